This design comes from an exercise in tuning for a short achievable clock period and few clock cycles on the open sky130 flow, not from production work.
Only simulation tests tie the RTL to the original design; equivalence was not proved.
Order is by start time. A run may have started before the one above it ended, and the first run may already hold edits.
Some runs may be left out. An edit can pass the tests and still lose a function that they never use.
Power figures rest on the tool's default switching activity, not on a simulated workload.

## flow/design.v

```verilog
`timescale 1ns / 1ps
module CPU(clk,rst,imem_addr,imem_rdata,dmem_addr,dmem_wdata,dmem_we,dmem_rdata);
input clk,rst;
output [31:0]imem_addr;
input [31:0]imem_rdata;
output [31:0]dmem_addr;
output [31:0]dmem_wdata;
output dmem_we;
input [31:0]dmem_rdata;
wire [31:0]Inst_code;
wire [5:0]op_code,funct;
wire [4:0]rs_addr,rt_addr,rd_addr,shamt;
wire [31:0]F;
wire OF,ZF;
wire [31:0]M_R_Data;
wire [2:0]ALU_OP;
wire [4:0]W_Addr;
wire imm_s,rt_imm_s,Mem_Write,Write_Reg;
wire [1:0]w_r_s;
wire [31:0]imm_data;
wire [31:0]R_Data_A;
wire [31:0]R_Data_B;
wire [15:0]imm;
wire [31:0]ALU_B;
wire [31:0]W_Data;
wire [1:0]PC_s;
wire [25:0]address;
wire [1:0]wr_data_s;
wire [31:0]PC_new;
wire [31:0]PC;
PC pc1(clk,rst,PC_s,R_Data_A,address,PC,imm_data,PC_new);
assign imem_addr = PC;
assign Inst_code = imem_rdata;
assign op_code = Inst_code[31:26];
assign rs_addr = Inst_code[25:21];
assign rt_addr = Inst_code[20:16];
assign rd_addr = Inst_code[15:11];
assign shamt = Inst_code[10:6];
assign funct = Inst_code[5:0];
assign imm = Inst_code[15:0];
assign address = Inst_code[25:0];
OP_Func op(op_code,funct,Write_Reg,ALU_OP,w_r_s,imm_s,rt_imm_s,Mem_Write,wr_data_s,PC_s,ZF);
assign W_Addr = (w_r_s[1])?5'b11111:((w_r_s[0])?rt_addr:rd_addr);
assign imm_data = (imm_s)?{{16{imm[15]}},imm}:{{16{1'b0}},imm};
Fourth_experiment_first F1(rs_addr,rt_addr,Write_Reg,R_Data_A,R_Data_B,rst,clk,W_Addr,W_Data);
assign ALU_B = (rt_imm_s)?imm_data:R_Data_B;
Third_experiment_first T1(OF,ZF,ALU_OP,R_Data_A,ALU_B,F); 
assign dmem_addr = F;
assign dmem_wdata = R_Data_B;
assign dmem_we = Mem_Write;
assign M_R_Data = dmem_rdata;
assign W_Data = (wr_data_s[1])?PC+4:((wr_data_s[0])? M_R_Data:F);
endmodule
`timescale 1ns / 1ps
module PC(clk,rst,PC_s,R_Data_A,address,PC,imm_data,PC_new);
input clk,rst;
input [1:0]PC_s;
input [31:0]R_Data_A;
input [25:0]address;
input [31:0]imm_data;
output reg[31:0]PC;
output [31:0]PC_new;
assign PC_new = PC +4;
always@(posedge clk or posedge rst)
	begin
		if(rst)
			begin PC <= 32'h0000_0000; end
		else
		begin
			case (PC_s)   
				2'b00:	PC <= PC_new;
				2'b01:	PC  <= R_Data_A;	
				2'b10:   PC <= PC_new + (imm_data<<2);	
				2'b11:	PC  <= {PC_new[31:28],address,2'b00};
			endcase
		end
	end
endmodule
`timescale 1ns / 1ps
module OP_Func(op_code,funct,Write_Reg,ALU_OP,w_r_s,imm_s,rt_imm_s,Mem_Write,wr_data_s,PC_s,ZF);
input [5:0]op_code;
input [5:0]funct;
input ZF;
output reg[2:0]ALU_OP;
output reg Write_Reg;
output reg [1:0]wr_data_s;
output reg imm_s;
output reg rt_imm_s;
output reg Mem_Write;
output reg [1:0]w_r_s;
output reg [1:0]PC_s;
always@(*)
	begin	
			Write_Reg=1;
			ALU_OP=3'b100;
			wr_data_s=0;
			imm_s=0;
			rt_imm_s=0;
			Mem_Write=0;
			w_r_s=0;
			PC_s = 0;
				if(op_code==6'b000000)
					begin 
						case(funct)
						6'b100000:begin ALU_OP=3'b100; end
						6'b100010:begin ALU_OP=3'b101; end
						6'b100100:begin ALU_OP=3'b000;end
						6'b100101:begin ALU_OP=3'b001;end
						6'b100110:begin ALU_OP=3'b010;end
						6'b100111:begin ALU_OP=3'b011;end
						6'b101011:begin ALU_OP=3'b110;end
						6'b000100:begin ALU_OP=3'b111;end
						6'b001000:begin Write_Reg=0;PC_s = 2'b01; end
						endcase 
					end
				else
					begin
						case(op_code)
							6'b001000:begin w_r_s=2'b01;imm_s=1;rt_imm_s=1;end  
							6'b001100:begin w_r_s=2'b01;rt_imm_s=1;ALU_OP=3'b000; end  
							6'b001110:begin w_r_s=2'b01;rt_imm_s=1;ALU_OP=3'b010;end  
							6'b001011:begin w_r_s=2'b01;rt_imm_s=1;ALU_OP=3'b110; end  
							6'b100011:begin w_r_s=2'b01;imm_s=1;rt_imm_s=1;wr_data_s=2'b01; end  
							6'b101011:begin imm_s=1;rt_imm_s=1;Write_Reg=0;Mem_Write=1; end  
							6'b000100:begin ALU_OP=3'b101;PC_s = (ZF)?2'b10:2'b00; Write_Reg = 1'b0;end  
							6'b000101:begin ALU_OP=3'b101;PC_s = (ZF)?2'b00:2'b10; Write_Reg = 1'b0;end  
							6'b000010:begin Write_Reg=0;PC_s = 2'b11; end  
							6'b000011:begin w_r_s=2'b10;wr_data_s=2'b10;PC_s = 2'b11; end  
					endcase
				end
			end
endmodule
`timescale 1ns / 1ps
module Fourth_experiment_first(R_Addr_A,R_Addr_B,Write_Reg,R_Data_A,R_Data_B,Reset,Clk,W_Addr,W_Data);
input [4:0]R_Addr_A,R_Addr_B,W_Addr;
input Write_Reg,Reset,Clk;
input[31:0] W_Data;
output [31:0] R_Data_A,R_Data_B;
reg [31:0] REG_Files[0:31];
integer i;
always @ (posedge Clk or posedge Reset)
	begin
		if(Reset)
			begin
				for(i=0;i<=31;i=i+1)
					REG_Files[i]<=0;
			end
		else
			begin
				if(Write_Reg)
					REG_Files[W_Addr]<=W_Data;
			end
	end
	assign R_Data_A = REG_Files[R_Addr_A];
	assign R_Data_B = REG_Files[R_Addr_B];
endmodule
`timescale 1ns / 1ps
module Third_experiment_first(OF,ZF,ALU_OP,A,B,F);
input [2:0]ALU_OP;
input [31:0]A,B;
output reg[31:0]F;
reg C32;
output reg OF;
output reg ZF;
always @(*)
 begin
	C32=1'b0;
	case(ALU_OP)
			 3'b000:F=A&B;
			 3'b001:F=A|B;
			 3'b010:F=A^B;
			 3'b011:F=A~^B;
			 3'b100:{C32,F}=A+B;
			 3'b101:{C32,F}=A-B;
			 3'b110:begin if(A<B)  F=32'h0000_0001;else F=32'h0000_0000;end
			 3'b111:begin F=B<<A;end
	endcase
	if(F==32'h0000_0000)	
			ZF=1;
	else
			ZF=0;
	OF=C32^F[31]^A[31]^B[31];	
	end
endmodule
```

## flow/run.sh

```bash
#!/bin/bash
# synth_recipe.tcl (not shown) runs the flow's synth.tcl, then flattens the netlist and writes it again
# the make line also repeats each setting of config.mk as NAME=value (left out here)
make -C /OpenROAD-flow-scripts/flow DESIGN_CONFIG=/design/flow/config.mk WORK_HOME=/design/flow/orfs CLKGATE_MAP_FILE= SYNTH_SCRIPT=/design/flow/synth_recipe.tcl finish
```

## flow/config.mk

```make
export PLATFORM = sky130hd
export DESIGN_NAME = CPU
export DESIGN_NICKNAME = CPU
export VERILOG_FILES = /design/flow/design.v
export SDC_FILE = /design/flow/constraint.sdc
export NUM_CORES = 4
export LEC_CHECK = 0
export CAP_MARGIN = 20
export CORE_MARGIN = 2
export CORE_UTILIZATION = 40
export SETUP_SLACK_MARGIN = 1
export SLEW_MARGIN = 20
```

## flow/constraint.sdc

```tcl
create_clock -name core_clock -period 12.0 [get_ports {clk}]
set_input_delay 2.4000 -clock core_clock [delete_from_list [all_inputs] [get_ports {clk}]]
set_output_delay 2.4000 -clock core_clock [all_outputs]
set_load 0.01 [all_outputs]
```

==> results.sh, run 1 <==
export IMPL_crit_start="imem_rdata[23]"
export IMPL_setup_violations=0
export IMPL_power_density_nw_per_um2=248
export IMPL_r2r_start="F1.REG_Files[9][0]"
export IMPL_grt_pass1_wl_mm=562
export IMPL_required_ps=9600
export IMPL_fp_coreArea_um2=162000
export IMPL_die_area_um2=166000
export IMPL_maxCapViolations=0
export IMPL_yosysMostFrequentCell="nand2_1"
export IMPL_setup_slack_ps=914
export IMPL_synth_area_top_cells="dfrtp_1 41%, o21ai_0 8.9%, nand2_1 7.1%"
export IMPL_seq_area_um2=26400
export IMPL_min_period_over_period_pct=92.4
export IMPL_pwr_share_seq_pct=34.7
export IMPL_fill_cells=15800
export IMPL_grt_max_degree=167
export IMPL_ys_flop_type="dfrtp_1"
export IMPL_crit_slowest_cell="a21oi_1"
export IMPL_firstDrtPassIters=8
export IMPL_final_hold_violation_count=0
export IMPL_ios=163
export IMPL_vdd_ir_drop_worst_uv=258
export IMPL_fin_crit_ps=11090
export IMPL_rsz0062_at_grt="yes"
export IMPL_vias_per_cell=7.05
export IMPL_chipWidth_um=408
export IMPL_comb_power_share_pct=45.1
export IMPL_gp_congestion=1.10
export IMPL_drt_iter0_drc=12900
export IMPL_synthArstFlopShare_pct=100
export IMPL_worstSetupPathType="input pin to output pin"
export IMPL_p_int_mw=10.1
export IMPL_area_growth_pct=19.4
export IMPL_final_cell_count_no_fill=10500
export IMPL_post_route_drc_count=0
export IMPL_hold_start="F1.REG_Files[24][2]"
export IMPL_synth_area_per_cell_um2=8.12
export IMPL_synth_common_cells="1,240 x nand2_1, 1,162 x o21ai_0, 1,056 x dfrtp_1"
export IMPL_yosys_warnings=5
export IMPL_track_usage_pct=47.8
export IMPL_dp_slack_ps=-465
export IMPL_clk_pin_slew_ps=60
export IMPL_synth_cell_types=112
export IMPL_p_switching_mw=9.18
export IMPL_tightest_slew_ps=1320
export IMPL_clockBufferDepth=3
export IMPL_final_max_slew_violation_count=0
export IMPL_ys_ff_latch=1056
export IMPL_cts_tree="yes"
export IMPL_power_leakage_nw=35.9
export IMPL_reg2reg_depth=34
export IMPL_detail_route_antenna_nets=0
export IMPL_cts_buffers=119
export IMPL_multi_input_area_um2=36500
export IMPL_die_y_um=408
export IMPL_antenna_found_initial=42
export IMPL_place_inst=10200
export IMPL_r2r_slack_ps=3710
export IMPL_wirelength_mm=411
export IMPL_row_count=148
export IMPL_critPathMostFrequentCell="buf_4"
export IMPL_seq_area_frac_synth_pct=40.5
export IMPL_skew_ps=84.1
export IMPL_drive_above_1_share_pct=15.1
export IMPL_synth_top_area_share_pct=40.5
export IMPL_max_freq_mhz=90.2
export IMPL_synth_top_area_cell="dfrtp_1"
export IMPL_vias=74300
export IMPL_cts_sinks=1056
export IMPL_synth_edf_count=0
export IMPL_initial_core_util_pct=40.2
export IMPL_hp_class="flop to flop"
export IMPL_whs_path_depth=2
export IMPL_netlist_instances=8037
export IMPL_relSlewSlack_pct=11.9
export IMPL_hpwl_mm=282
export IMPL_cp_end_kind="output pin"
export IMPL_syn_area_um2=65200
export IMPL_place_port_buffers=162
export IMPL_grt_overflow_total=0
export IMPL_switching_share_pct=47.6
export IMPL_critPathLaunchType="input pin"
export IMPL_crit_arrival_ps=8690
export IMPL_max_stage_delay_ps=960
export IMPL_cts_root_buffer_cell="clkbuf_16"
export IMPL_cp_max_fo=23
export IMPL_htreeDepth=3
export IMPL_grt_pass1_vias=68700
export IMPL_p_clk_share_pct=20.3
export IMPL_detail_route_wl_per_cell_um=39.0
export IMPL_nNetsFinal=8443
export IMPL_clkLatencyLatePin_ps=860
export IMPL_status="finished clean"
[cells in the final DEF, fill, tap and decap left out, types with 24 or more instances in the layout]
cell | Yosys | layout
a221oi_1 | 55 | 51
nand2_1 | 1240 | 1203
a221o_1 | 25 | 25
nor4_1 | 67 | 58
xnor2_1 | 39 | 39
nand4_1 | 240 | 240
buf_4 | 20 | 612
nand3_1 | 690 | 690
o21ai_0 | 1162 | 1126
a32oi_1 | 29 | 28
buf_12 | 0 | 49
nor3_1 | 79 | 71
a31oi_1 | 39 | 33
a22oi_1 | 205 | 205
nor2_2 | 4 | 31
a21oi_1 | 230 | 220
ha_1 | 126 | 124
o211ai_1 | 31 | 31
mux2_2 | 44 | 44
clkinv_2 | 0 | 24
mux2i_1 | 63 | 61
o22ai_1 | 35 | 31
a2111oi_0 | 118 | 88
nand2_4 | 0 | 32
and3_1 | 523 | 521
xor2_1 | 32 | 32
inv_1 | 135 | 133
clkbuf_16 | 0 | 119
a211oi_1 | 46 | 41
a22o_1 | 29 | 29
clkdlybuf4s50_1 | 0 | 146
dfrtp_1 | 1056 | 1056
nor2_1 | 356 | 313
and4_1 | 29 | 27
or3_1 | 31 | 29
[flip-flops by register name (all words and copies together), names as in the netlist]
signal,cells
F1.REG_Files,1024
pc1.PC,32
[power groups by stage]
stage | sequential (mW) | combinational (mW) | clock (mW)
finish | 6.68 | 8.69 | 3.91
global route | 6.77 | 9.08 | 4.04
CTS | 6.57 | 8.23 | 3.88
detailed placement | 6.60 | 8.06 | 0
global placement | 6.60 | 8.00 | 0
floorplan | 5.90 | 4.38 | 0
[worst max-delay path, delay by kind of cell]
| family | cells | cell delay, ps |
|---|---|---|
| simple gates | 4 | 790 |
| buf+inv | 11 | 2160 |
| fa+ha+maj | 1 | 340 |
| mux | 1 | 190 |
| compound gates | 10 | 2730 |
[routing by layer]
metal	GRT usage, %	vias up	wire [um]	share of wire (%)
li1	-	29800	-	-
met5	0.259	-	292	0.071
met2	67.1	6600	163000	40
met1	57.7	35700	145000	35
met4	36.9	32	41800	10
met3	20.1	2111	61100	15
[final timing paths]
path,to
max,dmem_addr[31]
min,F1.REG_Files[24][2]
max reg2reg,pc1.PC[4]
min reg2reg,F1.REG_Files[24][2]
max in group asynchronous,F1.REG_Files[7][18]
min in group asynchronous,F1.REG_Files[20][29]
[per-stage QoR]
stage	utilization [%]	total power, mW	cell area (um^2)	hold slack [ps]	TNS [ps]
global placement	44.3	14.6	72000	469	-806
detailed placement	44.4	14.7	72100	480	-510
floorplan	-	10.3	65300	450	-5239380
finish	48.0	19.3	77900	492	0
global route	47.9	19.9	77800	524	0
CTS	47.6	18.7	77300	493	0
[layout make-up]
type,count,share of cell area [%]
Multi-Input combinational cell,6081,46.9
Sequential cell,1056,33.9
Timing Repair Buffer,846,9.70
Clock buffer,155,4.24
Tap cell,2175,3.49
Clock inverter,63,0.975
Inverter,144,0.699
Antenna cell,20,0.0643
[what timing repair did]
item / CTS / global route
setup endpoints to repair: 20 / 12
pin swaps: 31 / 25
hold buffers: 0 / 0
resized for setup: 161 / 76
setup buffers: 52 / 18
gates cloned: 9 / 2
[kinds of logic (layout without fill, tap and decap cells)]
logic type	after synthesis	after routing	share of synthesized area, %
multiplexers	111	111	1.85
AND/OR/NAND/NOR	3489	3499	26.5
other	0	20	0
adder cells (fa/ha/maj)	129	129	2.51
flip-flops	1056	1056	40.5
XOR/XNOR	71	71	0.953
AO/OA/AOI/OAI	2271	2271	21.8
buffers and inverters	910	1208	5.86
Testbench counts, summed over its fixed seeds: cycles 27,658.
==> inputs of run 2 (changes only) <==
==> flow/design.v (replaced) <==
`timescale 1ns / 1ps
module CPU(clk,rst,imem_addr,imem_rdata,dmem_addr,dmem_wdata,dmem_we,dmem_rdata);
input clk,rst;
output [31:0]imem_addr;
input [31:0]imem_rdata;
output [31:0]dmem_addr;
output [31:0]dmem_wdata;
output dmem_we;
input [31:0]dmem_rdata;
reg [7:0] fidx;
reg [7:0] ras;
wire stall;
wire redirect;
wire [7:0] redirect_idx;
assign imem_addr = {22'd0, fidx, 2'b00};
wire [31:0] fi = imem_rdata;
wire f_isj   = (fi[31:27] == 5'b00001);               
wire f_isjal = (fi[31:26] == 6'b000011);
wire f_isbne = (fi[31:26] == 6'b000101);
wire f_isjr  = (fi[31:26] == 6'b000000) && (fi[5:0] == 6'b001000);
wire [7:0] finc = fidx + 8'd1;
wire [7:0] fbt  = finc + fi[7:0];
wire [7:0] fpred = f_isj ? fi[7:0] : f_isbne ? fbt : f_isjr ? ras : finc;
reg d_valid;
reg [31:0] d_ins;
reg [7:0] d_idx;
reg [7:0] d_pnext;
always @(posedge clk or posedge rst) begin
  if (rst) begin
    fidx <= 8'd0;
    ras <= 8'd0;
    d_valid <= 1'b0;
  end else if (redirect) begin
    fidx <= redirect_idx;
    d_valid <= 1'b0;
  end else if (!stall) begin
    fidx <= fpred;
    d_valid <= 1'b1;
    if (f_isjal) ras <= finc;
  end
end
always @(posedge clk) begin
  if (!stall) begin
    d_ins <= fi;
    d_idx <= fidx;
    d_pnext <= fpred;
  end
end
wire [5:0] op = d_ins[31:26];
wire [5:0] fn = d_ins[5:0];
wire [4:0] rs = d_ins[25:21];
wire [4:0] rt = d_ins[20:16];
wire [4:0] rd = d_ins[15:11];
wire [15:0] imm = d_ins[15:0];
wire isR    = (op == 6'b000000);
wire i_jr   = isR && (fn == 6'b001000);
wire i_addi = (op == 6'b001000);
wire i_andi = (op == 6'b001100);
wire i_xori = (op == 6'b001110);
wire i_sltiu= (op == 6'b001011);
wire i_lw   = (op == 6'b100011);
wire i_sw   = (op == 6'b101011);
wire i_beq  = (op == 6'b000100);
wire i_bne  = (op == 6'b000101);
wire i_j    = (op == 6'b000010);
wire i_jal  = (op == 6'b000011);
wire i_other = !(isR || i_addi || i_andi || i_xori || i_sltiu || i_lw || i_sw ||
                 i_beq || i_bne || i_j || i_jal);
reg [2:0] aluop;
always @(*) begin
  aluop = 3'b100;
  if (isR) begin
    case (fn)
      6'b100010: aluop = 3'b101;
      6'b100100: aluop = 3'b000;
      6'b100101: aluop = 3'b001;
      6'b100110: aluop = 3'b010;
      6'b100111: aluop = 3'b011;
      6'b101011: aluop = 3'b110;
      6'b000100: aluop = 3'b111;
      default:   aluop = 3'b100;
    endcase
  end else if (i_andi) aluop = 3'b000;
  else if (i_xori) aluop = 3'b010;
  else if (i_sltiu) aluop = 3'b110;
  else if (i_beq || i_bne) aluop = 3'b101;
end
wire d_useimm = i_addi || i_andi || i_xori || i_sltiu || i_lw || i_sw;
wire d_sext   = i_addi || i_lw || i_sw;
wire [31:0] d_immv = {{16{d_sext & imm[15]}}, imm};
wire d_wen = (isR && !i_jr) || i_addi || i_andi || i_xori || i_sltiu || i_lw || i_jal || i_other;
wire [4:0] d_wd = i_jal ? 5'd31 : (i_addi || i_andi || i_xori || i_sltiu || i_lw) ? rt : rd;
wire d_usert = (isR && !i_jr) || i_beq || i_bne || i_sw || i_other;    
wire d_users = !i_j && !i_jal;
reg [31:0] rf [0:31];
wire [31:0] rf_rs = rf[rs];
wire [31:0] rf_rt = rf[rt];
reg e_valid, e_wen, e_load;
reg [4:0] e_wd;
reg m_valid, m_wen, m_load;
reg [4:0] m_wd;
reg [31:0] res_M;
reg w_wen;
reg [4:0] w_wd;
reg [31:0] wb_val;
wire e_hit_s = e_valid && e_wen && (e_wd == rs);
wire e_hit_t = e_valid && e_wen && (e_wd == rt);
wire m_hit_s = m_valid && m_wen && (m_wd == rs);
wire m_hit_t = m_valid && m_wen && (m_wd == rt);
wire w_hit_s = w_wen && (w_wd == rs);
wire w_hit_t = w_wen && (w_wd == rt);
assign stall = d_valid && e_load && ((d_users && e_hit_s) || (d_usert && e_hit_t));
wire [31:0] m_val = m_load ? dmem_rdata : res_M;
wire [31:0] rsv = m_hit_s ? m_val : w_hit_s ? wb_val : rf_rs;
wire [31:0] rtv = m_hit_t ? m_val : w_hit_t ? wb_val : rf_rt;
reg [31:0] A_E, B_E, S_E;
reg fA, fB, fS;
reg [2:0] e_aluop;
reg e_link, e_store, e_beq, e_bne, e_jr, e_jmp, e_predtk;
reg [7:0] e_alt, e_pnext;
reg [25:0] e_tgt;
reg [15:0] e_imm;
wire [7:0] d_inc = d_idx + 8'd1;
wire [7:0] d_bt  = d_inc + imm[7:0];
wire d_go = d_valid && !stall && !redirect;
always @(posedge clk or posedge rst) begin
  if (rst) begin
    e_valid <= 1'b0;
    e_wen <= 1'b0;
    e_load <= 1'b0;
    e_store <= 1'b0;
    e_beq <= 1'b0;
    e_bne <= 1'b0;
    e_jr <= 1'b0;
    e_jmp <= 1'b0;
  end else begin
    e_valid <= d_go;
    e_wen <= d_go && d_wen;
    e_load <= d_go && i_lw;
    e_store <= d_go && i_sw;
    e_beq <= d_go && i_beq;
    e_bne <= d_go && i_bne;
    e_jr <= d_go && i_jr;
    e_jmp <= d_go && (i_j || i_jal);
  end
end
always @(posedge clk) begin
  e_wd <= d_wd;
  e_aluop <= aluop;
  e_link <= i_jal;
  e_predtk <= i_bne;
  e_alt <= i_bne ? d_inc : d_bt;
  e_pnext <= d_pnext;
  e_tgt <= d_ins[25:0];
  e_imm <= imm;
  A_E <= rsv;
  B_E <= d_useimm ? d_immv : rtv;
  S_E <= rtv;
  fA <= e_hit_s;
  fB <= e_hit_t && !d_useimm;
  fS <= e_hit_t;
end
wire [31:0] a = fA ? res_M : A_E;
wire [31:0] b = fB ? res_M : B_E;
wire [31:0] s = fS ? res_M : S_E;
reg [31:0] epc;
wire [31:0] epc4 = epc + 32'd4;
reg [31:0] alu;
always @(*) begin
  case (e_aluop)
    3'b000: alu = a & b;
    3'b001: alu = a | b;
    3'b010: alu = a ^ b;
    3'b011: alu = ~(a ^ b);
    3'b100: alu = a + b;
    3'b101: alu = a - b;
    3'b110: alu = {31'd0, a < b};
    default: alu = (a[31:5] == 27'd0) ? (b << a[4:0]) : 32'd0;
  endcase
end
wire [31:0] e_res = e_link ? epc4 : alu;
wire eq = (a == s);
wire taken = (e_beq && eq) || (e_bne && !eq);
wire br_miss = (e_beq || e_bne) && (taken != e_predtk);
wire jr_miss = e_jr && (a[9:2] != e_pnext);
assign redirect = br_miss || jr_miss;
assign redirect_idx = e_jr ? a[9:2] : e_alt;
wire [31:0] e_bt = epc4 + {14'd0, e_imm, 2'b00};
always @(posedge clk or posedge rst) begin
  if (rst) epc <= 32'd0;
  else if (e_valid) begin
    if (e_jr) epc <= a;
    else if (e_jmp) epc <= {epc4[31:28], e_tgt, 2'b00};
    else if (taken) epc <= e_bt;
    else epc <= epc4;
  end
end
reg [31:0] sd_M;
reg we_M;
always @(posedge clk or posedge rst) begin
  if (rst) begin
    m_valid <= 1'b0;
    m_wen <= 1'b0;
    m_load <= 1'b0;
    we_M <= 1'b0;
  end else begin
    m_valid <= e_valid;
    m_wen <= e_wen;
    m_load <= e_load;
    we_M <= e_store;
  end
end
always @(posedge clk) begin
  m_wd <= e_wd;
  res_M <= e_res;
  sd_M <= s;
end
assign dmem_addr = res_M;
assign dmem_wdata = sd_M;
assign dmem_we = we_M;
always @(posedge clk or posedge rst) begin
  if (rst) w_wen <= 1'b0;
  else w_wen <= m_wen;
end
always @(posedge clk) begin
  w_wd <= m_wd;
  wb_val <= m_val;
end
integer i;
always @(posedge clk or posedge rst) begin
  if (rst) begin
    for (i = 0; i < 32; i = i + 1) rf[i] <= 32'd0;
  end else if (w_wen) begin
    rf[w_wd] <= wb_val;
  end
end
endmodule
==> results.sh, run 2 <==
export IMPL_hp_class="flop to flop"
export IMPL_setup_violations=0
export IMPL_detail_route_antenna_nets=0
export IMPL_cts_sinks=1391
export IMPL_p_int_mw=12.5
export IMPL_ys_ff_latch=1391
export IMPL_grt_pass1_wl_mm=515
export IMPL_cts_tree="yes"
export IMPL_synth_top_area_cell="dfrtp_1"
export IMPL_cts_resized=0
export IMPL_syn_area_um2=74400
export IMPL_final_hold_violation_count=0
export IMPL_setup_slack_ps=6460
export IMPL_largest_reg_flops=1024
export IMPL_crit_chain="buf_4, mux2_2, ha_1, a21o_1, a21oi_1, o41ai_1, or3_1, a221o_1, a32oi_1, or3b_1, or4_1, o211ai_1, a2bb2oi_1"
export IMPL_grt_max_degree=167
export IMPL_post_cts_buffers=0
export IMPL_yosysMostFrequentCell="mux2_2"
export IMPL_yosys_warnings=2
export IMPL_crit_start="fA"
export IMPL_dp_slack_ps=6590
export IMPL_clockBufferDepth=3
export IMPL_firstDrtPassIters=7
export IMPL_ios=163
export IMPL_final_common_cell="mux2_2"
export IMPL_min_period_over_period_pct=46.2
export IMPL_cts_hold_buf=0
export IMPL_netlist_instances=7005
export IMPL_r2r_start="fA"
export IMPL_vias=67300
export IMPL_crit_buf_inv=1
export IMPL_area_growth_pct=13.1
export IMPL_pwr_share_seq_pct=42.5
export IMPL_gp_congestion=1.00
export IMPL_synth_area_top_cells="dfrtp_1 37%, mux2_2 17%, dfxtp_1 6.9%"
export IMPL_comb_power_share_pct=33.0
export IMPL_hold_start="d_pnext[1]"
export IMPL_drive_above_1_share_pct=24.3
export IMPL_p_clk_share_pct=24.5
export IMPL_p_switching_mw=8.48
export IMPL_required_ps=12750
export IMPL_antenna_found_initial=21
export IMPL_place_port_buffers=138
export IMPL_vias_per_cell=7.07
export IMPL_switching_share_pct=40.4
export IMPL_die_area_um2=190000
export IMPL_status="finished clean"
export IMPL_crit_arrival_ps=6290
export IMPL_ys_flop_type="dfrtp_1"
export IMPL_worstSetupPathType="flop to flop"
export IMPL_clkLatencyLatePin_ps=850
export IMPL_critPathLaunchType="flop"
export IMPL_grt_overflow_total=0
export IMPL_synth_cell_types=94
export IMPL_tightest_slew_ps=1350
export IMPL_crit_slowest_cell="mux2_2"
export IMPL_chipWidth_um=435
export IMPL_track_usage_pct=38.2
export IMPL_final_max_slew_violation_count=0
export IMPL_cts_root_buffer_cell="clkbuf_16"
export IMPL_fin_crit_ps=5540
export IMPL_cp_max_fo=56
export IMPL_grt_pass1_vias=63800
export IMPL_vdd_ir_drop_worst_uv=171
export IMPL_skew_ps=61.9
export IMPL_relSlewSlack_pct=9.55
export IMPL_seq_area_um2=33800
export IMPL_maxCapViolations=0
export IMPL_cp_end_kind="flop"
export IMPL_max_freq_mhz=180
export IMPL_row_count=158
export IMPL_drt_iter0_drc=12100
export IMPL_mostFrequentLayoutCells="1,102 x mux2_2, 1,085 x dfrtp_1, 635 x a22oi_1"
export IMPL_wirelength_mm=375
export IMPL_cp_top_family="compound AO/OA/AOI/OAI gates"
export IMPL_synth_common_cells="1,102 x mux2_2, 1,086 x dfrtp_1, 635 x a22oi_1"
export IMPL_detail_route_wl_per_cell_um=39.4
export IMPL_synth_edf_count=48
export IMPL_die_y_um=435
export IMPL_rsz0062_at_grt="no"
export IMPL_synth_top_area_share_pct=36.5
export IMPL_htreeDepth=4
export IMPL_max_stage_delay_ps=820
export IMPL_nNetsFinal=7096
export IMPL_place_area_um2=78700
export IMPL_power_density_nw_per_um2=250
export IMPL_seq_area_frac_synth_pct=45.4
export IMPL_synthArstFlopShare_pct=78.1
export IMPL_fill_cells=17300
export IMPL_power_leakage_nw=36.7
export IMPL_synth_area_per_cell_um2=10.6
export IMPL_multi_input_area_um2=38300
export IMPL_clk_pin_slew_ps=60
export IMPL_hpwl_mm=225
export IMPL_fp_coreArea_um2=185000
export IMPL_cts_buffers=154
export IMPL_postLayoutCellArea_um2=84200
export IMPL_largest_register="rf"
export IMPL_initial_core_util_pct=40.2
export IMPL_post_route_drc_count=0
## run 2: changes by cell type after synthesis, moves of 142 or more
cell     before   now
o21ai_0    1162   246
dfxtp_1       0   257
and3_1      523    25
a22o_1       29   171
a22oi_1     205   635
nand2_1    1240   444
mux2_2       44  1102
nand3_1     690    97
## run 2: layout make-up
| class | count | share of cell area (%) |
|---|---|---|
| multi-input cells | 4842 | 45.5 |
| inverters | 178 | 0.798 |
| flip-flops and latches | 1391 | 40.1 |
| clock inverters | 80 | 1.30 |
| well taps | 2480 | 3.69 |
| repair buffers | 327 | 3.39 |
| clock buffers | 203 | 5.16 |
| diodes | 11 | 0.0327 |
## run 2: worst reg2reg max path, stage by stage (launching register included)
cell and delay [ps]:
dfxtp_4 350, buf_4 660, mux2_2 850, ha_1 470
a21o_1 200, a21oi_1 280, o41ai_1 150, or3_1 390
a221o_1 420, a32oi_1 540, or3b_1 460, or4_1 410
o211ai_1 110, a2bb2oi_1 190
## run 2: final timing paths
check	to	cells after the start	slack (ps)
worst max register to register	res_M[28]	13	6460
worst min-delay path	e_pnext[1]	0	340
max in group asynchronous	rf[0][17]	4	7510
worst max-delay path	res_M[28]	13	6460
worst min register to register	e_pnext[1]	0	340
min in group asynchronous	rf[10][29]	2	2150
## run 2: kinds of logic after synthesis
group,after synthesis,share of synthesized area (%)
AO/OA/AOI/OAI,1876,18.0
XOR/XNOR,237,2.79
adder cells (fa/ha/maj),136,2.34
buffers and inverters,795,4.17
flip-flops,1391,45.4
multiplexers,1280,19.2
other,1,0.00504
AND/OR/NAND/NOR,1289,8.17
## run 2: per-stage QoR
step | TNS, ps | util (%) | cells | total power [mW] | hold slack [ps]
2_1_floorplan | -5843940 | - | 7028 | 12.6 | 323
3_3_place_gp | 0 | 42.5 | 9218 | 15.4 | 324
3_5_place_dp | 0 | 42.5 | 9218 | 15.5 | 327
4_1_cts | 0 | 45.4 | 9501 | 20.6 | 342
5_1_grt | 0 | 45.4 | 9504 | 21.7 | 354
6_report | 0 | 45.4 | 9512 | 21.0 | 342
## run 2: routing by layer
layer  global-route usage, %  share of wire, %
met2                    53.2                40
met1                    47.8                37
met5                   0.454             0.061
met4                    26.2               8.7
met3                    15.8                14
## run 2: power by group through the flow
| stage | registers [mW] | logic [mW] | clock network [mW] |
|---|---|---|---|
| 5_1_grt | 9.04 | 7.37 | 5.34 |
| 3_3_place_gp | 8.78 | 6.64 | 0 |
| 6_report | 8.92 | 6.94 | 5.14 |
| 4_1_cts | 8.75 | 6.74 | 5.14 |
| 2_1_floorplan | 7.74 | 4.83 | 0 |
| 3_5_place_dp | 8.82 | 6.72 | 0 |
Testbench counts for the RTL of run 2, summed over its fixed seeds: cycles 28,452.
==> inputs of run 3 (changes only) <==
--- a/flow/config.mk
+++ b/flow/config.mk
@@ -7,2 +7,3 @@
 export LEC_CHECK = 0
+export ABC_CLOCK_PERIOD_IN_PS = 2500
 export CAP_MARGIN = 20
@@ -10,3 +11,3 @@
 export CORE_UTILIZATION = 40
-export SETUP_SLACK_MARGIN = 1
+export SETUP_SLACK_MARGIN = 5
 export SLEW_MARGIN = 20
==> results.sh, run 3 <==
export IMPL_status="finished clean"
export IMPL_synth_top_area_cell="dfrtp_1"
export IMPL_die_area_um2=190000
export IMPL_synth_cell_types=94
export IMPL_max_freq_mhz=180
export IMPL_cts_root_buffer_cell="clkbuf_16"
export IMPL_min_period_over_period_pct=46.2
export IMPL_drive_above_1_share_pct=24.3
export IMPL_clockBufferDepth=3
export IMPL_grt_pass1_wl_mm=515
export IMPL_setup_violations=0
export IMPL_ios=163
export IMPL_relSlewSlack_pct=9.55
export IMPL_cp_end_kind="flop"
export IMPL_synth_area_per_cell_um2=10.6
export IMPL_gp_congestion=1.00
export IMPL_synth_area_top_cells="dfrtp_1 37%, mux2_2 17%, dfxtp_1 6.9%"
export IMPL_nNetsFinal=7096
export IMPL_cp_max_fo=56
export IMPL_drt_iter0_drc=12100
export IMPL_hp_class="flop to flop"
export IMPL_track_usage_pct=38.2
export IMPL_firstDrtPassIters=7
export IMPL_tightest_slew_ps=1350
export IMPL_place_area_um2=78700
export IMPL_vias=67300
export IMPL_final_max_slew_violation_count=0
export IMPL_antenna_found_initial=21
export IMPL_fin_crit_ps=5540
export IMPL_mostFrequentLayoutCells="1,102 x mux2_2, 1,085 x dfrtp_1, 635 x a22oi_1"
export IMPL_cts_tree="yes"
export IMPL_syn_area_um2=74400
export IMPL_synth_top_area_share_pct=36.5
export IMPL_maxCapViolations=0
export IMPL_netlist_instances=7005
export IMPL_p_int_mw=12.5
export IMPL_chipWidth_um=435
export IMPL_area_growth_pct=13.1
export IMPL_seq_area_frac_synth_pct=45.4
export IMPL_synth_edf_count=48
export IMPL_grt_max_degree=167
export IMPL_cts_buffers=154
export IMPL_htreeDepth=4
export IMPL_grt_overflow_total=0
export IMPL_final_util_pct=45.4
export IMPL_vdd_ir_drop_worst_uv=171
export IMPL_cts_resized=0
export IMPL_clk_pin_slew_ps=60
export IMPL_p_switching_mw=8.48
export IMPL_final_common_cell="mux2_2"
export IMPL_largest_register="rf"
export IMPL_post_cts_buffers=0
export IMPL_initial_core_util_pct=40.2
export IMPL_yosysMostFrequentCell="mux2_2"
export IMPL_vias_per_cell=7.07
export IMPL_fp_coreArea_um2=185000
export IMPL_required_ps=12750
export IMPL_cts_hold_buf=0
export IMPL_ys_flop_type="dfrtp_1"
export IMPL_clkLatencyLatePin_ps=850
export IMPL_comb_power_share_pct=33.0
export IMPL_cts_sinks=1391
export IMPL_yosys_warnings=2
export IMPL_place_port_buffers=138
export IMPL_pwr_share_seq_pct=42.5
export IMPL_row_count=158
export IMPL_synthArstFlopShare_pct=78.1
export IMPL_post_route_drc_count=0
export IMPL_crit_arrival_ps=6290
export IMPL_critPathLaunchType="flop"
export IMPL_die_y_um=435
export IMPL_hpwl_mm=225
export IMPL_p_clk_share_pct=24.5
export IMPL_synth_common_cells="1,102 x mux2_2, 1,086 x dfrtp_1, 635 x a22oi_1"
export IMPL_detail_route_wl_per_cell_um=39.4
export IMPL_postLayoutCellArea_um2=84200
export IMPL_wirelength_mm=375
export IMPL_largest_reg_flops=1024
export IMPL_worstSetupPathType="flop to flop"
export IMPL_detail_route_antenna_nets=0
export IMPL_final_hold_violation_count=0
export IMPL_skew_ps=61.9
export IMPL_grt_pass1_vias=63800
export IMPL_p_total_mw=21.0
export IMPL_power_leakage_nw=36.7
export IMPL_rsz0062_at_grt="no"
export IMPL_ys_ff_latch=1391
export IMPL_switching_share_pct=40.4
export IMPL_power_density_nw_per_um2=250
-- run 3: cell counts after synthesis --
Identical to the previous run, type by type.
-- run 3: final timing paths --
kind                       startpoint  slack (ps)          to  cells past startpoint
min in group asynchronous         rst        2150  rf[10][29]                      2
max reg2reg                        fA        6460   res_M[28]                     13
max in group asynchronous         rst        7510   rf[0][17]                      4
min reg2reg                d_pnext[1]         340  e_pnext[1]                      0
max                                fA        6460   res_M[28]                     13
min                        d_pnext[1]         340  e_pnext[1]                      0
-- run 3: cell families (layout without fill, tap and decap cells) --
| kind of cell | after synthesis | after routing | synth area share [%] |
|---|---|---|---|
| other | 1 | 35 | 0.00504 |
| AOI/OAI and AO/OA | 1876 | 1876 | 18.0 |
| and+or+nand+nor | 1289 | 1289 | 8.17 |
| buffers and inverters | 795 | 788 | 4.17 |
| xor gates and xnor gates | 237 | 237 | 2.79 |
| adders and majority gates | 136 | 136 | 2.34 |
| DFF | 1391 | 1391 | 45.4 |
| muxes | 1280 | 1280 | 19.2 |
-- run 3: worst max-delay path, cell delays in order, from the launching register on --
cell,delay [ps]
dfxtp_4,350
buf_4,660
mux2_2,820
ha_1,440
a21o_1,200
a21oi_1,280
o41ai_1,150
or3_1,390
a221o_1,420
a32oi_1,540
or3b_1,460
or4_1,410
o211ai_1,110
a2bb2oi_1,190
-- run 3: power by group through the flow --
stage / clock network [mW] / logic, mW / registers [mW]
global placement: 0 / 6.64 / 8.78
detailed placement: 0 / 6.72 / 8.82
floorplan: 0 / 4.83 / 7.74
finish: 5.14 / 6.94 / 8.92
CTS: 5.14 / 6.74 / 8.75
global route: 5.34 / 7.37 / 9.04
-- run 3: metal layers --
layer,wire [um],GRT usage (%)
met5,230,0.454
met1,138000,47.8
met3,53900,15.8
met4,32700,26.2
met2,150000,53.2
-- run 3: cell type report --
class	instances	area (um^2)
tap	2480	3100
multi-input combinational	4842	38300
fill	17300	101000
timing repair buffer	327	2850
antenna	11	27.5
clock buffer	203	4340
clock inverter	80	1100
inverter	178	672
sequential	1391	33800
-- run 3: through the flow --
stage / setup TNS (ps) / hold slack, ps / cells / setup slack, ps
after global routing: 0 / 354 / 9504 / 6280
after global placement: 0 / 324 / 9218 / 6700
after CTS: 0 / 342 / 9501 / 6560
after floorplan: -5843940 / 323 / 7028 / -5380
final: 0 / 342 / 9512 / 6460
after detailed placement: 0 / 327 / 9218 / 6590
==> inputs of run 4 (changes only) <==
--- a/flow/design.v
+++ b/flow/design.v
@@ -9,2 +9,24 @@
 input [31:0]dmem_rdata;
+function [32:0] ks_add;
+  input [31:0] x, y;
+  input ci;
+  reg [31:0] g, p, gn, pn;
+  integer k, d;
+  begin
+    g = x & y;
+    p = x ^ y;
+    g[0] = g[0] | (p[0] & ci);
+    for (d = 1; d < 32; d = d * 2) begin
+      gn = g; pn = p;
+      for (k = d; k < 32; k = k + 1) begin
+        gn[k] = g[k] | (p[k] & g[k-d]);
+        pn[k] = p[k] & p[k-d];
+      end
+      g = gn; p = pn;
+    end
+    ks_add[0] = x[0] ^ y[0] ^ ci;
+    for (k = 1; k < 32; k = k + 1) ks_add[k] = x[k] ^ y[k] ^ g[k-1];
+    ks_add[32] = g[31];
+  end
+endfunction
 reg [7:0] fidx;
@@ -14,11 +36,8 @@
 wire [7:0] redirect_idx;
-assign imem_addr = {22'd0, fidx, 2'b00};
+reg [7:0] fidx_o;
+assign imem_addr = {22'd0, fidx_o, 2'b00};
 wire [31:0] fi = imem_rdata;
-wire f_isj   = (fi[31:27] == 5'b00001);               
-wire f_isjal = (fi[31:26] == 6'b000011);
-wire f_isbne = (fi[31:26] == 6'b000101);
-wire f_isjr  = (fi[31:26] == 6'b000000) && (fi[5:0] == 6'b001000);
-wire [7:0] finc = fidx + 8'd1;
-wire [7:0] fbt  = finc + fi[7:0];
-wire [7:0] fpred = f_isj ? fi[7:0] : f_isbne ? fbt : f_isjr ? ras : finc;
+wire [7:0] finc, fpred, fnext, fnext_o;
+wire f_isjal;
+PC u_fnext(fi, fidx, ras, redirect, redirect_idx, stall, rst, fnext, fnext_o, fpred, finc, f_isjal);
 reg d_valid;
@@ -32,12 +51,14 @@
     d_valid <= 1'b0;
-  end else if (redirect) begin
-    fidx <= redirect_idx;
-    d_valid <= 1'b0;
-  end else if (!stall) begin
-    fidx <= fpred;
-    d_valid <= 1'b1;
-    if (f_isjal) ras <= finc;
-  end
-end
-always @(posedge clk) begin
+  end else begin
+    fidx <= fnext;
+    if (redirect) begin
+      d_valid <= 1'b0;
+    end else if (!stall) begin
+      d_valid <= 1'b1;
+      if (f_isjal) ras <= finc;
+    end
+  end
+end
+always @(posedge clk) begin
+  fidx_o <= fnext_o;
   if (!stall) begin
@@ -45,3 +66,3 @@
     d_idx <= fidx;
-    d_pnext <= fpred;
+    d_pnext <= ras;    
   end
@@ -113,11 +134,13 @@
 wire [31:0] m_val = m_load ? dmem_rdata : res_M;
-wire [31:0] rsv = m_hit_s ? m_val : w_hit_s ? wb_val : rf_rs;
-wire [31:0] rtv = m_hit_t ? m_val : w_hit_t ? wb_val : rf_rt;
+wire [31:0] rsv_r = (m_hit_s && !m_load) ? res_M : w_hit_s ? wb_val : rf_rs;
+wire [31:0] rtv_r = (m_hit_t && !m_load) ? res_M : w_hit_t ? wb_val : rf_rt;
+wire ld_s = m_hit_s && m_load;
+wire ld_t = m_hit_t && m_load;
 reg [31:0] A_E, B_E, S_E;
-reg fA, fB, fS;
-reg [2:0] e_aluop;
-reg e_link, e_store, e_beq, e_bne, e_jr, e_jmp, e_predtk;
+reg s_and, s_or, s_xor, s_xnor, s_add, s_sub, s_slt, s_sll, s_link;
+wire [31:0] e_res;
+reg e_store, e_beq, e_bne, e_jr, e_jmp, e_predtk;
 reg [7:0] e_alt, e_pnext;
 reg [25:0] e_tgt;
-reg [15:0] e_imm;
+reg [31:0] e_boff;
 wire [7:0] d_inc = d_idx + 8'd1;
@@ -148,4 +171,11 @@
   e_wd <= d_wd;
-  e_aluop <= aluop;
-  e_link <= i_jal;
+  s_and  <= !i_jal && aluop == 3'b000;
+  s_or   <= !i_jal && aluop == 3'b001;
+  s_xor  <= !i_jal && aluop == 3'b010;
+  s_xnor <= !i_jal && aluop == 3'b011;
+  s_add  <= !i_jal && aluop == 3'b100;
+  s_sub  <= !i_jal && aluop == 3'b101;
+  s_slt  <= !i_jal && aluop == 3'b110;
+  s_sll  <= !i_jal && aluop == 3'b111;
+  s_link <= i_jal;
   e_predtk <= i_bne;
@@ -154,29 +184,26 @@
   e_tgt <= d_ins[25:0];
-  e_imm <= imm;
-  A_E <= rsv;
-  B_E <= d_useimm ? d_immv : rtv;
-  S_E <= rtv;
-  fA <= e_hit_s;
-  fB <= e_hit_t && !d_useimm;
-  fS <= e_hit_t;
-end
-wire [31:0] a = fA ? res_M : A_E;
-wire [31:0] b = fB ? res_M : B_E;
-wire [31:0] s = fS ? res_M : S_E;
+  A_E <= e_hit_s ? e_res : ld_s ? dmem_rdata : rsv_r;
+  B_E <= (e_hit_t && !d_useimm) ? e_res : (ld_t && !d_useimm) ? dmem_rdata : d_useimm ? d_immv : rtv_r;
+  S_E <= e_hit_t ? e_res : ld_t ? dmem_rdata : rtv_r;
+  e_boff <= {14'd0, imm, 2'b00} + 32'd4;
+end
+wire [31:0] a = A_E;
+wire [31:0] b = B_E;
+wire [31:0] s = S_E;
 reg [31:0] epc;
 wire [31:0] epc4 = epc + 32'd4;
-reg [31:0] alu;
-always @(*) begin
-  case (e_aluop)
-    3'b000: alu = a & b;
-    3'b001: alu = a | b;
-    3'b010: alu = a ^ b;
-    3'b011: alu = ~(a ^ b);
-    3'b100: alu = a + b;
-    3'b101: alu = a - b;
-    3'b110: alu = {31'd0, a < b};
-    default: alu = (a[31:5] == 27'd0) ? (b << a[4:0]) : 32'd0;
-  endcase
-end
-wire [31:0] e_res = e_link ? epc4 : alu;
+wire [32:0] e_sum = ks_add(a, b, 1'b0);
+wire [32:0] e_dif = ks_add(a, ~b, 1'b1);
+wire e_lt = !e_dif[32];
+wire [31:0] e_shl = (a[31:5] == 27'd0) ? (b << a[4:0]) : 32'd0;
+wire [31:0] alu = ({32{s_and}} & (a & b)) |
+                  ({32{s_or}}  & (a | b)) |
+                  ({32{s_xor}} & (a ^ b)) |
+                  ({32{s_xnor}} & ~(a ^ b)) |
+                  ({32{s_add}} & e_sum[31:0]) |
+                  ({32{s_sub}} & e_dif[31:0]) |
+                  ({32{s_slt}} & {31'd0, e_lt}) |
+                  ({32{s_sll}} & e_shl) |
+                  ({32{s_link}} & epc4);
+assign e_res = alu;
 wire eq = (a == s);
@@ -187,3 +214,3 @@
 assign redirect_idx = e_jr ? a[9:2] : e_alt;
-wire [31:0] e_bt = epc4 + {14'd0, e_imm, 2'b00};
+wire [31:0] e_bt = epc + e_boff;
 always @(posedge clk or posedge rst) begin
@@ -198,3 +225,4 @@
 reg [31:0] sd_M;
-reg we_M;
+reg [31:0] da_M;    
+reg we_M;           
 always @(posedge clk or posedge rst) begin
@@ -204,3 +232,2 @@
     m_load <= 1'b0;
-    we_M <= 1'b0;
   end else begin
@@ -209,3 +236,2 @@
     m_load <= e_load;
-    we_M <= e_store;
   end
@@ -216,4 +242,6 @@
   sd_M <= s;
-end
-assign dmem_addr = res_M;
+  da_M <= e_sum[31:0];
+  we_M <= e_store && !rst;
+end
+assign dmem_addr = da_M;
 assign dmem_wdata = sd_M;
@@ -237 +265,24 @@
 endmodule
+`timescale 1ns / 1ps
+module PC(fi, fidx, ras, redirect, redirect_idx, stall, rst, fnext, fnext_o, fpred, finc, f_isjal);
+input [31:0] fi;
+input [7:0] fidx, ras, redirect_idx;
+input redirect, stall, rst;
+output [7:0] fnext, fnext_o, fpred, finc;
+output f_isjal;
+wire f_isj   = (fi[31:27] == 5'b00001);               
+assign f_isjal = (fi[31:26] == 6'b000011);
+wire f_isbne = (fi[31:26] == 6'b000101);
+wire f_isjr  = (fi[31:26] == 6'b000000) && (fi[5:0] == 6'b001000);
+assign finc = fidx + 8'd1;
+wire [7:0] fbt = finc + fi[7:0];
+wire f_seq = !(f_isj || f_isbne || f_isjr);
+assign fpred = ({8{f_isj}} & fi[7:0]) | ({8{f_isbne}} & fbt) |
+               ({8{f_isjr}} & ras) | ({8{f_seq}} & finc);
+wire f_go = !redirect && !stall;
+wire f_hold = !redirect && stall;
+assign fnext = ({8{redirect}} & redirect_idx) | ({8{f_hold}} & fidx) |
+               ({8{f_go && f_isj}} & fi[7:0]) | ({8{f_go && f_isbne}} & fbt) |
+               ({8{f_go && f_isjr}} & ras) | ({8{f_go && f_seq}} & finc);
+assign fnext_o = rst ? 8'd0 : fnext;
+endmodule
==> flow/flow/run.sh (new file) <==
#!/bin/bash
# Own layout flow: the standard flow (standard synthesis, same constraints and
# clock period), with a larger setup-slack target for timing repair, port buffers
# of a plain buffer cell, and sizing not restricted to the same cell footprint.
set -euo pipefail
sed 's|"\${@:-finish}"|SETUP_SLACK_MARGIN=9 MATCH_CELL_FOOTPRINT=0 BUFFER_PORTS_ARGS="-buffer_cell sky130_fd_sc_hd__buf_4" "${@:-finish}"|' standard.sh > own_standard.sh
grep -q 'SETUP_SLACK_MARGIN=9' own_standard.sh
bash own_standard.sh finish > own_flow_make.log 2>&1
==> flow/standard.sh (new file) <==
#!/bin/bash
# synth_recipe.tcl (not shown) runs the flow's synth.tcl, then flattens the netlist and writes it again
# the make line also repeats each setting of config.mk as NAME=value (left out here)
make -C /OpenROAD-flow-scripts/flow DESIGN_CONFIG=/design/flow/config.mk WORK_HOME=/design/flow/orfs CLKGATE_MAP_FILE= SYNTH_SCRIPT=/design/flow/synth_recipe.tcl "${@:-finish}"
--- a/flow/config.mk
+++ b/flow/config.mk
@@ -7,3 +7,2 @@
 export LEC_CHECK = 0
-export ABC_CLOCK_PERIOD_IN_PS = 2500
 export CAP_MARGIN = 20
@@ -11,3 +10,5 @@
 export CORE_UTILIZATION = 40
-export SETUP_SLACK_MARGIN = 5
+export PLACE_DENSITY = 0.45
 export SLEW_MARGIN = 20
+export SYNTH_HIERARCHICAL = 1
+export SYNTH_MINIMUM_KEEP_SIZE = 0
removed: flow/run.sh
==> results.sh, run 4 <==
export IMPL_power_leakage_nw=43.2
export IMPL_nNetsFinal=7949
export IMPL_die_area_um2=197000
export IMPL_setup_violations=0
export IMPL_cp_max_fo=1
export IMPL_syn_area_um2=77200
export IMPL_drt_iter0_drc=11200
export IMPL_clk_pin_slew_ps=60
export IMPL_htreeDepth=4
export IMPL_mostFrequentLayoutCells="1,082 x dfrtp_1, 1,067 x mux2_2, 741 x a22oi_1"
export IMPL_detail_route_wl_per_cell_um=42.7
export IMPL_netlist_instances=7296
export IMPL_cts_hold_buf=0
export IMPL_vias=72500
export IMPL_hpwl_mm=259
export IMPL_wl_met2_mm=186
export IMPL_grt_pass1_vias=69200
export IMPL_gp_congestion=0.989
export IMPL_max_freq_mhz=270
export IMPL_crit_slowest_cell="dfxtp_2"
export IMPL_fin_crit_ps=3710
export IMPL_final_common_cell="dfrtp_1"
export IMPL_p_clk_share_pct=21.4
export IMPL_grt_max_degree=77
export IMPL_synth_area_per_cell_um2=10.6
export IMPL_row_count=161
export IMPL_p_total_mw=26.2
export IMPL_wl_met1_mm=163
export IMPL_relSlewSlack_pct=18.9
export IMPL_routed_wl_met3_mm=52.5
export IMPL_comb_power_share_pct=41.4
export IMPL_tightest_slew_ps=1220
export IMPL_p_switching_mw=10.9
export IMPL_firstDrtPassIters=9
export IMPL_cp_end_kind="output pin"
export IMPL_pwr_share_seq_pct=37.2
export IMPL_yosys_warnings=8
export IMPL_wirelength_mm=445
export IMPL_crit_chain="buf_6"
export IMPL_chipWidth_um=443
export IMPL_initial_core_util_pct=40.2
export IMPL_detail_route_antenna_nets=0
export IMPL_fp_coreArea_um2=192000
export IMPL_grt_overflow_total=0
export IMPL_switching_share_pct=41.4
export IMPL_skew_ps=56.2
export IMPL_cts_buffers=167
export IMPL_cts_sinks=1450
export IMPL_maxCapViolations=0
export IMPL_clockBufferDepth=3
export IMPL_place_port_buffers=138
export IMPL_clkLatencyLatePin_ps=880
export IMPL_crit_arrival_ps=1310
export IMPL_largest_register="rf"
export IMPL_rsz0062_at_grt="yes"
export IMPL_p_int_mw=15.3
export IMPL_crit_buf_inv=1
export IMPL_grt_pass1_wl_mm=597
export IMPL_final_max_slew_violation_count=0
export IMPL_hp_class="flop to flop"
export IMPL_top_layer_used="met5"
export IMPL_ios=163
export IMPL_status="finished clean"
export IMPL_final_util_pct=51.7
export IMPL_area_growth_pct=28.8
export IMPL_die_y_um=443
export IMPL_drive_above_1_share_pct=40.0
export IMPL_post_route_drc_count=0
export IMPL_vias_per_cell=6.96
export IMPL_final_hold_violation_count=0
export IMPL_largest_reg_flops=1024
export IMPL_cts_tree="yes"
export IMPL_critPathLaunchType="flop"
export IMPL_worstSetupPathType="flop to output pin"
export IMPL_power_density_nw_per_um2=263
export IMPL_cp_top_family="flip-flops"
export IMPL_min_period_over_period_pct=30.9
export IMPL_antenna_found_initial=36
export IMPL_cts_root_buffer_cell="clkbuf_16"
export IMPL_track_usage_pct=43.7
export IMPL_vdd_ir_drop_worst_uv=167
export IMPL_max_stage_delay_ps=350
export IMPL_required_ps=9600
## run 4: final timing paths
kind,from,to,slack [ps],cells after the start
worst max-delay path,fidx_o[6],imem_addr[8],8290,1
worst min-delay path,d_pnext[3],e_pnext[3],340,0
worst max register to register,d_ins[21],A_E[18],8360,13
worst min register to register,d_pnext[3],e_pnext[3],340,0
max in group asynchronous,rst,rf[19][3],8960,5
min in group asynchronous,rst,ras[1],1890,3
## run 4: routing by layer
layer / global-route usage (%) / up-vias
li1: - / 28200
met1: 53.6 / 36700
met2: 63.8 / 5679
met3: 14.3 / 1930
met4: 32.8 / 30
met5: 0 / -
## run 4: worst reg2reg max path: cells and delay by family, from the launching register on
family                 cells  cell delay (ps)
buffers and inverters      4              760
DFF                        1              350
and+or+nand+nor            4             1050
AOI/OAI and AO/OA          5             1330
## run 4: layout make-up
class                   instances  area, um^2
flip-flops and latches       1450       35200
repair inverters                2        12.5
clock buffers                 243        4980
multi-input cells            5036       43900
fillers                     17300       92700
diodes                         17        42.5
clock inverters                64         977
inverters                     180         722
repair buffers                907       10400
well taps                    2526        3160
## run 4: power by group through the flow
stage / clock network [mW] / logic (mW) / registers (mW)
floorplan: 0 / 5.56 / 8.37
global placement: 0 / 8.09 / 9.51
detailed placement: 0 / 8.15 / 9.48
CTS: 5.65 / 10.2 / 9.53
global route: 5.85 / 11.3 / 9.86
finish: 5.61 / 10.8 / 9.75
## run 4: timing repair
item / CTS / global route
cloned: 37 / 11
setup buffers: 413 / 91
setup endpoints to repair: 1513 / 969
gates resized for setup: 1339 / 294
pin swaps: 318 / 183
## run 4: per-stage QoR
step / instance area [um^2] / hold WS (ps) / setup slack (ps) / cells / TNS, ps
after global routing: 99400 / 347 / 8260 / 10400 / 0
after floorplan: 77500 / 323 / -5370 / 7319 / -5823380
final: 99400 / 341 / 8290 / 10400 / 0
after CTS: 97100 / 342 / 8250 / 10300 / 0
after global placement: 81100 / 329 / 6820 / 9548 / 0
after detailed placement: 81100 / 329 / 6790 / 9548 / 0
Testbench counts for the RTL of run 4, summed over its fixed seeds: cycles 28,452.
==> inputs of run 5 (changes only) <==
--- a/flow/design.v
+++ b/flow/design.v
@@ -44,2 +44,3 @@
 reg [31:0] d_ins;
+reg [31:0] d_rs_oh, d_rt_oh;    
 reg [7:0] d_idx;
@@ -65,2 +66,4 @@
     d_ins <= fi;
+    d_rs_oh <= 32'd1 << fi[25:21];
+    d_rt_oh <= 32'd1 << fi[20:16];
     d_idx <= fidx;
@@ -116,4 +119,12 @@
 reg [31:0] rf [0:31];
-wire [31:0] rf_rs = rf[rs];
-wire [31:0] rf_rt = rf[rt];
+reg [31:0] rf_rs, rf_rt;
+integer j;
+always @(*) begin
+  rf_rs = 32'd0;
+  rf_rt = 32'd0;
+  for (j = 0; j < 32; j = j + 1) begin
+    rf_rs = rf_rs | (rf[j] & {32{d_rs_oh[j]}});
+    rf_rt = rf_rt | (rf[j] & {32{d_rt_oh[j]}});
+  end
+end
 reg e_valid, e_wen, e_load;
==> results.sh, run 5 <==
export IMPL_cp_top_family="flip-flops"
export IMPL_grt_pass1_wl_mm=567
export IMPL_syn_area_um2=76700
export IMPL_critPathCapture="dmem_wdata[29]"
export IMPL_relSlewSlack_pct=16.7
export IMPL_mostFrequentLayoutCells="1,079 x dfrtp_1, 1,066 x mux2_2, 753 x a22oi_1"
export IMPL_final_hold_violation_count=0
export IMPL_worstSetupPathType="flop to output pin"
export IMPL_largest_register="rf"
export IMPL_fp_coreArea_um2=190000
export IMPL_chipWidth_um=442
export IMPL_drt_iter0_drc=10900
export IMPL_status="finished clean"
export IMPL_met2_usage_pct=57.2
export IMPL_detail_route_antenna_nets=0
export IMPL_crit_slowest_cell="dfxtp_4"
export IMPL_grt_overflow_total=0
export IMPL_area_growth_pct=22.7
export IMPL_skew_ps=33.9
export IMPL_cp_depth=1
export IMPL_wirelength_mm=424
export IMPL_cts_hold_buf=0
export IMPL_holdWs_ps=330
export IMPL_cts_tree="yes"
export IMPL_final_max_slew_violation_count=0
export IMPL_r2r_slack_ps=8400
export IMPL_final_util_pct=49.4
export IMPL_maxCapViolations=0
export IMPL_htreeDepth=4
export IMPL_netlist_instances=6903
export IMPL_firstDrtPassIters=9
export IMPL_largest_reg_flops=1024
export IMPL_gp_congestion=0.997
export IMPL_drive_above_1_share_pct=37.0
export IMPL_detail_route_wl_per_cell_um=43.1
export IMPL_cts_root_buffer_cell="clkbuf_16"
export IMPL_max_freq_mhz=268
export IMPL_post_route_drc_count=0
export IMPL_power_leakage_nw=40.1
export IMPL_max_stage_delay_ps=400
export IMPL_clockBufferDepth=3
export IMPL_row_count=160
export IMPL_r2r_end="B_E[14]"
export IMPL_final_common_cell="dfrtp_1"
export IMPL_die_y_um=442
export IMPL_rsz0062_at_grt="yes"
export IMPL_vdd_ir_drop_worst_uv=160
export IMPL_required_ps=9600
export IMPL_critPathLaunchType="flop"
export IMPL_p_total_mw=25.6
export IMPL_antenna_found_initial=25
export IMPL_reg2reg_depth=14
export IMPL_crit_chain="buf_6"
export IMPL_hpwl_mm=252
export IMPL_met1_usage_pct=57.2
export IMPL_place_port_buffers=138
export IMPL_dp_slack_ps=6490
export IMPL_ios=163
export IMPL_cts_sinks=1514
export IMPL_final_cell_count_no_fill=9835
export IMPL_clkLatencyLatePin_ps=840
export IMPL_setup_violations=0
export IMPL_use_met3_pct=15.5
export IMPL_setup_slack_ps=8270
export IMPL_cp_max_fo=1
export IMPL_track_usage_pct=41.9
export IMPL_initial_core_util_pct=40.3
export IMPL_grt_busiest_layer="met1"
export IMPL_crit_buf_inv=1
export IMPL_vias_per_cell=7.03
export IMPL_cp_end_kind="output pin"
export IMPL_clk_pin_slew_ps=60
export IMPL_die_area_um2=195000
export IMPL_power_density_nw_per_um2=273
export IMPL_vias=69100
export IMPL_fill_cells=17300
export IMPL_nNetsFinal=7364
export IMPL_r2r_start="A_E[0]"
export IMPL_min_period_over_period_pct=31.1
export IMPL_grt_pass1_vias=65500
export IMPL_synth_area_per_cell_um2=11.1
export IMPL_yosys_warnings=8
export IMPL_hp_class="flop to flop"
export IMPL_place_inst=9200
export IMPL_crit_arrival_ps=1330
export IMPL_fin_crit_ps=3730
export IMPL_cts_buffers=175
export IMPL_crit_start="sd_M[29]"
export IMPL_tightest_slew_ps=1250
export IMPL_grt_max_degree=91
==> run 5: worst min path at each step <==
stage | startpoint | endpoint | slack, ps | cells past startpoint
2_1_floorplan | d_pnext[0] | e_pnext[0] | 320 | 0
3_3_place_gp | d_pnext[2] | e_pnext[2] | 330 | 0
3_5_place_dp | d_pnext[5] | e_pnext[5] | 330 | 0
4_1_cts | d_pnext[5] | e_pnext[5] | 340 | 0
5_1_grt | d_pnext[1] | e_pnext[1] | 350 | 0
6_report | d_pnext[5] | e_pnext[5] | 330 | 0
==> run 5: report_power, final <==
group          internal, mW  leakage, nW  switching (mW)  total [mW]
clock                  3.24         2.90            2.34        5.58
combinational          4.75         19.0            5.64        10.4
sequential             7.31         18.2            2.36        9.67
total                  15.3         40.1            10.3        25.6
==> run 5: metal layers <==
layer,part of all wire (%),vias to the layer above
met3,13,1391
met4,6.5,22
met5,0.053,-
li1,-,26600
met1,40,35800
met2,40,5288
==> run 5: cell type report <==
| type | instances | area (um^2) | share of cell area [%] |
|---|---|---|---|
| Clock inverter | 47 | 437 | 0.464 |
| Multi-Input combinational cell | 4633 | 40200 | 42.7 |
| Clock buffer | 277 | 5450 | 5.79 |
| Sequential cell | 1514 | 37100 | 39.5 |
| Tap cell | 2511 | 3140 | 3.34 |
| Timing Repair inverter | 4 | 25.0 | 0.0266 |
| Antenna cell | 18 | 45.0 | 0.0479 |
| Timing Repair Buffer | 652 | 6900 | 7.34 |
| Inverter | 179 | 714 | 0.760 |
==> run 5: stage by stage <==
step	TNS (ps)	area, um^2
finish	0	94100
global route	0	94000
CTS	0	91800
detailed placement	0	80700
global placement	0	80700
floorplan	-5823380	76800
==> run 5: timing repair <==
| item | in CTS | in global routing |
|---|---|---|
| resized for setup | 835 | 351 |
| pin swaps | 167 | 152 |
| endpoints found under the setup margin | 1580 | 904 |
| cloned | 18 | 5 |
| setup buffers | 188 | 82 |
Testbench counts for the RTL of run 5, summed over its fixed seeds: cycles 28,452.
==> inputs of run 6 (changes only) <==
--- a/flow/design.v
+++ b/flow/design.v
@@ -119,2 +119,3 @@
 reg [31:0] rf [0:31];
+reg [31:0] rf_ok;
 reg [31:0] rf_rs, rf_rt;
@@ -125,4 +126,4 @@
   for (j = 0; j < 32; j = j + 1) begin
-    rf_rs = rf_rs | (rf[j] & {32{d_rs_oh[j]}});
-    rf_rt = rf_rt | (rf[j] & {32{d_rt_oh[j]}});
+    rf_rs = rf_rs | (rf[j] & {32{d_rs_oh[j] && rf_ok[j]}});
+    rf_rt = rf_rt | (rf[j] & {32{d_rt_oh[j] && rf_ok[j]}});
   end
@@ -152,2 +153,3 @@
 wire [31:0] e_res;
+wire [31:0] a_next, b_next, s_next;
 reg e_store, e_beq, e_bne, e_jr, e_jmp, e_predtk;
@@ -195,5 +197,5 @@
   e_tgt <= d_ins[25:0];
-  A_E <= e_hit_s ? e_res : ld_s ? dmem_rdata : rsv_r;
-  B_E <= (e_hit_t && !d_useimm) ? e_res : (ld_t && !d_useimm) ? dmem_rdata : d_useimm ? d_immv : rtv_r;
-  S_E <= e_hit_t ? e_res : ld_t ? dmem_rdata : rtv_r;
+  A_E <= a_next;
+  B_E <= b_next;
+  S_E <= s_next;
   e_boff <= {14'd0, imm, 2'b00} + 32'd4;
@@ -219,2 +221,39 @@
 assign e_res = alu;
+wire fa_e = e_hit_s;
+wire fb_e = e_hit_t && !d_useimm;
+wire fs_e = e_hit_t;
+assign a_next = ({32{s_and && fa_e}} & (a & b)) |
+                  ({32{s_or && fa_e}}  & (a | b)) |
+                  ({32{s_xor && fa_e}} & (a ^ b)) |
+                  ({32{s_xnor && fa_e}} & ~(a ^ b)) |
+                  ({32{s_add && fa_e}} & e_sum[31:0]) |
+                  ({32{s_sub && fa_e}} & e_dif[31:0]) |
+                  ({32{s_slt && fa_e}} & {31'd0, e_lt}) |
+                  ({32{s_sll && fa_e}} & e_shl) |
+                  ({32{s_link && fa_e}} & epc4) |
+                  ({32{!fa_e && ld_s}} & dmem_rdata) |
+                  ({32{!fa_e && !ld_s}} & rsv_r);
+assign b_next = ({32{s_and && fb_e}} & (a & b)) |
+                  ({32{s_or && fb_e}}  & (a | b)) |
+                  ({32{s_xor && fb_e}} & (a ^ b)) |
+                  ({32{s_xnor && fb_e}} & ~(a ^ b)) |
+                  ({32{s_add && fb_e}} & e_sum[31:0]) |
+                  ({32{s_sub && fb_e}} & e_dif[31:0]) |
+                  ({32{s_slt && fb_e}} & {31'd0, e_lt}) |
+                  ({32{s_sll && fb_e}} & e_shl) |
+                  ({32{s_link && fb_e}} & epc4) |
+                  ({32{!fb_e && ld_t && !d_useimm}} & dmem_rdata) |
+                  ({32{!fb_e && d_useimm}} & d_immv) |
+                  ({32{!fb_e && !ld_t && !d_useimm}} & rtv_r);
+assign s_next = ({32{s_and && fs_e}} & (a & b)) |
+                  ({32{s_or && fs_e}}  & (a | b)) |
+                  ({32{s_xor && fs_e}} & (a ^ b)) |
+                  ({32{s_xnor && fs_e}} & ~(a ^ b)) |
+                  ({32{s_add && fs_e}} & e_sum[31:0]) |
+                  ({32{s_sub && fs_e}} & e_dif[31:0]) |
+                  ({32{s_slt && fs_e}} & {31'd0, e_lt}) |
+                  ({32{s_sll && fs_e}} & e_shl) |
+                  ({32{s_link && fs_e}} & epc4) |
+                  ({32{!fs_e && ld_t}} & dmem_rdata) |
+                  ({32{!fs_e && !ld_t}} & rtv_r);
 wire eq = (a == s);
@@ -267,9 +306,8 @@
 end
-integer i;
+always @(posedge clk) begin
+  if (w_wen) rf[w_wd] <= wb_val;
+end
 always @(posedge clk or posedge rst) begin
-  if (rst) begin
-    for (i = 0; i < 32; i = i + 1) rf[i] <= 32'd0;
-  end else if (w_wen) begin
-    rf[w_wd] <= wb_val;
-  end
+  if (rst) rf_ok <= 32'd0;
+  else if (w_wen) rf_ok[w_wd] <= 1'b1;
 end
==> results.sh, run 6 <==
export IMPL_min_period_over_period_pct=31.4
export IMPL_htreeDepth=4
export IMPL_final_max_slew_violation_count=0
export IMPL_final_common_cell="edfxtp_1"
export IMPL_wirelength_mm=395
export IMPL_area_growth_pct=24.8
export IMPL_required_ps=9600
export IMPL_chipWidth_um=428
export IMPL_largest_register="rf"
export IMPL_nNetsFinal=6463
export IMPL_rsz0062_at_grt="yes"
export IMPL_largest_reg_flops=1024
export IMPL_row_count=155
export IMPL_max_stage_delay_ps=410
export IMPL_drive_above_1_share_pct=28.1
export IMPL_post_route_drc_count=0
export IMPL_relSlewSlack_pct=17.8
export IMPL_worstSetupPathType="flop to output pin"
export IMPL_crit_chain="buf_6"
export IMPL_initial_core_util_pct=40.3
export IMPL_cp_end_kind="output pin"
export IMPL_pwr_share_seq_pct=38.6
export IMPL_grt_max_degree=74
export IMPL_netlist_instances=5874
export IMPL_fp_coreArea_um2=179000
export IMPL_r2r_slack_ps=8560
export IMPL_place_area_um2=76300
export IMPL_grt_overflow_total=0
export IMPL_max_freq_mhz=265
export IMPL_track_usage_pct=41.4
export IMPL_final_hold_violation_count=0
export IMPL_antenna_found_initial=19
export IMPL_yosys_warnings=7
export IMPL_cts_buffers=173
export IMPL_cts_sinks=1546
export IMPL_vias_per_cell=7.13
export IMPL_p_int_mw=13.2
export IMPL_mostFrequentLayoutCells="1,136 x edfxtp_1, 693 x a22oi_1, 392 x buf_4"
export IMPL_r2r_end="B_E[18]"
export IMPL_detail_route_antenna_nets=0
export IMPL_grt_pass1_vias=58200
export IMPL_place_port_buffers=138
export IMPL_tightest_slew_ps=1230
export IMPL_r2r_start="d_rt_oh[26]"
export IMPL_die_y_um=428
export IMPL_crit_slowest_cell="dfxtp_4"
export IMPL_cts_root_buffer_cell="clkbuf_16"
export IMPL_switching_share_pct=37.1
export IMPL_grt_pass1_wl_mm=520
export IMPL_cp_top_family="flip-flops"
export IMPL_status="finished clean"
export IMPL_comb_power_share_pct=35.0
export IMPL_cts_tree="yes"
export IMPL_hp_class="flop to flop"
export IMPL_clockBufferDepth=3
export IMPL_postLayoutCellArea_um2=89800
export IMPL_hold_start="d_pnext[5]"
export IMPL_maxCapViolations=0
export IMPL_clkLatencyLatePin_ps=860
export IMPL_power_leakage_nw=31.4
export IMPL_cp_max_fo=1
export IMPL_vias=62500
export IMPL_detail_route_wl_per_cell_um=45.1
export IMPL_crit_buf_inv=1
export IMPL_vdd_ir_drop_worst_uv=127
export IMPL_hold_end="e_pnext[5]"
export IMPL_fin_setup_tns_ps=0
export IMPL_fin_crit_ps=3770
export IMPL_cts_hold_buf=0
export IMPL_syn_area_um2=72000
export IMPL_gp_congestion=0.997
export IMPL_hpwl_mm=230
export IMPL_setup_violations=0
export IMPL_ios=163
export IMPL_firstDrtPassIters=7
export IMPL_fill_cells=15600
export IMPL_drt_iter0_drc=11400
export IMPL_clk_pin_slew_ps=60
export IMPL_crit_arrival_ps=1370
export IMPL_whs_path_depth=0
export IMPL_reg2reg_depth=10
export IMPL_p_clk_share_pct=26.4
export IMPL_power_density_nw_per_um2=234
export IMPL_skew_ps=47.7
export IMPL_synth_area_per_cell_um2=12.3
export IMPL_die_area_um2=183000
export IMPL_p_switching_mw=7.78
export IMPL_critPathLaunchType="flop"
run 6: cell types whose count changed in the layout (fill, tap and decap cells not counted), sizes merged, moves of 55 or more:
cell / delta
a22oi: -59
mux2: -1013
edfxtp: +1024
nor4: -62
dfrtp: -992
nand4: +83
a31oi: +55
nand3: -104
and2: +58
a21oi: -55
nor3: +58
run 6: repair_timing:
item / 4_1_cts / 5_1_grt
pin swaps: 143 / 149
buffers inserted: 206 / 114
resized for setup: 849 / 307
gates cloned: 15 / 5
endpoints found under the setup margin: 1023 / 364
run 6: per-layer routing:
metal  global-route usage (%)  wire [um]
met1                     51.1     142000
met2                     63.4     174000
met3                     11.4      46300
met4                     28.0      33100
met5                        0         84
run 6: worst max-delay path by stage:
stage / start / end / slack (ps) / depth (start not counted)
6_report: sd_M[21] / dmem_wdata[21] / 8230 / 1
5_1_grt: sd_M[21] / dmem_wdata[21] / 8230 / 1
4_1_cts: sd_M[21] / dmem_wdata[21] / 8200 / 1
3_5_place_dp: A_E[2] / B_E[15] / 7260 / 12
3_3_place_gp: A_E[2] / S_E[30] / 7300 / 11
2_1_floorplan: imem_rdata[31] / fidx_o[3] / 8120 / 6
run 6: area by class of cell:
type | count | area (um^2) | area share [%]
Inverter | 176 | 758 | 0.844
Multi-Input combinational cell | 3714 | 30900 | 34.3
Tap cell | 2355 | 2950 | 3.28
Antenna cell | 5 | 12.5 | 0.0139
Clock buffer | 239 | 4810 | 5.35
Sequential cell | 1546 | 43100 | 47.9
Timing Repair inverter | 3 | 17.5 | 0.0195
Clock inverter | 85 | 1010 | 1.13
Timing Repair Buffer | 639 | 6370 | 7.09
run 6: through the flow:
stage	hold WS (ps)	util, %	setup WS (ps)	instances	total power [mW]
CTS	340	49.0	8200	8638	20.1
detailed placement	327	42.7	7260	8093	13.3
finish	336	50.3	8230	8762	21.0
global placement	330	42.7	7300	8092	13.3
floorplan	323	-	8120	5897	10.8
global route	347	50.3	8230	8758	21.5
run 6: power by group through the flow:
stage,logic (mW),clock network (mW),registers (mW)
2_1_floorplan,3.20,0,7.61
3_3_place_gp,5.20,0,8.07
3_5_place_dp,5.19,0,8.07
4_1_cts,6.54,5.56,8.03
5_1_grt,7.60,5.75,8.15
6_report,7.35,5.54,8.10
Testbench counts for the RTL of run 6, summed over its fixed seeds: cycles 28,452.
==> inputs of run 7 (changes only) <==
--- a/flow/config.mk
+++ b/flow/config.mk
@@ -9,4 +9,4 @@
 export CORE_MARGIN = 2
-export CORE_UTILIZATION = 40
-export PLACE_DENSITY = 0.45
+export CORE_UTILIZATION = 60
+export PLACE_DENSITY = 0.65
 export SLEW_MARGIN = 20
==> results.sh, run 7 <==
export IMPL_drt_iter0_drc=14400
export IMPL_crit_slowest_cell="dfxtp_2"
export IMPL_setup_violations=0
export IMPL_fp_coreArea_um2=119000
export IMPL_vias_per_cell=8.08
export IMPL_maxCapViolations=0
export IMPL_clkLatencyLatePin_ps=850
export IMPL_netlist_instances=5874
export IMPL_min_period_over_period_pct=31.1
export IMPL_cts_root_buffer_cell="clkbuf_16"
export IMPL_status="finished clean"
export IMPL_firstDrtPassIters=15
export IMPL_grt_pass1_wl_mm=461
export IMPL_reg2reg_depth=14
export IMPL_initial_core_util_pct=60.2
export IMPL_largest_register="rf"
export IMPL_cts_hold_buf=0
export IMPL_whs_path_depth=0
export IMPL_place_inst=7325
export IMPL_worstSetupPathType="flop to output pin"
export IMPL_grt_busiest_layer="met2"
export IMPL_cts_buffers=160
export IMPL_holdWs_ps=336
export IMPL_critPathLaunchType="flop"
export IMPL_track_usage_pct=54.4
export IMPL_place_port_buffers=138
export IMPL_wirelength_mm=344
export IMPL_power_leakage_nw=30.7
export IMPL_use_met3_pct=26.5
export IMPL_power_density_nw_per_um2=235
export IMPL_crit_arrival_ps=1330
export IMPL_row_count=127
export IMPL_largest_reg_flops=1024
export IMPL_required_ps=9600
export IMPL_fill_cells=7948
export IMPL_area_growth_pct=21.3
export IMPL_final_hold_violation_count=0
export IMPL_crit_chain="buf_6"
export IMPL_final_common_cell="edfxtp_1"
export IMPL_gp_congestion=1.07
export IMPL_p_total_mw=20.5
export IMPL_rsz0062_at_grt="yes"
export IMPL_drive_above_1_share_pct=26.2
export IMPL_tightest_slew_ps=1370
export IMPL_hpwl_mm=196
export IMPL_chipWidth_um=350
export IMPL_cp_depth=1
export IMPL_ios=163
export IMPL_cp_end_kind="output pin"
export IMPL_detail_route_antenna_nets=0
export IMPL_die_y_um=350
export IMPL_hp_class="flop to flop"
export IMPL_syn_area_um2=72000
export IMPL_fin_setup_tns_ps=0
export IMPL_clockBufferDepth=3
export IMPL_grt_overflow_total=0
export IMPL_skew_ps=53.0
export IMPL_synth_area_per_cell_um2=12.3
export IMPL_antenna_found_initial=20
export IMPL_yosys_warnings=7
export IMPL_final_util_pct=73.1
export IMPL_met1_usage_pct=64.0
export IMPL_max_freq_mhz=268
export IMPL_clk_pin_slew_ps=70
export IMPL_htreeDepth=4
export IMPL_final_max_slew_violation_count=0
export IMPL_met2_usage_pct=74.2
export IMPL_grt_pass1_vias=59200
export IMPL_cp_top_family="flip-flops"
export IMPL_cts_sinks=1546
export IMPL_mostFrequentLayoutCells="1,136 x edfxtp_1, 694 x a22oi_1, 360 x buf_4"
export IMPL_final_cell_count_no_fill=7943
export IMPL_vdd_ir_drop_worst_uv=194
export IMPL_post_route_drc_count=0
export IMPL_grt_max_degree=62
export IMPL_cts_tree="yes"
export IMPL_die_area_um2=123000
export IMPL_detail_route_wl_per_cell_um=43.2
export IMPL_fin_crit_ps=3730
export IMPL_vias=64200
export IMPL_relSlewSlack_pct=8.91
export IMPL_nNetsFinal=6399
export IMPL_cp_max_fo=1
export IMPL_max_stage_delay_ps=370
export IMPL_crit_buf_inv=1
## run 7: report_power, final
part	internal [mW]	switching, mW	total, mW
combinational	3.08	4.19	7.26
sequential	6.95	1.17	8.12
clock	2.88	2.22	5.10
total	12.9	7.57	20.5
## run 7: cell type report
class	instances	area (um^2)	share of cell area, %
inverters	176	756	0.866
diodes	9	22.5	0.0258
flip-flops and latches	1546	43000	49.3
clock buffers	213	4430	5.08
repair buffers	591	5640	6.46
well taps	1612	2020	2.31
repair inverters	2	10.0	0.0115
clock inverters	82	826	0.946
multi-input cells	3712	30600	35.0
## run 7: timing repair
item                                    in CTS  in global routing
endpoints found under the setup margin     982                407
cloned                                      10                  3
setup buffers                              191                110
gates resized for setup                    698                347
pin swaps                                  163                148
## run 7: final timing paths
check | end | slack [ps] | from
max | dmem_addr[13] | 8270 | da_M[13]
min | e_pnext[4] | 340 | d_pnext[4]
max reg2reg | B_E[20] | 8530 | A_E[0]
min reg2reg | e_pnext[4] | 340 | d_pnext[4]
max in group asynchronous | m_load | 9250 | rst
min in group asynchronous | epc[31] | 1750 | rst
## run 7: worst reg2reg max path, stage by stage (launching register included)
cell,delay (ps)
dfxtp_4,380
buf_6,140
ha_4,160
fa_2,360
a21o_1,220
a221oi_4,240
buf_6,170
a21bo_4,190
nand2_4,80
o41ai_4,390
a2111oi_2,60
buf_4,150
a221o_1,390
o21a_1,250
a21o_1,200
## run 7: stage by stage
stage	worst slack, ps	area [um^2]
after floorplan	8120	72700
after global placement	7410	75100
after detailed placement	7480	75100
after CTS	8270	84900
after global routing	8280	87300
final	8270	87300
## run 7: metal layers
metal  wire length [um]  part of all wire (%)  vias to the layer above
met3              61400                    18                     2487
met5                618                  0.18                        -
li1                   -                     -                    23900
met2             136000                    40                     7328
met1             106000                    31                    30500
met4              39300                    11                       36
==> inputs of run 8 (changes only) <==
==> flow/design.v: back to that of run 4 <==
--- a/flow/config.mk
+++ b/flow/config.mk
@@ -9,4 +9,6 @@
 export CORE_MARGIN = 2
-export CORE_UTILIZATION = 60
-export PLACE_DENSITY = 0.65
+export CORE_UTILIZATION = 40
+export CTS_CLUSTER_DIAMETER = 100
+export CTS_CLUSTER_SIZE = 20
+export PLACE_DENSITY = 0.45
 export SLEW_MARGIN = 20
==> results.sh, run 8 <==
export IMPL_status="finished clean"
export IMPL_wirelength_mm=453
export IMPL_crit_chain="buf_6"
export IMPL_max_freq_mhz=275
export IMPL_grt_overflow_total=0
export IMPL_yosys_warnings=8
export IMPL_track_usage_pct=43.9
export IMPL_maxCapViolations=0
export IMPL_drt_iter0_drc=11500
export IMPL_critPathCapture="imem_addr[8]"
export IMPL_required_ps=9600
export IMPL_row_count=161
export IMPL_crit_arrival_ps=1240
export IMPL_clockBufferDepth=3
export IMPL_vias=72900
export IMPL_setup_violations=0
export IMPL_tightest_slew_ps=1320
export IMPL_cts_sinks=1450
export IMPL_pwr_share_seq_pct=40.4
export IMPL_rsz0062_at_grt="yes"
export IMPL_setup_slack_ps=8360
export IMPL_largest_register="rf"
export IMPL_final_hold_violation_count=0
export IMPL_post_route_drc_count=0
export IMPL_grt_pass1_vias=68900
export IMPL_crit_buf_inv=1
export IMPL_final_util_pct=51.2
export IMPL_netlist_instances=7296
export IMPL_vdd_ir_drop_worst_uv=126
export IMPL_drive_above_1_share_pct=40.9
export IMPL_clkLatencyLatePin_ps=820
export IMPL_hp_class="flop to flop"
export IMPL_grt_pass1_wl_mm=599
export IMPL_crit_slowest_cell="dfxtp_2"
export IMPL_cp_max_fo=1
export IMPL_reg2reg_depth=14
export IMPL_detail_route_wl_per_cell_um=43.7
export IMPL_ios=163
export IMPL_power_leakage_nw=42.5
export IMPL_place_port_buffers=138
export IMPL_cts_buffers=90
export IMPL_r2r_slack_ps=8370
export IMPL_cts_root_buffer_cell="clkbuf_16"
export IMPL_cp_end_kind="output pin"
export IMPL_syn_area_um2=77200
export IMPL_initial_core_util_pct=40.2
export IMPL_chipWidth_um=443
export IMPL_cts_hold_buf=0
export IMPL_min_period_over_period_pct=30.3
export IMPL_hpwl_mm=259
export IMPL_die_y_um=443
export IMPL_firstDrtPassIters=10
export IMPL_die_area_um2=197000
export IMPL_clk_pin_slew_ps=90
export IMPL_cp_depth=1
export IMPL_synth_area_per_cell_um2=10.6
export IMPL_p_clk_share_pct=14.1
export IMPL_power_density_nw_per_um2=245
export IMPL_cp_top_family="flip-flops"
export IMPL_crit_start="fidx_o[6]"
export IMPL_vias_per_cell=7.04
export IMPL_fp_coreArea_um2=192000
export IMPL_dp_slack_ps=6790
export IMPL_skew_ps=53.8
export IMPL_antenna_found_initial=34
export IMPL_max_stage_delay_ps=370
export IMPL_worstSetupPathType="flop to output pin"
export IMPL_p_int_mw=13.6
export IMPL_critPathLaunchType="flop"
export IMPL_r2r_start="d_ins[18]"
export IMPL_area_growth_pct=27.4
export IMPL_nNetsFinal=7986
export IMPL_p_switching_mw=10.6
export IMPL_final_max_slew_violation_count=0
export IMPL_mostFrequentLayoutCells="1,080 x dfrtp_1, 1,066 x mux2_2, 702 x a22oi_1"
export IMPL_holdWs_ps=349
export IMPL_largest_reg_flops=1024
export IMPL_grt_max_degree=75
export IMPL_htreeDepth=3
export IMPL_relSlewSlack_pct=11.4
export IMPL_comb_power_share_pct=45.5
export IMPL_switching_share_pct=43.9
export IMPL_gp_congestion=0.989
export IMPL_detail_route_antenna_nets=0
export IMPL_final_common_cell="dfrtp_1"
export IMPL_fill_cells=17300
export IMPL_r2r_end="B_E[28]"
export IMPL_cts_tree="yes"
export IMPL_fin_crit_ps=3640
==> run 8: timing repair <==
action,CTS,global route
setup endpoints to repair,1540,1083
gates resized for setup,1364,471
cloned,40,19
pin swaps,321,287
setup buffers,455,153
==> run 8: power groups by stage <==
stage	clock [mW]	combinational, mW	sequential (mW)
after floorplan	0	5.56	8.37
after global placement	0	8.09	9.51
after detailed placement	0	8.15	9.48
after CTS	3.44	10.1	9.51
after global routing	3.61	11.5	9.85
final	3.41	11.0	9.75
==> run 8: layout make-up <==
class	count	area (um^2)	area share, %
multi-input combinational	5035	44600	45.3
clock buffer	117	2450	2.49
sequential	1450	35200	35.8
inverter	180	733	0.745
timing repair inverter	3	17.5	0.0178
antenna	15	37.5	0.0382
timing repair buffer	1021	11900	12.1
tap	2526	3160	3.21
clock inverter	22	264	0.268
==> run 8: worst min path at each step <==
stage                 endpoint       start  cells after the start  slack (ps)
floorplan           e_pnext[0]  d_pnext[0]                      0         320
global placement    e_pnext[3]  d_pnext[3]                      0         330
detailed placement  e_pnext[3]  d_pnext[3]                      0         330
CTS                 e_pnext[3]  d_pnext[3]                      0         350
global route        e_pnext[5]  d_pnext[5]                      0         360
finish              e_pnext[3]  d_pnext[3]                      0         350
==> run 8: per-layer routing <==
metal  track usage (%)  routed length [um]  vias to the layer above
met5                 0                 126                        -
met4              33.5               44300                       16
met3              14.2               54200                     1991
met2              64.2              189000                     5744
met1              53.7              166000                    37000
li1                  -                   -                    28200
==> run 8: metrics by stage <==
stage | power [mW] | cell area (um^2) | TNS [ps] | std cells
2_1_floorplan | 13.9 | 77500 | -5823380 | 7319
3_5_place_dp | 17.6 | 81100 | 0 | 9548
5_1_grt | 24.9 | 98400 | 0 | 10400
4_1_cts | 23.0 | 94400 | 0 | 10200
3_3_place_gp | 17.6 | 81100 | 0 | 9548
6_report | 24.1 | 98400 | 0 | 10400
Testbench counts for the RTL of run 8, summed over its fixed seeds: cycles 28,452.
==> inputs of run 9 (changes only) <==
==> flow/design.v: back to that of run 6 <==
==> results.sh, run 9 <==
export IMPL_status="finished clean"
export IMPL_crit_arrival_ps=1320
export IMPL_chipWidth_um=428
export IMPL_cp_depth=1
export IMPL_cp_top_family="flip-flops"
export IMPL_wirelength_mm=392
export IMPL_antenna_found_initial=15
export IMPL_wl_met2_mm=172
export IMPL_top_layer_used="met5"
export IMPL_area_growth_pct=20.9
export IMPL_hp_class="flop to flop"
export IMPL_crit_slowest_cell="dfxtp_4"
export IMPL_nNetsFinal=6384
export IMPL_crit_buf_inv=1
export IMPL_drive_above_1_share_pct=26.4
export IMPL_comb_power_share_pct=39.1
export IMPL_grt_pass1_wl_mm=517
export IMPL_post_route_drc_count=0
export IMPL_p_clk_share_pct=18.2
export IMPL_ios=163
export IMPL_setup_violations=0
export IMPL_routed_wl_met3_mm=46.1
export IMPL_yosys_warnings=7
export IMPL_drt_iter0_drc=10700
export IMPL_row_count=155
export IMPL_final_common_cell="edfxtp_1"
export IMPL_largest_reg_flops=1024
export IMPL_firstDrtPassIters=8
export IMPL_netlist_instances=5874
export IMPL_grt_max_degree=74
export IMPL_fin_setup_tns_ps=0
export IMPL_max_freq_mhz=269
export IMPL_min_period_over_period_pct=31.0
export IMPL_die_y_um=428
export IMPL_cp_end_kind="output pin"
export IMPL_htreeDepth=3
export IMPL_cts_sinks=1546
export IMPL_p_int_mw=11.5
export IMPL_crit_start="sd_M[21]"
export IMPL_crit_chain="buf_6"
export IMPL_track_usage_pct=41.2
export IMPL_worstSetupPathType="flop to output pin"
export IMPL_cts_root_buffer_cell="clkbuf_16"
export IMPL_vdd_ir_drop_worst_uv=120
export IMPL_syn_area_um2=72000
export IMPL_holdWs_ps=342
export IMPL_fp_coreArea_um2=179000
export IMPL_cts_tree="yes"
export IMPL_gp_congestion=0.997
export IMPL_synth_area_per_cell_um2=12.3
export IMPL_final_hold_violation_count=0
export IMPL_power_leakage_nw=30.0
export IMPL_initial_core_util_pct=40.3
export IMPL_detail_route_antenna_nets=0
export IMPL_hpwl_mm=230
export IMPL_maxCapViolations=0
export IMPL_place_port_buffers=138
export IMPL_mostFrequentLayoutCells="1,136 x edfxtp_1, 693 x a22oi_1, 357 x buf_4"
export IMPL_whs_path_depth=0
export IMPL_fin_crit_ps=3720
export IMPL_p_switching_mw=7.37
export IMPL_r2r_start="A_E[0]"
export IMPL_grt_overflow_total=0
export IMPL_clk_pin_slew_ps=90
export IMPL_final_max_slew_violation_count=0
export IMPL_critPathCapture="dmem_wdata[21]"
export IMPL_detail_route_wl_per_cell_um=45.6
export IMPL_power_density_nw_per_um2=217
export IMPL_skew_ps=49.2
export IMPL_r2r_end="B_E[30]"
export IMPL_cp_max_fo=1
export IMPL_wl_met1_mm=141
export IMPL_cts_buffers=89
export IMPL_reg2reg_depth=14
export IMPL_relSlewSlack_pct=21.4
export IMPL_vias_per_cell=7.13
export IMPL_pwr_share_seq_pct=42.7
export IMPL_clkLatencyLatePin_ps=800
export IMPL_tightest_slew_ps=1180
export IMPL_max_stage_delay_ps=420
export IMPL_required_ps=9600
export IMPL_critPathLaunchType="flop"
export IMPL_rsz0062_at_grt="yes"
export IMPL_largest_register="rf"
export IMPL_die_area_um2=183000
export IMPL_clockBufferDepth=3
export IMPL_r2r_slack_ps=8530
export IMPL_grt_pass1_vias=57800
export IMPL_vias=61400
export IMPL_switching_share_pct=39.0
export IMPL_cts_hold_buf=0
## run 9: how the worst min path moves through the flow
stage	from	slack (ps)	end
final	d_pnext[5]	340	e_pnext[5]
after global routing	d_pnext[5]	350	e_pnext[5]
after CTS	d_pnext[5]	340	e_pnext[5]
after detailed placement	d_pnext[4]	330	e_pnext[4]
after global placement	d_pnext[5]	330	e_pnext[5]
after floorplan	d_pnext[0]	320	e_pnext[0]
## run 9: power groups by stage
stage	Sequential, mW	Clock, mW	Combinational [mW]
floorplan	7.61	0	3.20
global placement	8.07	0	5.20
detailed placement	8.07	0	5.19
CTS	8.01	3.46	6.61
global route	8.13	3.63	7.64
finish	8.07	3.44	7.39
## run 9: layout make-up
class	instances	area, um^2
inverter	176	737
sequential	1546	43000
fill	15900	91600
tap	2355	2950
timing repair buffer	645	6570
clock inverter	14	240
antenna	6	15.0
timing repair inverter	3	17.5
clock buffer	150	2490
multi-input combinational	3713	31000
## run 9: routing by layer
metal,vias to the layer above,GRT usage (%)
met5,-,0
met4,8,27.3
met3,1378,11.2
met2,5142,63.2
met1,31200,51.0
li1,23700,-
## run 9: stage by stage
stage          instance area, um^2  instances  util, %  worst slack (ps)  power, mW
2_1_floorplan                72700       5897        -              8120       10.8
3_3_place_gp                 76200       8092     42.7              7300       13.3
3_5_place_dp                 76300       8093     42.7              7260       13.3
4_1_cts                      84800       8505     47.5              8240       18.1
5_1_grt                      87000       8602     48.7              8250       19.4
6_report                     87000       8608     48.7              8280       18.9
## run 9: worst register-to-register path, stage by stage, from the launching register on
cell and delay [ps]:
dfxtp_4 420, clkinv_8 80, ha_4 170, fa_2 390, o21bai_4 170, o2111ai_4 170, a2111oi_4 320, buf_4 190
buf_6 100, a21oi_4 80, o311a_4 410, o31a_1 330, xor2_1 170, a221oi_1 260, nand2_1 100
## run 9: timing repair
action / CTS / global route
setup endpoints to repair: 1020 / 411
pin swaps: 180 / 174
resized for setup: 882 / 318
gates cloned: 18 / 2
buffers inserted: 230 / 95
Testbench counts for the RTL of run 9, summed over its fixed seeds: cycles 28,452.

[what the ideal ports hide]
The results above use ideal ports. As a check the final layouts listed here were re-extracted and re-timed, cells and wires unchanged. Step 1 sets driving cells, clkbuf_16 on the clock port and buf_2 on the other inputs (assumed; they add their load-dependent delay and slew). Step 2 adds t to the input delays and takes it off the output delays; t is the mean of the earliest and latest rising clock arrival at the registers after step 1. Input paths then give back, and output paths get back, about the clock's delay inside the block. a / b / c = ideal / step 1 / step 2; a / b = the first two.
run	t (ns)	setup WS [ns]	hold slack, ns	slew at the worst register clock pin (ns)
run 1	0.902	0.914 / 0.785 / 0.785	0.492 / 0.492 / 0.492	0.08 / 0.08
run 2	0.908	6.459 / 6.459 / 6.459	0.342 / 0.342 / 0.342	0.07 / 0.07
run 3	0.908	6.459 / 6.459 / 6.459	0.342 / 0.342 / 0.342	0.07 / 0.07
run 4	0.944	8.293 / 8.204 / 7.795	0.341 / 0.341 / 0.341	0.07 / 0.07
run 5	0.917	8.274 / 8.177 / 7.689	0.330 / 0.330 / 0.330	0.07 / 0.07
run 6	0.925	8.232 / 8.147 / 7.699	0.336 / 0.336 / 0.336	0.07 / 0.07
run 7	0.905	8.270 / 8.190 / 7.743	0.336 / 0.336 / 0.336	0.07 / 0.07
run 8	0.875	8.363 / 8.273 / 7.752	0.349 / 0.349 / 0.349	0.10 / 0.10
run 9	0.855	8.281 / 8.197 / 7.703	0.342 / 0.342 / 0.342	0.10 / 0.10
After both steps setup and hold are still met in every run listed. The setup slack of run 8, which loses most, moves by -0.090 ns with the drivers and by -0.611 ns with both steps.
